Background: an optimization exercise with open tools, aiming at small area, a short achievable clock period and few clock cycles. Do not read the settings as production practice. The RTL was checked by simulation tests, not by an equivalence proof against the original design. The runs stand in the order in which they began. Some may have run side by side, so a run need not build on the results above it, and the first need not be the original design. The series may have gaps, and a smaller design here may also do less where the tests do not look. Power and IR drop assume default switching activity.

<file path="config.mk">
export PLATFORM = sky130hd
export DESIGN_NAME = mips_core
export DESIGN_NICKNAME = mips_core
export VERILOG_FILES = /design/flow/design.v
export SDC_FILE = /design/flow/constraint.sdc
export NUM_CORES = 4
export LEC_CHECK = 0
export CAP_MARGIN = 20
export CORE_MARGIN = 2
export CORE_UTILIZATION = 40
export SLEW_MARGIN = 20
</file>
<file path="constraint.sdc">
create_clock -name core_clock -period 10.0 [get_ports {clk}]
set_input_delay 2.0000 -clock core_clock [delete_from_list [all_inputs] [get_ports {clk}]]
set_output_delay 2.0000 -clock core_clock [all_outputs]
set_load 0.01 [all_outputs]
</file>
<file path="design.v">
module ALU(Zero, ALU_Result, InputData1, InputData2, shamt, ALU_Control);
input [31:0] InputData1, InputData2;
input [4:0] shamt;
input [3:0] ALU_Control;
output Zero;
output reg [31:0] ALU_Result;
assign Zero = (ALU_Result == 0) ? 1 : 0;
always @ (*)
begin
	case(ALU_Control)
		4'd1: begin 
			ALU_Result <= InputData1+InputData2;
		       end
		4'd2: begin 
			ALU_Result <= InputData1-InputData2;
		       end
		4'd3: begin 
			ALU_Result <= InputData2 << shamt;
		       end
		4'd4: begin 
			ALU_Result <= InputData2 >> shamt;
		       end
		4'd5: begin 
			ALU_Result <= InputData1&InputData2;
		       end
		4'd6: begin 
			ALU_Result <= InputData1|InputData2;
		       end
		4'd7: begin 
			ALU_Result <= ~(InputData1|InputData2);
		       end
		4'd8: begin 
			ALU_Result <= (InputData1<InputData2)? 1 : 0;
		       end
		4'd9: begin
			ALU_Result <= (InputData1 < InputData2);
		       end
		default: ALU_Result <= 0;
	endcase
end
endmodule
module ALU_Controller(ALU_Control,ALUOP,Function);
output reg [3:0] ALU_Control;
input wire [5:0] ALUOP;
input wire [5:0] Function;
always @ (*)
begin
	ALU_Control = 4'd0;	 
	case(ALUOP)
		6'h0:  
		begin
			case(Function)
				6'h20: ALU_Control = 4'd1;	 
				6'h22: ALU_Control = 4'd2;	 
				6'h0: ALU_Control = 4'd3;	 
				6'h2: ALU_Control = 4'd4;	 
				6'h24: ALU_Control = 4'd5;	 
				6'h25: ALU_Control = 4'd6;	 
				6'h27: ALU_Control = 4'd7;	 
				6'h2B: ALU_Control = 4'd8;	 
				6'h2A: ALU_Control = 4'd9;	 
			endcase
		end
		6'h8: ALU_Control = 4'd1;	 
		6'h23: ALU_Control = 4'd1;	 
		6'h21: ALU_Control = 4'd1;	 
		6'h25: ALU_Control = 4'd1;	 
		6'h2B: ALU_Control = 4'd1;	 
		6'hC : ALU_Control = 4'd5;	 
		6'hD : ALU_Control = 4'd6;	 
		6'h4 : ALU_Control = 4'd2;	 
	endcase
end  
endmodule
module SignExtender(ExtendedValue,HalfWord,Unsigned);
output reg [31:0]ExtendedValue;
input wire [15:0]HalfWord;
input wire Unsigned;
always @ (*) begin
	ExtendedValue[15:0] <= HalfWord;
	if(Unsigned==1)
		ExtendedValue[31:16] <= 0;
	else
		ExtendedValue[31:16] <= { 16 { HalfWord[15] } };
end
endmodule
module control_unit (
			beq, shift, aluSrc, regDst, memToReg,
			regWrite, memWrite, memRead, loadFullWord, loadSigned,
			instrOpCode, instrFunct);
	input [5:0] instrOpCode, instrFunct;
	output beq, shift, aluSrc, regDst, memToReg;
	output regWrite, memWrite, memRead, loadFullWord, loadSigned;
	assign beq = (instrOpCode == 6'h4);  
	assign shift = (instrOpCode == 6'h0) & (instrFunct == 6'h0 | instrFunct == 6'h2);  
	assign aluSrc = (instrOpCode == 6'h23 | instrOpCode == 6'h2B		 
			| instrOpCode == 6'h21 | instrOpCode == 6'h25		 
			| instrOpCode == 6'h8);					 
	assign regDst = ~aluSrc;
	assign regWrite = (instrOpCode != 6'h2B & instrOpCode != 6'h4);  
	assign memWrite = (instrOpCode == 6'h2B);  
	assign memRead = (instrOpCode == 6'h23 | instrOpCode == 6'h21 | instrOpCode == 6'h25);
	assign loadFullWord = (instrOpCode == 6'h23);
	assign loadSigned = (instrOpCode == 6'h23 | instrOpCode == 6'h21);
	assign memToReg = memRead;
endmodule
module fwd_unit(fwdA, fwdB,
		instrRs_E, instrRt_E, writeReg_M, writeReg_WB, regWrite_M, regWrite_WB);
	input [4:0] instrRs_E, instrRt_E, writeReg_M, writeReg_WB;
	input regWrite_M, regWrite_WB;
	output [1:0] fwdA, fwdB;
	wire fwd_ALU_A, fwd_Full_A;
	wire fwd_ALU_B, fwd_Full_B;
	wire fwd_ALU, fwd_Full;
	assign fwdA = { fwd_ALU_A, fwd_Full_A };
	assign fwdB = { fwd_ALU_B, fwd_Full_B };
	assign fwd_ALU = regWrite_M & (writeReg_M != 5'd0);
	assign fwd_Full = regWrite_WB & (writeReg_WB != 5'd0);
	assign fwd_ALU_A = fwd_ALU & (instrRs_E == writeReg_M);
	assign fwd_ALU_B = fwd_ALU & (instrRt_E == writeReg_M);
	assign fwd_Full_A = fwd_Full & (instrRs_E == writeReg_WB) & ~fwd_ALU_A;
	assign fwd_Full_B = fwd_Full & (instrRt_E == writeReg_WB) & ~fwd_ALU_B;
endmodule
module mux_4_x_32 (out, in0, in1, in2, in3, defaultWire, sel);
	input [1:0] sel;
	input [31:0] in0, in1, in2, in3, defaultWire;
	output reg [31:0] out;
	always @(*) begin
		case (sel)
			00: out <= in0;
			01: out <= in1;
			10: out <= in2;
			11: out <= in3;
			default: out <= defaultWire;
		endcase
	end
endmodule
module register_32 (wordOut, wordIn, write, reset, clk);
	input write, reset, clk;
	input [31:0] wordIn;
	output reg [31:0] wordOut;
	always @(posedge clk, posedge reset) begin
		if(reset) wordOut <= 32'd0;
		else if(write) wordOut <= wordIn;
	end
endmodule
module register_5 (wordOut, wordIn, write, reset, clk);
	input write, reset, clk;
	input [4:0] wordIn;
	output reg [4:0] wordOut;
	always @(posedge clk, posedge reset) begin
		if(reset) wordOut <= 4'd0;
		else if(write) wordOut <= wordIn;
	end
endmodule
module D_FlipFlop (bitOut, bitIn, write, reset, clk);
	input write, reset, clk;
	input bitIn;
	output reg bitOut;
	always @(posedge clk, posedge reset) begin
		if(reset) bitOut <= 1'd0;
		else if(write) bitOut <= bitIn;
	end
endmodule
module IF_ID_ppreg (instrOut, pcPlus4Out, instrIn, pcPlus4In, write, reset, clk);
	input write, reset, clk;
	input [31:0] instrIn, pcPlus4In;
	output [31:0] instrOut, pcPlus4Out;
	register_32 instrReg (instrOut, instrIn, write, reset, clk);
	register_32 pcPlus4Reg (pcPlus4Out, pcPlus4In, write, reset, clk);
endmodule
module ID_EXE_ppreg (
	pcPlus4Out, pcPlus4In, syscallOut, syscallIn,
	instrRsOut, instrRsIn, instrRtOut, instrRtIn, instrRdOut, instrRdIn,
	imm32Out, imm32In, shamtOut, shamtIn,
	regData1Out, regData1In, regData2Out, regData2In,
	aluOpOut, aluOpIn, aluSrcOut, aluSrcIn, shiftOut, shiftIn,
	regDstOut, regDstIn, regWriteOut, regWriteIn,
	branchOut, branchIn, memToRegOut, memToRegIn,
	memWriteOut, memWriteIn, memReadOut, memReadIn,
	loadFullWordOut, loadFullWordIn, loadSignedOut, loadSignedIn,
	write, reset, clk);
	input write, reset, clk;
	input [31:0] pcPlus4In, imm32In, regData1In, regData2In;
	input [4:0] instrRsIn, instrRtIn, instrRdIn, shamtIn;
	input [3:0] aluOpIn;
	input aluSrcIn, shiftIn, regDstIn, regWriteIn, branchIn, memToRegIn;
	input memWriteIn, memReadIn, loadFullWordIn, loadSignedIn;
	input syscallIn;
	output [31:0] pcPlus4Out, imm32Out, regData1Out, regData2Out;
	output [4:0] instrRsOut, instrRtOut, instrRdOut, shamtOut;
	output [3:0] aluOpOut;
	output aluSrcOut, shiftOut, regDstOut, regWriteOut, branchOut, memToRegOut;
	output memWriteOut, memReadOut, loadFullWordOut, loadSignedOut;
	output syscallOut;
	wire [4:0] aluOpIn5, aluOpOut5;
	assign aluOpOut = aluOpOut5[3:0];
	assign aluOpIn5 = { 1'd0, aluOpIn };
	register_32 pcPlus4Reg (pcPlus4Out, pcPlus4In, write, reset, clk);
	register_32 imm32Reg (imm32Out, imm32In, write, reset, clk);
	register_32 regData1Reg (regData1Out, regData1In, write, reset, clk);
	register_32 regData2Reg (regData2Out, regData2In, write, reset, clk);
	register_5 instrRsReg (instrRsOut, instrRsIn, write, reset, clk);
	register_5 instrRtReg (instrRtOut, instrRtIn, write, reset, clk);
	register_5 instrRdReg (instrRdOut, instrRdIn, write, reset, clk);
	register_5 shamtReg (shamtOut, shamtIn, write, reset, clk);
	register_5 aluOpReg (aluOpOut5, aluOpIn5, write, reset, clk);
	D_FlipFlop aluSrcFF	(aluSrcOut, aluSrcIn, write, reset, clk);
	D_FlipFlop shiftFF	(shiftOut, shiftIn, write, reset, clk);
	D_FlipFlop regDstFF	(regDstOut, regDstIn, write, reset, clk);
	D_FlipFlop regWriteFF	(regWriteOut, regWriteIn, write, reset, clk);
	D_FlipFlop branchFF	(branchOut, branchIn, write, reset, clk);
	D_FlipFlop memToRegFF	(memToRegOut, memToRegIn, write, reset, clk);
	D_FlipFlop memWriteFF	(memWriteOut, memWriteIn, write, reset, clk);
	D_FlipFlop memReadFF	(memReadOut, memReadIn, write, reset, clk);
	D_FlipFlop loadFullWord	(loadFullWordOut, loadFullWordIn, write, reset, clk);
	D_FlipFlop loadSignedFF	(loadSignedOut, loadSignedIn, write, reset, clk);
	D_FlipFlop syscallFF	(syscallOut, syscallIn, write, reset, clk);
endmodule
module EXE_MEM_ppreg (
	syscallOut, syscallIn,
	regData2Out, regData2In, aluResultOut, aluResultIn,
	writeRegOut, writeRegIn,
	regWriteOut, regWriteIn, memToRegOut, memToRegIn,
	memWriteOut, memWriteIn, memReadOut, memReadIn,
	loadFullWordOut, loadFullWordIn, loadSignedOut, loadSignedIn,
	write, reset, clk);
	input write, reset, clk;
	input [31:0] regData2In, aluResultIn;
	input [4:0] writeRegIn;
	input regWriteIn, memToRegIn;
	input memWriteIn, memReadIn, loadFullWordIn, loadSignedIn;
	input syscallIn;
	output [31:0] regData2Out, aluResultOut;
	output [4:0] writeRegOut;
	output regWriteOut, memToRegOut;
	output memWriteOut, memReadOut, loadFullWordOut, loadSignedOut;
	output syscallOut;
	register_32 regData2Reg (regData2Out, regData2In, write, reset, clk);
	register_32 aluResultReg (aluResultOut, aluResultIn, write, reset, clk);
	register_5 writeRegReg (writeRegOut, writeRegIn, write, reset, clk);
	D_FlipFlop regWriteFF	(regWriteOut, regWriteIn, write, reset, clk);
	D_FlipFlop memToRegFF	(memToRegOut, memToRegIn, write, reset, clk);
	D_FlipFlop memWriteFF	(memWriteOut, memWriteIn, write, reset, clk);
	D_FlipFlop memReadFF	(memReadOut, memReadIn, write, reset, clk);
	D_FlipFlop loadFullWord	(loadFullWordOut, loadFullWordIn, write, reset, clk);
	D_FlipFlop loadSignedFF	(loadSignedOut, loadSignedIn, write, reset, clk);
	D_FlipFlop syscallFF	(syscallOut, syscallIn, write, reset, clk);
endmodule
module MEM_WB_ppreg (
	syscallOut, syscallIn,
	memDataOut, memDataIn, aluResultOut, aluResultIn,
	writeRegOut, writeRegIn,
	regWriteOut, regWriteIn, memToRegOut, memToRegIn,
	write, reset, clk);
	input write, reset, clk;
	input [31:0] memDataIn, aluResultIn;
	input [4:0] writeRegIn;
	input regWriteIn, memToRegIn;
	input syscallIn;
	output [31:0] memDataOut, aluResultOut;
	output [4:0] writeRegOut;
	output regWriteOut, memToRegOut;
	output syscallOut;
	register_32 memDataReg (memDataOut, memDataIn, write, reset, clk);
	register_32 aluResultReg (aluResultOut, aluResultIn, write, reset, clk);
	register_5 writeRegReg (writeRegOut, writeRegIn, write, reset, clk);
	D_FlipFlop regWriteFF	(regWriteOut, regWriteIn, write, reset, clk);
	D_FlipFlop memToRegFF	(memToRegOut, memToRegIn, write, reset, clk);
	D_FlipFlop syscallFF	(syscallOut, syscallIn, write, reset, clk);
endmodule
module RegisterFile(ReadData1,ReadData2,ReadReg1,ReadReg2,WriteReg,WriteData,RegWriteSignal,clk);
    input [4:0] ReadReg1, ReadReg2, WriteReg;
    input [31:0] WriteData;
    input clk, RegWriteSignal;
    output [31:0] ReadData1, ReadData2;
    reg [31:0] Registers[31:0];
	assign ReadData1 = (ReadReg1 == 0) ? 32'd0 : Registers[ReadReg1];
	assign ReadData2 = (ReadReg2 == 0) ? 32'd0 : Registers[ReadReg2];
    always @ (posedge clk)
    begin
        if(RegWriteSignal==1)
            Registers[WriteReg] <= WriteData; 
    end
endmodule
module mips_core (
	input         clk,
	input         rst,           
	output [31:0] imem_addr,     
	input  [31:0] imem_rdata,    
	output [31:0] dmem_addr,     
	output [31:0] dmem_wdata,    
	output        dmem_we,       
	input  [31:0] dmem_rdata,    
	output        halt           
);
	wire pipeReset = rst;
	wire pipeWrite = 1'b1;
	wire syscall_D, syscall_E, syscall_M, syscall_W;
	wire [31:0] pcValue, pcNext;
	wire [31:0] pcPlus4_F, pcPlus4_D, pcPlus4_E;
	wire [31:0] pcOffsetNextInst_E;
	wire pcSrc;
	wire [31:0] instruction, instruction_D;
	wire [5:0] instrOpCode, instrFunct;
	wire [15:0] instrImm;
	wire [4:0] instrRs, instrRs_E;
	wire [4:0] instrRt, instrRt_E;
	wire [4:0] instrRd, instrRd_E;
	wire [4:0] instrShamt;
	wire [31:0] imm32_D, imm32_E;
	wire [31:0] regData1, regData1_E;
	wire [31:0] regData2, regData2_E, regData2_M;
	wire [31:0] writeData;
	wire [4:0] readReg1, readReg2;
	wire [4:0] writeReg_E, writeReg_M, writeReg;
	wire regWrite_D, regWrite_E, regWrite_M, regWrite;
	wire [31:0] aluOprd1, aluOprd2_FWD, aluOprd2;
	wire [4:0] aluShamt;
	wire [3:0] aluOp_D, aluOp;
	wire [31:0] aluResult, aluResult_M, aluResult_W;
	wire aluZero;
	wire [31:0] memDataOut, memDataOut_W;
	wire memWrite_D, memRead_D, loadFullWord_D, loadSigned_D;
	wire memWrite_E, memRead_E, loadFullWord_E, loadSigned_E;
	wire memWrite_M, memRead_M, loadFullWord_M, loadSigned_M;
	wire branch_D, aluSrc_D, regDst_D;
	wire branch_E, aluSrc_E, regDst_E;
	wire memToReg_D, memToReg_E, memToReg_M, memToReg_W;
	wire shift_D, shift_E;
	wire [1:0] fwdA, fwdB;
	assign pcPlus4_F = pcValue + 4;
	assign pcOffsetNextInst_E = pcPlus4_E + (imm32_E << 2);
	assign pcSrc = branch_E & aluZero;
	assign pcNext = pcSrc ? pcOffsetNextInst_E : pcPlus4_F;
	assign imem_addr = pcValue;
	assign instruction = imem_rdata;
	assign instrOpCode = instruction_D[31:26];
	assign instrRs = instruction_D[25:21];
	assign instrRt = instruction_D[20:16];
	assign instrRd = instruction_D[15:11];
	assign instrFunct = instruction_D[5:0];
	assign instrShamt = instruction_D[10:6];
	assign instrImm = instruction_D[15:0];
	assign syscall_D = (instruction_D == 32'h0000000c);
	SignExtender offsetSignExtender (imm32_D, instrImm, 1'b0);
	assign readReg1 = instrRs;
	assign readReg2 = instrRt;
	assign aluOprd2 = aluSrc_E ? imm32_E : aluOprd2_FWD;
	mux_4_x_32 aluOprd1_fwdMux (aluOprd1, regData1_E, writeData, aluResult_M, 32'd0, regData1_E, fwdA);
	mux_4_x_32 aluOprd2_fwdMux (aluOprd2_FWD, regData2_E, writeData, aluResult_M, 32'd0, regData2_E, fwdB);
	assign writeReg_E = regDst_E ? instrRd_E : instrRt_E;
	assign dmem_addr = aluResult_M;
	assign dmem_wdata = regData2_M;
	assign dmem_we = memWrite_M;
	assign memDataOut[15:0] = dmem_rdata[15:0];
	assign memDataOut[31:16] = loadFullWord_M ? dmem_rdata[31:16] :
				   loadSigned_M ? {16{dmem_rdata[15]}} : 16'd0;
	assign writeData = memToReg_W ? memDataOut_W : aluResult_W;
	assign halt = syscall_W;
	register_32	PC (pcValue, pcNext, pipeWrite, pipeReset, clk);
	RegisterFile	reg_file (regData1, regData2, readReg1, readReg2, writeReg, writeData, regWrite, clk);
	ALU		alu (aluZero, aluResult, aluOprd1, aluOprd2, aluShamt, aluOp);
	ALU_Controller	aluControl (aluOp_D, instrOpCode, instrFunct);
	control_unit	CU (branch_D, shift_D, aluSrc_D, regDst_D, memToReg_D, regWrite_D,
				memWrite_D, memRead_D, loadFullWord_D, loadSigned_D,
				instrOpCode, instrFunct);
	fwd_unit	FU (fwdA, fwdB, instrRs_E, instrRt_E, writeReg_M, writeReg, regWrite_M, regWrite);
	IF_ID_ppreg IF_ID (instruction_D, pcPlus4_D, instruction, pcPlus4_F, pipeWrite, pipeReset, clk);
	ID_EXE_ppreg ID_EXE (
		pcPlus4_E, pcPlus4_D, syscall_E, syscall_D,
		instrRs_E, instrRs, instrRt_E, instrRt, instrRd_E, instrRd,
		imm32_E, imm32_D, aluShamt, instrShamt,
		regData1_E, regData1, regData2_E, regData2,
		aluOp, aluOp_D, aluSrc_E, aluSrc_D, shift_E, shift_D,
		regDst_E, regDst_D, regWrite_E, regWrite_D, branch_E, branch_D, memToReg_E, memToReg_D,
		memWrite_E, memWrite_D, memRead_E, memRead_D,
		loadFullWord_E, loadFullWord_D, loadSigned_E, loadSigned_D,
		pipeWrite, pipeReset, clk);
	EXE_MEM_ppreg EXE_MEM (
		syscall_M, syscall_E,
		regData2_M, regData2_E, aluResult_M, aluResult,
		writeReg_M, writeReg_E,
		regWrite_M, regWrite_E, memToReg_M, memToReg_E,
		memWrite_M, memWrite_E, memRead_M, memRead_E,
		loadFullWord_M, loadFullWord_E, loadSigned_M, loadSigned_E,
		pipeWrite, pipeReset, clk);
	MEM_WB_ppreg MEM_WB (
		syscall_W, syscall_M,
		memDataOut_W, memDataOut, aluResult_W, aluResult_M,
		writeReg, writeReg_M,
		regWrite, regWrite_M, memToReg_W, memToReg_M,
		pipeWrite, pipeReset, clk);
endmodule
</file>
<file path="run.sh">
#!/bin/bash
# synth_recipe.tcl (not shown) runs the flow's synth.tcl, then flattens the netlist and writes it again
# the make line also repeats each setting of config.mk as NAME=value (left out here)
make -C /OpenROAD-flow-scripts/flow DESIGN_CONFIG=/design/flow/config.mk WORK_HOME=/design/flow/orfs CLKGATE_MAP_FILE= SYNTH_SCRIPT=/design/flow/synth_recipe.tcl finish
</file>
==> impl_metrics.csv, run 1 <==
group,metric,value,unit
run_status,status,"complete, no violations",
synthesis,yosysWarningCount,8,
cts,cts_buffers,149,
global_routing,grt-ovfl-total,0,
critical_path,rrSetupSlack,1150,ps
sta,min_period_over_period,0.885,
cts,cts_tree,"built",
sta,finalClockSkew,32.2,ps
synthesis,syn-cell-area,0.0700,mm2
floorplanning,pin_count,164,
layout,layout.nets,4817,
synthesis,synth-edff-count,1024,
cts,ctsResizeCount,0,
critical_path,cp_slowest_cell,"or4_1",
pwr,powerDensity,198,mW/mm2
critical_path,crit_fanout,32,
layout,syn_to_final_growth,13.3,%
synthesis,synth_cells,4479,
synthesis,synth_flop_cell,"edfxtp_1",
sta,period_needed,8850,ps
synthesis,synth_area_per_cell,15.6,um2
min_path,hold_path.class,"reg2reg",
drt,vias,44900,
global_routing,antenna_found_initial,6,
layout,nFillCells,15100,
critical_path,cp_num_buf_inv,1,
sta,rsz0062_at_grt,"no",
critical_path,cpPeakStageDelay,870,ps
cts,cts-root-buf,"clkbuf_16",
critical_path,crit_path_cell_trace,"or4_1, o21ai_2, or4_1, a21oi_1, o31ai_1, ha_1, or4_1, o2111a_1, o41ai_1, a21o_1, nor4b_1, o21ai_0, o2bb2ai_1, o311ai_0, nand2_1, a2111oi_0, o2111ai_1, nor4_4, buf_4, mux2_2",
critical_path,cpMostUsedCell,"or4_1",
critical_path,required,10680,ps
floorplanning,die_area,0.178,mm2
sta,clock.fmax,0.113,GHz
sta,drv_slew,0,
critical_path,cp.arrival,9530,ps
sta,hold_viol,0,
sta,worst_slew_pin_slew,1270,ps
run,drv_cap,0,
synthesis,seq_area_frac_synth,0.574,
cts,clockBufferDepth,3,
drt,routed_wl,237000,um
drt,drc,0,
synthesis,synth.distinct_cells,93,
floorplanning,start_util,0.403,
layout,finalNonFillerCells,7055,
drt,post_drt_wl_per_cell,33.6,um
placement,dp_cells,6788,
global_routing,grt_pass1_wl,336000,um
placement,gp_congestion,0.989,
sta,fin_tns_setup,0,ps
critical_path,crit_type,"reg2reg",
global_routing,grt_pass1_vias,44600,
placement,numPortBuffers,163,
pwr,leakagePower,0.0282,uW
synthesis,async_reset_ff_frac,0.270,
critical_path,cp-start-kind,"flop",
critical_path,crit_family,"compound AO/OA/AOI/OAI gates",
layout,seq_area,0.0402,mm2
sta,maxSlewHeadroom,0.144,
pwr,power.total,15700,uW
drt,drtIter0Drc,6218,
floorplanning,coreArea,0.174,mm2
sta,setup_violations,0,
floorplanning,rows,153,
drt,post_drt_via_cell_ratio,6.36,
floorplanning,die_h,422,um
global_routing,grt_use_total,0.264,
drt,drt-pass1-iter-count,8,
pwr,worst_ir_drop_vdd,0.000184,V
drt,ant_nets,0,
cts,post_cts.repair.setup_buffers,0,
cts,cts_hold_buf,0,
cts,cts_max_level,4,
cts,clock_latency,820,ps
critical_path,cp-end-kind,"flop",
global_routing,grt_start_max_net_pins,165,
cts,cts_sinks,1402,
layout,drive_gt1_frac,0.245,
synthesis,synth-seq-cells,1402,
placement,place_hpwl,149000,um
layout,multiInputGateArea,0.0283,mm2
cts,clk_pin_slew,60,ps
floorplanning,die_x,422,um
cell usage after synthesis (31+ instances only):
library cell     n  share of area
edfxtp_1      1024           0.44
mux4_2         648           0.21
dfrtp_1        378           0.14
nor2_1         290          0.016
nand2_1        221          0.012
clkbuf_1       202          0.011
a21oi_1        162          0.012
inv_1          147         0.0079
mux2i_1        135          0.019
ha_1           131          0.023
nand3_1        111         0.0079
o21ai_0        109         0.0078
buf_1           77         0.0041
nor3_1          59         0.0042
mux2_2          55         0.0088
xnor2_1         52         0.0065
o22ai_1         44         0.0039
xor2_1          35         0.0044
o211ai_1        33         0.0035
a21o_1          32         0.0034
nor2b_1         31         0.0028
cell families (layout without fill, tap and decap cells):
| logic type | count (synthesis) | in the layout | synth area share |
|---|---|---|---|
| AOI/OAI and AO/OA | 652 | 652 | 0.0626 |
| xor gates and xnor gates | 87 | 87 | 0.0109 |
| adders and majority gates | 134 | 134 | 0.0243 |
| buffers and inverters | 452 | 701 | 0.0254 |
| DFF | 1402 | 1402 | 0.574 |
| muxes | 866 | 866 | 0.243 |
| other | 0 | 2 | 0 |
| and+or+nand+nor | 886 | 886 | 0.0599 |
sequential cells by signal, indices dropped and copies added (netlist names), 16 cells and up:
register                      flops
ID_EXE.imm32Reg.wordOut          16
MEM_WB.memDataReg.wordOut        32
ID_EXE.pcPlus4Reg.wordOut        32
reg_file.Registers             1024
ID_EXE.regData2Reg.wordOut       32
EXE_MEM.aluResultReg.wordOut     32
PC.wordOut                       32
IF_ID.instrReg.wordOut           32
ID_EXE.regData1Reg.wordOut       32
EXE_MEM.regData2Reg.wordOut      32
IF_ID.pcPlus4Reg.wordOut         32
MEM_WB.aluResultReg.wordOut      32
area by class of cell:
| cell class | instances | area share |
|---|---|---|
| antenna | 2 | 0.0000631 |
| clock buffer | 206 | 0.0520 |
| clock inverter | 56 | 0.00576 |
| inverter | 151 | 0.00719 |
| multi-input combinational | 2625 | 0.357 |
| sequential | 1402 | 0.508 |
| tap | 2325 | 0.0367 |
| timing repair buffer | 288 | 0.0337 |
stage by stage:
stage | hold slack, ps | setup slack [ps] | cell area [um2] | util
after floorplan | 331 | 2920 | 70000 | -
after global placement | 332 | 1560 | 74600 | 0.429
after detailed placement | 335 | 1500 | 74600 | 0.429
after CTS | 346 | 1430 | 79200 | 0.456
after global routing | 353 | 736 | 79300 | 0.456
final | 334 | 1150 | 79300 | 0.456
worst paths after layout:
path / from / end / cells after the start
worst max-delay path: EXE_MEM.writeRegReg.wordOut[0] / PC.wordOut[1] / 20
worst min-delay path: IF_ID.pcPlus4Reg.wordOut[0] / ID_EXE.pcPlus4Reg.wordOut[0] / 0
worst max register to register: EXE_MEM.writeRegReg.wordOut[0] / PC.wordOut[1] / 20
worst min register to register: IF_ID.pcPlus4Reg.wordOut[0] / ID_EXE.pcPlus4Reg.wordOut[0] / 0
max in group asynchronous: rst / ID_EXE.regData1Reg.wordOut[24] / 4
min in group asynchronous: rst / ID_EXE.pcPlus4Reg.wordOut[28] / 3
power breakdown:
group          switching, uW  internal, uW
Combinational           2050          1120
Clock                   2330          2990
Sequential               292          6930
Total                   4670         11000
routing by layer:
metal / wire length, um / global-route usage
met5: 8 / 0
met4: 11600 / 0.114
met1: 90900 / 0.346
met3: 19600 / 0.0499
met2: 115000 / 0.430
cell usage in the layout (no fill, tap or decap), drive strengths merged, types with 13 or more instances in the layout:
| master | netlist | final |
|---|---|---|
| clkdlybuf4s50 | 0 | 163 |
| a22oi | 15 | 15 |
| dfrtp | 378 | 378 |
| xor2 | 35 | 35 |
| nand3 | 111 | 111 |
| mux4 | 648 | 648 |
| clkbuf | 202 | 206 |
| ha | 131 | 131 |
| a211oi | 15 | 15 |
| inv | 149 | 155 |
| nor2b | 31 | 31 |
| a221oi | 14 | 14 |
| o221ai | 29 | 29 |
| nand2b | 24 | 24 |
| or4 | 27 | 27 |
| nor3 | 61 | 61 |
| o21ai | 129 | 129 |
| edfxtp | 1024 | 1024 |
| a31oi | 17 | 17 |
| buf | 99 | 125 |
| o22ai | 44 | 44 |
| o211ai | 33 | 33 |
| mux2 | 83 | 83 |
| mux2i | 135 | 135 |
| o32ai | 13 | 13 |
| xnor2 | 52 | 52 |
| nor2 | 291 | 291 |
| a21o | 32 | 32 |
| a21oi | 162 | 162 |
| nand4 | 24 | 24 |
| clkinv | 2 | 44 |
| o31ai | 31 | 31 |
| nand2 | 222 | 222 |
| nor4 | 22 | 22 |
| a211o | 14 | 14 |
Testbench counts, summed over its fixed seeds: cycles 77,646.
==> run 2, diff against run 1 <==
==> design.v (replaced) <==
module mips_core (
	input         clk,
	input         rst,           
	output [31:0] imem_addr,
	input  [31:0] imem_rdata,
	output [31:0] dmem_addr,
	output [31:0] dmem_wdata,
	output        dmem_we,
	input  [31:0] dmem_rdata,
	output        halt
);
	reg  [9:0]  pc;                  
	reg  [31:0] aX, bX;              
	reg  [15:0] immX;                
	reg  [9:0]  tgtX;                
	reg  [4:0]  rdX;
	reg         weX, swX, beqX, sysX, ldX, lwX, lhX;
	reg         immSelX, addX, subX, sltX, andX, orX, norX, sllX, srlX;
	reg  [31:0] resM, wdM;           
	reg  [4:0]  rdM;
	reg         weM, swM, sysM, ldM, lwM, lhM;
	wire [31:0] valM;                
	wire [31:0] rq [0:31];
	assign rq[0] = 32'd0;
	genvar g;
	generate
		for (g = 1; g < 32; g = g + 1) begin : R
			reg [31:0] r;
			always @(posedge clk)
				if (weM && rdM == g) r <= valM;
			assign rq[g] = r;
		end
	endgenerate
	wire [31:0] ir = imem_rdata;
	wire [5:0] op = ir[31:26];
	wire [5:0] fn = ir[5:0];
	wire [4:0] rs = ir[25:21];
	wire [4:0] rt = ir[20:16];
	wire [4:0] rd = ir[15:11];
	wire isR    = op == 6'h00;
	wire isAddi = op == 6'h08;
	wire isLw   = op == 6'h23;
	wire isLh   = op == 6'h21;
	wire isLhu  = op == 6'h25;
	wire isSw   = op == 6'h2B;
	wire isBeq  = op == 6'h04;
	wire isLd   = isLw | isLh | isLhu;
	wire isImm  = isAddi | isLd | isSw;
	wire isSys  = ir == 32'h0000000c;
	wire [4:0] dst = isR ? rd : rt;
	wire weF = (isR | isAddi | isLd) & (dst != 5'd0);
	wire beqSame = isBeq & (rs == rt);           
	wire [9:0] tgtF = pc + 10'd1 + ir[9:0];
	reg [31:0] rfA, rfB;
	integer k;
	always @(*) begin
		rfA = 32'd0;
		rfB = 32'd0;
		for (k = 1; k < 32; k = k + 1) begin
			rfA = rfA | ({32{rs == k}} & rq[k]);
			rfB = rfB | ({32{rt == k}} & rq[k]);
		end
	end
	wire hitA = weM & (rdM == rs);
	wire hitB = weM & (rdM == rt);
	wire [31:0] opA = hitA ? valM : rfA;
	wire [31:0] opB = hitB ? valM : rfB;
	wire [31:0] imm32 = {{16{immX[15]}}, immX};
	wire [31:0] b  = immSelX ? imm32 : bX;
	wire [31:0] bx = subX ? ~b : b;
	wire [32:0] sum = {1'b0, aX} + {1'b0, bx} + {32'd0, subX};
	wire lt = ~sum[32];              
	wire [4:0] sh = immX[10:6];
	wire [31:0] res = ({32{addX}} & sum[31:0])
			| {31'd0, sltX & lt}
			| ({32{andX}} & (aX & bX))
			| ({32{orX}}  & (aX | bX))
			| ({32{norX}} & ~(aX | bX))
			| ({32{sllX}} & (bX << sh))
			| ({32{srlX}} & (bX >> sh));
	wire takeX = beqX & (aX == bX);
	wire [31:0] ldv = {lwM ? dmem_rdata[31:16] : {16{lhM & dmem_rdata[15]}}, dmem_rdata[15:0]};
	assign valM = ldM ? ldv : resM;
	wire [9:0] pcNext = takeX   ? tgtX :
			    beqSame ? tgtF :
			    isBeq   ? pc + 10'd3 : pc + 10'd1;
	wire vF = ~takeX;                
	always @(posedge clk or posedge rst) begin
		if (rst) begin
			pc <= 10'd0;
			weX <= 1'b0; swX <= 1'b0; beqX <= 1'b0; sysX <= 1'b0;
			weM <= 1'b0; swM <= 1'b0; sysM <= 1'b0;
		end else begin
			pc <= pcNext;
			weX  <= vF & weF;
			swX  <= vF & isSw;
			beqX <= vF & isBeq & ~beqSame;
			sysX <= vF & isSys;
			weM  <= weX;
			swM  <= swX;
			sysM <= sysX;
		end
	end
	always @(posedge clk) begin
		aX      <= opA;
		bX      <= opB;
		immX    <= ir[15:0];
		tgtX    <= tgtF;
		rdX     <= dst;
		ldX     <= isLd;
		lwX     <= isLw;
		lhX     <= isLh;
		immSelX <= isImm;
		addX    <= isImm | (isR & (fn == 6'h20 | fn == 6'h22));
		subX    <= isR & (fn == 6'h22 | fn == 6'h2A | fn == 6'h2B);
		sltX    <= isR & (fn == 6'h2A | fn == 6'h2B);
		andX    <= isR & fn == 6'h24;
		orX     <= isR & fn == 6'h25;
		norX    <= isR & fn == 6'h27;
		sllX    <= isR & fn == 6'h00;
		srlX    <= isR & fn == 6'h02;
		resM <= res;
		wdM  <= bX;
		rdM  <= rdX;
		ldM  <= ldX;
		lwM  <= lwX;
		lhM  <= lhX;
	end
	assign imem_addr  = {20'd0, pc, 2'b00};
	assign dmem_addr  = resM;
	assign dmem_wdata = wdM;
	assign dmem_we    = swM;
	assign halt       = sysM;
endmodule
==> run 2 against run 1 <==
Compared with the run above:
- still clean
- worst hold slack got worse by 9.6 ps
- combinational power decreased by 48%
- non-clock buffer count is 15 higher
- total power is 22% lower
- sequential power is about 20% lower
- sequential share of layout area is 2.6 points higher
- flip-flop and latch count is 214 lower
- routed wire length rose by 13%
- largest power group unchanged
==> impl_metrics.csv, run 2 <==
group,metric,value,unit
min_path,min_from,"ldX",
critical_path,cp-end-kind,"flop",
floorplanning,start_util,0.404,
global_routing,met2_usage,0.528,
drt,post_drt_wl_per_cell,43.3,um
global_routing,grt_pass1_wl,360000,um
pwr,p_sw,3360,uW
drt,ant_nets,0,
synthesis,synth.distinct_cells,84,
sta,min_period_over_period,0.522,
pwr,internal-power,8910,uW
pwr,p_seq_frac,0.469,
synthesis,synth_most_common_cell,"edfxtp_1",
sta,fin_ws,4780,ps
critical_path,cp-start-kind,"primary input",
synthesis,synth-edff-count,992,
run,drv_cap,0,
global_routing,grt_start_max_net_pins,63,
drt,drtIter0Drc,10400,
global_routing,grt-ovfl-total,0,
min_path,hold_path.class,"reg2reg",
layout,syn_to_final_growth,15.7,%
critical_path,cp.arrival,5850,ps
sta,clock.fmax,0.192,GHz
pwr,powerDensity,194,mW/mm2
synthesis,synth_area_per_cell,13.1,um2
pwr,worst_ir_drop_vdd,0.000133,V
layout,mostFrequentLayoutCells,"edfxtp_1 (992), a22oi_1 (380), a221oi_1 (293)",
critical_path,crit_fanout,18,
layout,drive_gt1_frac,0.126,
synthesis,syn-cell-area,0.0547,mm2
floorplanning,die_h,374,um
sta,drv_slew,0,
placement,place_hpwl,160000,um
cts,post_cts.repair.setup_buffers,0,
critical_path,required,10640,ps
synthesis,synth_cells,4189,
placement,post-place-ws,4300,ps
floorplanning,die_x,374,um
cts,cts_max_level,4,
cts,cts_tree,"built",
pwr,power.total,12300,uW
sta,maxSlewHeadroom,0.167,
cts,cts_hold_buf,0,
pwr,comb_power_share,0.135,
floorplanning,rows,135,
drt,post_drt_via_cell_ratio,7.48,
global_routing,grt.busiest_layer,"met2",
drt,drt-pass1-iter-count,15,
global_routing,grt_util_met1,0.455,
global_routing,grt_pass1_vias,43300,
synthesis,synth_top_area_share,0.544,
cts,clockBufferDepth,3,
global_routing,grt_use_total,0.372,
sta,fin_tns_setup,0,ps
cts,clock_latency,810,ps
critical_path,reg2regPathDepth,12,
sta,rsz0062_at_grt,"no",
sta,period_needed,5220,ps
layout,largest_register_ffs,992,
sta,holdWs,324,ps
floorplanning,coreArea,0.136,mm2
drt,vias,46500,
drt,routed_wl,269000,um
sta,finalClockSkew,50.1,ps
cts,cts_sinks,1188,
placement,numPortBuffers,141,
synthesis,yosysTopAreaCell,"edfxtp_1",
critical_path,r2r_end,"resM[0]",
synthesis,synth_flop_cell,"edfxtp_1",
sta,hold_viol,0,
critical_path,crit_type,"in2reg",
global_routing,antenna_found_initial,10,
floorplanning,die_area,0.140,mm2
layout,layout.nets,4494,
synthesis,seq_area_frac_synth,0.617,
synthesis,yosys-top-cells-count,"edfxtp_1 (992), a22oi_1 (380), a221oi_1 (293)",
global_routing,grt_use_met3,0.174,
cts,ctsResizeCount,0,
pwr,switching_share,0.274,
min_path,worst_hold_path.num_cells,0,
drt,drc,0,
pwr,clockPowerShare,0.396,
cts,cts_buffers,130,
synthesis,synth-seq-cells,1188,
placement,gp_congestion,1.03,
critical_path,r2r-start,"immSelX",
synthesis,async_reset_ff_frac,0.0143,
layout,top_register,"R.r",
layout,final_util,0.467,
min_path,hold-path-endpoint,"ldM",
critical_path,rrSetupSlack,5400,ps
layout,layout_commonest_cell,"edfxtp_1",
floorplanning,pin_count,164,
sta,worst_slew_pin_slew,1250,ps
cts,clk_pin_slew,60,ps
sta,setup_violations,0,
synthesis,synth_area_leaders,"edfxtp_1 (54%), dfxtp_1 (6.5%), a22oi_1 (5.2%)",
cts,cts-root-buf,"clkbuf_16",
run_status,status,"complete, no violations",
synthesis,yosysWarningCount,1,
pwr,leakagePower,0.0213,uW
## run 2: cell count changes after synthesis, moves of 40 or more
cell	change
a22oi_1	+365
dfxtp_1	+179
mux4_2	-613
buf_2	+84
buf_1	-61
o22ai_1	-40
a222oi_1	+58
nand2_1	-111
dfrtp_1	-361
a221oi_1	+279
a22o_1	+259
inv_1	-62
nand4_1	+92
## run 2: cell families (layout without fill, tap and decap cells)
family | after synthesis | after routing | synth area share
other | 1 | 30 | 0.0000685
AOI/OAI and AO/OA | 1381 | 1381 | 0.196
DFF | 1188 | 1188 | 0.617
adders and majority gates | 109 | 109 | 0.0251
buffers and inverters | 412 | 623 | 0.0327
xor gates and xnor gates | 89 | 89 | 0.0142
and+or+nand+nor | 836 | 836 | 0.0741
muxes | 173 | 173 | 0.0407
## run 2: worst max-delay path by stage
stage	from	to	slack, ps	cells after the start
6_report	imem_rdata[22]	aX[24]	4780	9
5_1_grt	imem_rdata[22]	aX[24]	4810	10
4_1_cts	immSelX	resM[0]	5060	12
3_5_place_dp	imem_rdata[22]	aX[24]	4300	9
3_3_place_gp	imem_rdata[22]	aX[24]	4250	10
2_1_floorplan	imem_rdata[0]	pc[8]	6080	10
## run 2: power by group through the flow
stage | combinational, uW | sequential, uW | clock [uW]
2_1_floorplan | 976 | 5740 | 0
3_3_place_gp | 1570 | 5850 | 0
3_5_place_dp | 1590 | 5850 | 0
4_1_cts | 1590 | 5740 | 4850
5_1_grt | 1740 | 5760 | 5060
6_report | 1650 | 5760 | 4860
## run 2: through the flow
stage / instances / instance area, um2
after global routing: 6204 / 63300
after global placement: 5966 / 59000
after detailed placement: 5966 / 59000
after CTS: 6199 / 63200
final: 6210 / 63300
after floorplan: 4210 / 54800
## run 2: layout make-up
cell class	count	area (um2)
fill	11900	72300
sequential	1188	33800
multi-input combinational	2610	20000
clock buffer	169	3530
timing repair buffer	303	2660
tap	1781	2230
clock inverter	64	681
inverter	87	327
antenna	8	20.0
## run 2: per-layer routing
| metal | vias up | wire [um] |
|---|---|---|
| met1 | 22400 | 91900 |
| met5 | - | 166 |
| met4 | 16 | 23300 |
| met3 | 1546 | 45400 |
| li1 | 17400 | - |
| met2 | 5059 | 108000 |
## run 2: worst max-delay path, cell delays in order
cell,delay [ps]
clkdlybuf4s50_1,730
nand2b_1,770
nor2_4,380
buf_4,410
a22o_1,240
a221oi_1,260
nand4_1,140
nor3_1,720
a21oi_1,150
Testbench counts for the RTL of run 2, summed over its fixed seeds: cycles 60,988.
==> run 3, diff against run 2 <==
--- a/config.mk
+++ b/config.mk
@@ -7,5 +7,6 @@
 export LEC_CHECK = 0
-export CAP_MARGIN = 20
+export CAP_MARGIN = 50
 export CORE_MARGIN = 2
 export CORE_UTILIZATION = 40
-export SLEW_MARGIN = 20
+export SETUP_SLACK_MARGIN = 5
+export SLEW_MARGIN = 80
==> run 3 against run 2 <==
Compared with the run above:
- still clean
- non-clock buffer count is 481 higher
- first-iteration DRC count is 8.6% higher
- final area is 13% higher
- largest cell class unchanged
==> impl_metrics.csv, run 3 <==
group,metric,value,unit
cts,clk_pin_slew,60,ps
critical_path,required,10700,ps
layout,syn_to_final_growth,30.4,%
pwr,power.total,12500,uW
global_routing,grt_start_max_net_pins,38,
synthesis,yosys-top-cells-count,"edfxtp_1 (992), a22oi_1 (380), a221oi_1 (293)",
synthesis,synth.distinct_cells,84,
floorplanning,rows,135,
sta,min_period_over_period,0.468,
critical_path,cp.arrival,5380,ps
synthesis,synth-seq-cells,1188,
global_routing,grt_use_total,0.380,
drt,ant_nets,0,
sta,fin_tns_setup,0,ps
sta,hold_viol,0,
layout,layout_commonest_cell,"edfxtp_1",
synthesis,synthMuxAreaShare,0.0407,
critical_path,crit_fanout,9,
critical_path,cp-start-kind,"primary input",
synthesis,yosysWarningCount,1,
drt,routed_wl,276000,um
run_status,status,"complete, no violations",
pwr,worst_ir_drop_vdd,0.000175,V
placement,dp_cells,6425,
global_routing,grt-ovfl-total,0,
floorplanning,coreArea,0.136,mm2
sta,clock.fmax,0.213,GHz
synthesis,synth_area_per_cell,13.1,um2
synthesis,synth_top_family_by_area,"compound AO/OA/AOI/OAI gates",
floorplanning,die_area,0.140,mm2
sta,setup_violations,0,
synthesis,syn-cell-area,0.0547,mm2
synthesis,async_reset_ff_frac,0.0143,
cts,cts-root-buf,"clkbuf_16",
synthesis,synth_most_common_cell,"edfxtp_1",
pwr,leakagePower,0.0248,uW
synthesis,synth-simple-area-share,0.0741,
layout,largest_register_ffs,992,
cts,clockBufferDepth,3,
placement,gp_congestion,1.03,
sta,drv_slew,0,
cts,cts_max_level,3,
sta,period_needed,4680,ps
layout,top_register,"R.r",
synthesis,synth-xor-area-share,0.0142,
drt,drtIter0Drc,11300,
floorplanning,die_h,374,um
run,drv_cap,0,
layout,layout.nets,4964,
cts,cts_buffers,119,
cts,cts_tree,"built",
drt,vias,49200,
synthesis,synth_top_area_share,0.544,
global_routing,grt_pass1_vias,46200,
drt,post_drt_via_cell_ratio,7.36,
global_routing,grt_pass1_wl,371000,um
sta,finalClockSkew,82.9,ps
synthesis,synth_flop_cell,"edfxtp_1",
synthesis,synth_adder_area_share,0.0251,
synthesis,synth_compound_area_frac,0.196,
critical_path,crit_type,"in2reg",
floorplanning,start_util,0.404,
placement,place_hpwl,192000,um
drt,drt-pass1-iter-count,17,
critical_path,cp-end-kind,"flop",
drt,drc,0,
synthesis,synth-edff-count,992,
sta,holdWs,324,ps
cts,cts_sinks,1188,
cts,clock_latency,830,ps
layout,finalNonFillerCells,6689,
global_routing,antenna_found_initial,12,
layout,final_util,0.526,
sta,rsz0062_at_grt,"no",
synthesis,synth_area_leaders,"edfxtp_1 (54%), dfxtp_1 (6.5%), a22oi_1 (5.2%)",
synthesis,seq_area_frac_synth,0.617,
placement,numPortBuffers,141,
synthesis,yosysTopAreaCell,"edfxtp_1",
floorplanning,pin_count,164,
layout,mostFrequentLayoutCells,"edfxtp_1 (992), a22oi_1 (379), a221oi_1 (267)",
min_path,hold_path.class,"reg2reg",
synthesis,synth_cells,4189,
pwr,powerDensity,176,mW/mm2
layout,drive_gt1_frac,0.261,
floorplanning,die_x,374,um
drt,post_drt_wl_per_cell,41.3,um
run 3: power breakdown:
group	switching, uW	internal, uW	total, uW
combinational	1190	803	1990
clock	2060	2720	4780
sequential	230	5530	5760
run 3: through the flow:
| step | setup slack (ps) | instance area, um2 |
|---|---|---|
| 2_1_floorplan | 6080 | 54800 |
| 3_3_place_gp | 4250 | 59000 |
| 3_5_place_dp | 4200 | 66300 |
| 4_1_cts | 5200 | 70400 |
| 5_1_grt | 5150 | 71300 |
| 6_report | 5320 | 71400 |
run 3: critical path: stages:
cell,delay [ps]
buf_2,170
ha_1,310
a21oi_1,220
o21ai_2,110
a2111oi_4,290
clkdlybuf4s50_1,540
clkdlybuf4s50_1,520
clkdlybuf4s50_1,510
o31ai_2,80
xnor2_1,190
nor2_1,70
a211oi_1,250
a21o_1,120
run 3: path summary, 6_finish.rpt:
| check | start | end | slack (ps) | depth (start not counted) |
|---|---|---|---|---|
| setup / recovery | imem_rdata[1] | pc[9] | 5320 | 13 |
| hold / removal | ldX | ldM | 320 | 0 |
| setup reg to reg | pc[2] | pc[9] | 5720 | 14 |
| hold reg to reg | ldX | ldM | 320 | 0 |
| max in group asynchronous | rst | pc[0] | 8240 | 2 |
| min in group asynchronous | rst | swX | 1550 | 2 |
run 3: routing by layer:
layer | global-route usage | wire length [um]
met1 | 0.452 | 90400
met2 | 0.540 | 111000
met3 | 0.179 | 47700
met4 | 0.265 | 26600
met5 | 0.0226 | 747
run 3: what timing repair did:
action | CTS | global route
resized for setup | 3 | 0
setup endpoints to repair | 1 | 0
buffers inserted | 0 | 0
hold buffers | 0 | 0
run 3: kinds of logic after synthesis:
| family | Yosys count |
|---|---|
| other | 1 |
| AO/OA/AOI/OAI | 1381 |
| XOR/XNOR | 89 |
| multiplexers | 173 |
| adder cells (fa/ha/maj) | 109 |
| flip-flops | 1188 |
| buffers and inverters | 412 |
| AND/OR/NAND/NOR | 836 |
run 3: cell type report:
type / instances / area [um2]
timing repair buffer: 784 / 8770
clock buffer: 134 / 3080
inverter: 87 / 372
sequential: 1188 / 34000
fill: 11100 / 64300
multi-input combinational: 2610 / 21800
antenna: 16 / 40.0
tap: 1781 / 2230
clock inverter: 89 / 1090
==> run 4, diff against run 3 <==
==> flow/run.sh (new file) <==
#!/bin/bash
cp standard.sh standard_sh.txt.log
cat config.mk > config_in.log
echo "export SETUP_SLACK_MARGIN = 6.6" >> config.mk
bash standard.sh > standard.log 2>&1
==> standard.sh (new file) <==
#!/bin/bash
# synth_recipe.tcl (not shown) runs the flow's synth.tcl, then flattens the netlist and writes it again
# the make line also repeats each setting of config.mk as NAME=value (left out here)
make -C /OpenROAD-flow-scripts/flow DESIGN_CONFIG=/design/flow/config.mk WORK_HOME=/design/flow/orfs CLKGATE_MAP_FILE= SYNTH_SCRIPT=/design/flow/synth_recipe.tcl "${@:-finish}"
--- a/config.mk
+++ b/config.mk
@@ -7,6 +7,6 @@
 export LEC_CHECK = 0
-export CAP_MARGIN = 50
+export CAP_MARGIN = 20
 export CORE_MARGIN = 2
 export CORE_UTILIZATION = 40
-export SETUP_SLACK_MARGIN = 5
-export SLEW_MARGIN = 80
+export SLEW_MARGIN = 20
+export SETUP_SLACK_MARGIN = 6.6
removed: run.sh
==> run 4 against run 3 <==
Compared with the run above:
- critical endpoint is now aX[10]
- via count shrank 3.5%
- critical path type unchanged
- final area shrank 6.8%
- clock power shrank 3%
==> impl_metrics.csv, run 4 <==
group,metric,value,unit
run_status,status,"complete, no violations",
synthesis,yosys-top-cells-count,"edfxtp_1 (992), a22oi_1 (380), a221oi_1 (293)",
floorplanning,die_h,374,um
synthesis,synth_area_leaders,"edfxtp_1 (54%), dfxtp_1 (6.5%), a22oi_1 (5.2%)",
layout,syn_to_final_growth,21.5,%
drt,drc,0,
global_routing,grt_pass1_wl,367000,um
synthesis,synth_top_area_share,0.544,
placement,post-place-ws,4190,ps
layout,drive_gt1_frac,0.213,
synthesis,synth_most_common_cell,"edfxtp_1",
sta,rsz0062_at_grt,"yes",
min_path,min_from,"rdX[2]",
critical_path,crit_start,"imem_rdata[23]",
critical_path,cp.arrival,4250,ps
synthesis,synth-edff-count,992,
drt,routed_wl,278000,um
critical_path,r2r-start,"immSelX",
layout,mostFrequentLayoutCells,"edfxtp_1 (992), a22oi_1 (377), a22o_1 (263)",
critical_path,cp-end-kind,"flop",
cts,cts-root-buf,"clkbuf_16",
layout,n_antenna_cell,0,
floorplanning,rows,135,
cts,clock_latency,800,ps
sta,setup_violations,0,
global_routing,grt_use_total,0.379,
critical_path,crit_type,"in2reg",
cts,cts_buffers,118,
drt,drt-pass1-iter-count,15,
layout,layout.nets,4649,
min_path,hold_path.class,"reg2reg",
sta,fin_ws,6350,ps
critical_path,rrSetupSlack,6570,ps
layout,top_register,"R.r",
sta,finalClockSkew,80.6,ps
synthesis,async_reset_ff_frac,0.0143,
critical_path,crit_fanout,11,
global_routing,grt-ovfl-total,0,
placement,numPortBuffers,141,
cts,clockBufferDepth,3,
drt,post_drt_wl_per_cell,43.7,um
run,drv_cap,0,
cts,cts_max_level,3,
global_routing,antenna_found_initial,7,
drt,drtIter0Drc,10800,
sta,worst_slew_pin_slew,1220,ps
pwr,leakagePower,0.0227,uW
floorplanning,die_area,0.140,mm2
layout,largest_register_ffs,992,
drt,post_drt_via_cell_ratio,7.47,
synthesis,yosysWarningCount,1,
floorplanning,coreArea,0.136,mm2
sta,period_needed,3650,ps
placement,place_hpwl,150000,um
floorplanning,pin_count,164,
synthesis,synth_cells,4189,
synthesis,seq_area_frac_synth,0.617,
critical_path,required,10600,ps
placement,dp_cells,5951,
cts,clk_pin_slew,60,ps
synthesis,synth_area_per_cell,13.1,um2
global_routing,grt_start_max_net_pins,65,
pwr,power.total,12200,uW
cts,cts_tree,"built",
floorplanning,start_util,0.404,
placement,gp_congestion,1.01,
synthesis,yosysTopAreaCell,"edfxtp_1",
synthesis,synth-seq-cells,1188,
layout,nFillCells,11700,
synthesis,syn-cell-area,0.0547,mm2
drt,ant_nets,0,
cts,cts_hold_buf,0,
sta,fin_tns_setup,0,ps
floorplanning,die_x,374,um
cts,cts_sinks,1188,
drt,vias,47500,
synthesis,synth_flop_cell,"edfxtp_1",
sta,min_period_over_period,0.365,
synthesis,synth.distinct_cells,84,
sta,maxSlewHeadroom,0.185,
pwr,worst_ir_drop_vdd,0.000161,V
sta,clock.fmax,0.274,GHz
pwr,powerDensity,184,mW/mm2
critical_path,cp-start-kind,"primary input",
global_routing,grt_pass1_vias,44300,
layout,finalNonFillerCells,6362,
sta,drv_slew,0,
layout,layout_commonest_cell,"edfxtp_1",
sta,hold_viol,0,
-- run 4: routing by layer --
metal	share of wire	global-route usage
met1	0.33	0.464
met2	0.40	0.538
met3	0.18	0.166
met4	0.093	0.253
met5	0.0013	0.0117
-- run 4: worst paths after layout --
| kind | endpoint | cells past startpoint |
|---|---|---|
| max in group asynchronous | pc[0] | 2 |
| worst min register to register | rdM[2] | 0 |
| worst max register to register | resM[24] | 15 |
| worst min-delay path | rdM[2] | 0 |
| worst max-delay path | aX[10] | 10 |
| min in group asynchronous | swX | 2 |
-- run 4: layout make-up --
type                    count  area [um2]  share of cell area
well taps                1781        2230              0.0335
repair buffers            454        4630              0.0697
flip-flops and latches   1188       33900               0.509
multi-input cells        2621       21300               0.321
clock buffers             154        3260              0.0490
repair inverters            5        32.5            0.000489
inverters                  87         348             0.00523
clock inverters            72         788              0.0119
-- run 4: timing repair --
item                                    4_1_cts  5_1_grt
endpoints found under the setup margin      377      366
cloned                                       13        7
pin swaps                                    57       45
gates resized for setup                     388      179
buffers inserted                            105       60
-- run 4: power by group --
group	internal, uW	switching [uW]	leakage [uW]	total (uW)
logic	710	1180	0.00991	1890
clock network	2600	2030	0.00194	4630
registers	5530	192	0.0109	5720
-- run 4: logic make-up (layout without fill, tap and decap cells) --
logic type	after synthesis	in the layout	synth area share
buffers and inverters	412	772	0.0327
AND/OR/NAND/NOR	836	836	0.0741
multiplexers	173	173	0.0407
AO/OA/AOI/OAI	1381	1392	0.196
other	1	22	0.0000685
XOR/XNOR	89	89	0.0142
adder cells (fa/ha/maj)	109	109	0.0251
flip-flops	1188	1188	0.617
-- run 4: worst max-delay path, stage by stage --
cell,delay (ps)
buf_6,130
or3b_4,460
buf_4,170
nor2_4,270
buf_4,370
a22o_1,210
a221oi_2,40
nand4_1,100
nor3_1,70
a21oi_2,410
-- run 4: metrics by stage --
stage | util | hold slack (ps) | instance area, um2
after floorplan | - | 310 | 56500
after global placement | 0.439 | 311 | 59500
after detailed placement | 0.439 | 313 | 59500
after CTS | 0.481 | 327 | 65200
after global routing | 0.490 | 330 | 66500
final | 0.490 | 320 | 66500
==> run 5, diff against run 4 <==
--- a/design.v
+++ b/design.v
@@ -12,2 +12,5 @@
 	reg  [9:0]  pc;                  
+	reg  [31:0] ir;                  
+	reg  [9:0]  tgtD;                
+	reg         vD;                  
 	reg  [31:0] aX, bX;              
@@ -22,4 +25,3 @@
 	wire [31:0] valM;                
-	wire [31:0] rq [0:31];
-	assign rq[0] = 32'd0;
+	wire [32*31-1:0] rqv;            
 	genvar g;
@@ -30,6 +32,9 @@
 				if (weM && rdM == g) r <= valM;
-			assign rq[g] = r;
-		end
-	endgenerate
-	wire [31:0] ir = imem_rdata;
+			assign rqv[32*(g-1) +: 32] = r;
+		end
+	endgenerate
+	wire [31:0] ins = imem_rdata;
+	wire beqF  = ins[31:26] == 6'h04;
+	wire sameF = beqF & (ins[25:21] == ins[20:16]);    
+	wire [9:0] tgtF = pc + 10'd1 + ins[9:0];
 	wire [5:0] op = ir[31:26];
@@ -50,19 +55,16 @@
 	wire [4:0] dst = isR ? rd : rt;
-	wire weF = (isR | isAddi | isLd) & (dst != 5'd0);
+	wire weD = (isR | isAddi | isLd) & (dst != 5'd0);
 	wire beqSame = isBeq & (rs == rt);           
-	wire [9:0] tgtF = pc + 10'd1 + ir[9:0];
-	reg [31:0] rfA, rfB;
-	integer k;
-	always @(*) begin
-		rfA = 32'd0;
-		rfB = 32'd0;
-		for (k = 1; k < 32; k = k + 1) begin
-			rfA = rfA | ({32{rs == k}} & rq[k]);
-			rfB = rfB | ({32{rt == k}} & rq[k]);
-		end
-	end
 	wire hitA = weM & (rdM == rs);
 	wire hitB = weM & (rdM == rt);
-	wire [31:0] opA = hitA ? valM : rfA;
-	wire [31:0] opB = hitB ? valM : rfB;
+	reg [31:1] selA, selB;
+	integer k;
+	always @(*)
+		for (k = 1; k < 32; k = k + 1) begin
+			selA[k] = (rs == k) & ~(weM & (rdM == k));
+			selB[k] = (rt == k) & ~(weM & (rdM == k));
+		end
+	wire [31:0] opA, opB;
+	rf_read readA (selA, rqv, hitA, valM, opA);
+	rf_read readB (selB, rqv, hitB, valM, opB);
 	wire [31:0] imm32 = {{16{immX[15]}}, immX};
@@ -70,19 +72,43 @@
 	wire [31:0] bx = subX ? ~b : b;
-	wire [32:0] sum = {1'b0, aX} + {1'b0, bx} + {32'd0, subX};
-	wire lt = ~sum[32];              
+	wire [31:0] p0, g0, G, sum;
+	wire [31:0] cin = {G[30:0], subX};    
+	genvar q;
+	generate
+		for (q = 0; q < 32; q = q + 1) begin : PG
+			xor2_g px (aX[q], bx[q], p0[q]);
+			and2_g gx (aX[q], bx[q], g0[q]);
+			xor2_g sx (p0[q], cin[q], sum[q]);
+		end
+	endgenerate
+	prefix32 carries (p0, g0, subX, G);
+	wire lt = ~G[31];                
+	integer i;
 	wire [4:0] sh = immX[10:6];
-	wire [31:0] res = ({32{addX}} & sum[31:0])
-			| {31'd0, sltX & lt}
-			| ({32{andX}} & (aX & bX))
-			| ({32{orX}}  & (aX | bX))
-			| ({32{norX}} & ~(aX | bX))
-			| ({32{sllX}} & (bX << sh))
-			| ({32{srlX}} & (bX >> sh));
-	wire takeX = beqX & (aX == bX);
+	reg  [31:0] bs, shr;
+	wire [31:0] shl = bs << sh;
+	always @(*)
+		for (i = 0; i < 32; i = i + 1) begin
+			bs[i]  = srlX ? bX[31 - i] : bX[i];
+			shr[i] = shl[31 - i];
+		end
+	wire [31:0] orv = p0 | g0;
+	wire [31:0] other = {31'd0, sltX & lt}
+			| ({32{andX}} & g0)
+			| ({32{orX}}  & orv)
+			| ({32{norX}} & ~orv)
+			| ({32{sllX}} & shl)
+			| ({32{srlX}} & shr);
+	wire [31:0] res;
+	generate
+		for (q = 0; q < 32; q = q + 1) begin : RS
+			ao21_g r (addX, sum[q], other[q], res[q]);
+		end
+	endgenerate
+	wire takeX = beqX & ~|p0;        
 	wire [31:0] ldv = {lwM ? dmem_rdata[31:16] : {16{lhM & dmem_rdata[15]}}, dmem_rdata[15:0]};
 	assign valM = ldM ? ldv : resM;
-	wire [9:0] pcNext = takeX   ? tgtX :
-			    beqSame ? tgtF :
-			    isBeq   ? pc + 10'd3 : pc + 10'd1;
-	wire vF = ~takeX;                
+	wire [9:0] pcNext = takeX ? tgtX :
+			    sameF ? tgtF :
+			    beqF  ? pc + 10'd3 : pc + 10'd1;
+	wire kD = vD & ~takeX;           
 	always @(posedge clk or posedge rst) begin
@@ -90,2 +116,3 @@
 			pc <= 10'd0;
+			vD <= 1'b0;
 			weX <= 1'b0; swX <= 1'b0; beqX <= 1'b0; sysX <= 1'b0;
@@ -94,6 +121,7 @@
 			pc <= pcNext;
-			weX  <= vF & weF;
-			swX  <= vF & isSw;
-			beqX <= vF & isBeq & ~beqSame;
-			sysX <= vF & isSys;
+			vD <= ~takeX;
+			weX  <= kD & weD;
+			swX  <= kD & isSw;
+			beqX <= kD & isBeq & ~beqSame;
+			sysX <= kD & isSys;
 			weM  <= weX;
@@ -104,2 +132,4 @@
 	always @(posedge clk) begin
+		ir      <= ins;
+		tgtD    <= tgtF;
 		aX      <= opA;
@@ -107,3 +137,3 @@
 		immX    <= ir[15:0];
-		tgtX    <= tgtF;
+		tgtX    <= tgtD;
 		rdX     <= dst;
@@ -134 +164,109 @@
 endmodule
+module rf_read (
+	input  [31:1]        sel,
+	input  [32*31-1:0]   d,
+	input                byp,
+	input  [31:0]        bv,
+	output [31:0]        q
+);
+	genvar b, t;
+	generate
+		for (b = 0; b < 32; b = b + 1) begin : B
+			wire [10:0] n;       
+			for (t = 0; t < 10; t = t + 1) begin : T
+				aoi222 g (sel[3*t+1], d[32*(3*t)+b], sel[3*t+2], d[32*(3*t+1)+b],
+					  sel[3*t+3], d[32*(3*t+2)+b], n[t]);
+			end
+			nand2_g  g10 (sel[31], d[32*30+b], n[10]);
+			wire o0, o1, o2;     
+			nand4_g  h0 (n[0], n[1], n[2], n[3], o0);
+			nand4_g  h1 (n[4], n[5], n[6], n[7], o1);
+			nand3_g  h2 (n[8], n[9], n[10], o2);
+			wire m0, m1;         
+			nor2_g   k0 (o0, o1, m0);
+			aoi21_g  k1 (byp, bv[b], o2, m1);
+			nand2_g  k2 (m0, m1, q[b]);
+		end
+	endgenerate
+endmodule
+module aoi222 (
+	input  a0, b0, a1, b1, a2, b2,
+	output y
+);
+	assign y = ~((a0 & b0) | (a1 & b1) | (a2 & b2));
+endmodule
+module aoi21_g (
+	input  a0, a1, b,
+	output y
+);
+	assign y = ~((a0 & a1) | b);
+endmodule
+module nand2_g (
+	input  a, b,
+	output y
+);
+	assign y = ~(a & b);
+endmodule
+module nand3_g (
+	input  a, b, c,
+	output y
+);
+	assign y = ~(a & b & c);
+endmodule
+module nand4_g (
+	input  a, b, c, d,
+	output y
+);
+	assign y = ~(a & b & c & d);
+endmodule
+module nor2_g (
+	input  a, b,
+	output y
+);
+	assign y = ~(a | b);
+endmodule
+module prefix32 (
+	input  [31:0] p,
+	input  [31:0] g,
+	input         c,
+	output [31:0] G
+);
+	reg [31:0] Gs, Ps, Gn, Pn;
+	integer l, i, j;
+	always @(*) begin
+		Gs = g;
+		Ps = p;
+		Gs[0] = g[0] | (p[0] & c);
+		for (l = 0; l < 5; l = l + 1) begin
+			Gn = Gs;
+			Pn = Ps;
+			for (i = 0; i < 32; i = i + 1)
+				if ((i >> l) & 1) begin
+					j = ((i >> l) << l) - 1;
+					Gn[i] = Gs[i] | (Ps[i] & Gs[j]);
+					Pn[i] = Ps[i] & Ps[j];
+				end
+			Gs = Gn;
+			Ps = Pn;
+		end
+	end
+	assign G = Gs;
+endmodule
+module xor2_g (
+	input  a, b,
+	output y
+);
+	assign y = a ^ b;
+endmodule
+module and2_g (
+	input  a, b,
+	output y
+);
+	assign y = a & b;
+endmodule
+module ao21_g (
+	input  a0, a1, b,
+	output y
+);
+	assign y = (a0 & a1) | b;
+endmodule
==> flow/run.sh (replaced) <==
#!/bin/bash
# Standard layout (standard.sh, its synthesis unchanged), with:
# - gates allowed to be resized to any footprint;
# - the ports buffered with buf_2 rather than a delay cell.
# The SDC (clock period, I/O delays) is the standard flow's.
cp standard.sh standard_sh.txt.log
cat config.mk > config_in.log
echo "export SETUP_SLACK_MARGIN = 6.8" >> config.mk
echo "export MATCH_CELL_FOOTPRINT = 0" >> config.mk
echo "export BUFFER_PORTS_ARGS = -buffer_cell sky130_fd_sc_hd__buf_2" >> config.mk
bash standard.sh > standard.log 2>&1
--- a/config.mk
+++ b/config.mk
@@ -9,4 +9,9 @@
 export CORE_MARGIN = 2
-export CORE_UTILIZATION = 40
+export CORE_UTILIZATION = 50
+export CTS_CLUSTER_DIAMETER = 120
+export CTS_CLUSTER_SIZE = 20
 export SLEW_MARGIN = 20
-export SETUP_SLACK_MARGIN = 6.6
+export SYNTH_HIERARCHICAL = 1
+export SETUP_SLACK_MARGIN = 6.8
+export MATCH_CELL_FOOTPRINT = 0
+export BUFFER_PORTS_ARGS = -buffer_cell sky130_fd_sc_hd__buf_2
==> run 5 against run 4 <==
Compared with the run above:
- maximum frequency grew 8.6%
- flip-flop and latch count grew 43
- sequential power grew 12%
- final area shrank 7.8%
- critical path type is now reg2reg
- clock-buffer cell count shrank 47
- setup slack gained 290 ps
- clock power shrank 33%
- sequential share of layout area grew 5.8 points
- routed wire length shrank 24%
- critical path depth grew 5
- still clean on timing, DRC and antenna
==> impl_metrics.csv, run 5 <==
group,metric,value,unit
run_status,status,"complete, no violations",
synthesis,synth_flop_cell,"edfxtp_1",
drt,wl_met3,28600,um
critical_path,required,10570,ps
global_routing,grt_pass1_wl,288000,um
placement,dp_cells,5144,
cts,cts_sinks,1231,
cts,cts-root-buf,"clkbuf_16",
drt,drtIter0Drc,8597,
synthesis,syn-cell-area,0.0524,mm2
floorplanning,rows,118,
layout,largest_register_ffs,992,
critical_path,reg2regPathDepth,15,
sta,period_needed,3360,ps
synthesis,synth_adder_area_share,0.00301,
sta,hold_viol,0,
drt,top_layer_used,"met5",
cts,cts_hold_buf,0,
synthesis,synth_most_common_cell,"edfxtp_1",
critical_path,cp-end-kind,"flop",
synthesis,synthMuxAreaShare,0.0370,
layout,mostFrequentLayoutCells,"edfxtp_1 (992), a222oi_1 (641), nand2_1 (223)",
drt,drc,0,
min_path,worst_hold_path.num_cells,0,
synthesis,synth-xor-area-share,0.0239,
run,drv_cap,0,
layout,finalNonFillerCells,5388,
floorplanning,coreArea,0.104,mm2
critical_path,crit_fanout,7,
drt,wl_met2,95300,um
synthesis,synth.distinct_cells,87,
sta,finalClockSkew,65.3,ps
synthesis,yosysWarningCount,8,
drt,post_drt_via_cell_ratio,7.68,
sta,clock.fmax,0.298,GHz
synthesis,synth-seq-cells,1231,
layout,drive_gt1_frac,0.242,
sta,worst_slew_pin_slew,1120,ps
floorplanning,die_x,328,um
synthesis,synth_compound_area_frac,0.180,
sta,fin_tns_setup,0,ps
drt,wl_met1,74600,um
cts,clock_latency,710,ps
synthesis,yosysTopAreaCell,"edfxtp_1",
synthesis,synth-simple-area-share,0.0810,
synthesis,yosys-top-cells-count,"edfxtp_1 (992), a222oi_1 (641), nand2_1 (228)",
synthesis,synth_area_leaders,"edfxtp_1 (57%), a222oi_1 (12%), dfxtp_1 (8.4%)",
layout,layout.nets,4041,
global_routing,grt_start_max_net_pins,66,
drt,routed_wl,212000,um
layout,layout_commonest_cell,"edfxtp_1",
synthesis,synth_top_area_share,0.569,
synthesis,async_reset_ff_frac,0.0146,
floorplanning,die_area,0.107,mm2
drt,drt-pass1-iter-count,14,
pwr,worst_ir_drop_vdd,0.000211,V
drt,ant_nets,0,
global_routing,grt-ovfl-total,0,
global_routing,antenna_found_initial,4,
cts,clk_pin_slew,100,ps
critical_path,cp.arrival,3930,ps
placement,place_hpwl,129000,um
critical_path,r2r-start,"immSelX",
layout,top_register,"R.r",
synthesis,synth-edff-count,992,
drt,post_drt_wl_per_cell,39.4,um
sta,maxSlewHeadroom,0.250,
floorplanning,start_util,0.505,
layout,nFillCells,8040,
critical_path,crit_type,"reg2reg",
pwr,powerDensity,198,mW/mm2
global_routing,grt_use_total,0.378,
sta,drv_slew,0,
critical_path,r2r_end,"resM[0]",
min_path,hold-path-endpoint,"rdM[2]",
synthesis,synth_top_family_by_area,"compound AO/OA/AOI/OAI gates",
placement,numPortBuffers,141,
sta,min_period_over_period,0.336,
pwr,leakagePower,0.0201,uW
layout,syn_to_final_growth,17.1,%
cts,cts_buffers,72,
layout,final_util,0.592,
critical_path,rrSetupSlack,6640,ps
global_routing,grt_pass1_vias,39200,
floorplanning,pin_count,164,
cts,cts_max_level,3,
placement,gp_congestion,0.948,
cts,cts_tree,"built",
synthesis,seq_area_frac_synth,0.662,
synthesis,synth_cells,3591,
sta,rsz0062_at_grt,"yes",
critical_path,cp-start-kind,"flop",
min_path,min_from,"rdX[2]",
sta,setup_violations,0,
cts,clockBufferDepth,3,
synthesis,synth_area_per_cell,14.6,um2
drt,vias,41400,
min_path,hold_path.class,"reg2reg",
floorplanning,die_h,328,um
[run 5: cell count changes in the layout (fill, tap and decap cells not counted), moves of 82 or more]
cell      before  now
nand2_1      104  223
a222oi_1      59  641
a22oi_1      377    5
buf_2          4  118
a22o_1       263    1
a21oi_1      138   56
ha_1          98    6
a221oi_1     225    3
[run 5: layer usage]
| metal | vias to the layer above | track usage |
|---|---|---|
| met5 | - | 0 |
| met4 | 6 | 0.204 |
| met3 | 667 | 0.0958 |
| met2 | 3443 | 0.584 |
| met1 | 20800 | 0.493 |
| li1 | 16500 | - |
[run 5: worst max-delay path by stage]
stage / depth (start not counted) / endpoint / slack, ps / startpoint
floorplan: 9 / pc[8] / 6650 / imem_rdata[0]
global placement: 15 / resM[0] / 5800 / immSelX
detailed placement: 15 / resM[0] / 5780 / immSelX
CTS: 1 / imem_addr[7] / 6670 / pc[5]
global route: 15 / resM[0] / 6600 / immSelX
finish: 15 / resM[0] / 6640 / immSelX
[run 5: final cells by class]
cell class              count  area (um2)  area share
diodes                      3        7.51    0.000122
clock buffers             107        1950      0.0319
clock inverters             9         150     0.00245
inverters                  32         128     0.00208
multi-input cells        2250       19200       0.314
flip-flops and latches   1231       34800       0.567
well taps                1380        1730      0.0282
repair buffers            376        3330      0.0542
[run 5: logic make-up after synthesis]
kind of cell             count (synthesis)
flip-flops                            1231
XOR/XNOR                               143
buffers and inverters                  132
AND/OR/NAND/NOR                        865
AO/OA/AOI/OAI                         1051
other                                    1
multiplexers                           156
adder cells (fa/ha/maj)                 12
[run 5: where the power goes]
part           internal [uW]  switching, uW
Combinational            832           1800
Clock                   1390           1720
Sequential              6160            231
Total                   8380           3750
[run 5: modules after synthesis (local to each module, per instance), excerpt]
module | copies in the design | cell area (um2) | cells inside
mips_core | 1 | 41900 | 2264
aoi222 | 640 | 10.0 | 1
nand2_g | 128 | 3.75 | 1
aoi21_g | 64 | 8.76 | 1
nor2_g | 64 | 3.75 | 1
nand4_g | 128 | 6.26 | 1
xor2_g | 64 | 8.76 | 1
nand3_g | 64 | 5.00 | 1
[run 5: what timing repair did]
item,CTS,global route
setup endpoints to repair,149,115
gates cloned,5,7
resized for setup,234,135
setup buffers,55,58
pin swaps,43,57
[run 5: stage by stage]
stage	area [um2]	hold slack [ps]	worst slack, ps	total power (uW)
2_1_floorplan	53300	310	6650	7670
3_3_place_gp	56500	310	5800	8680
3_5_place_dp	56500	314	5780	8730
4_1_cts	60000	305	6670	11900
5_1_grt	61300	311	6600	12400
6_report	61300	297	6640	12100
[run 5: worst max-delay path, stage by stage (launching register included)]
cell and delay (ps):
dfxtp_2 340, buf_12 140, buf_4 150, mux2i_1 130, xnor2_1 340, xor2_2 230, nand4_1 260, nor4_4 400
inv_2 80, o31ai_4 210, o21ai_2 110, a21oi_2 240, o221ai_1 160, nor3_1 200, o21ai_1 100, a21o_1 170
Testbench counts for the RTL of run 5, summed over its fixed seeds: cycles 62,370.
==> run 6, diff against run 5 <==
--- a/design.v
+++ b/design.v
@@ -20,3 +20,3 @@
 	reg         weX, swX, beqX, sysX, ldX, lwX, lhX;
-	reg         immSelX, addX, subX, sltX, andX, orX, norX, sllX, srlX;
+	reg         addX, sltX, andX, orX, norX, sllX, srlX;
 	reg  [31:0] resM, wdM;           
@@ -54,2 +54,3 @@
 	wire isSys  = ir == 32'h0000000c;
+	wire isSub  = isR & (fn == 6'h22 | fn == 6'h2A | fn == 6'h2B);
 	wire [4:0] dst = isR ? rd : rt;
@@ -69,5 +70,16 @@
 	rf_read readB (selB, rqv, hitB, valM, opB);
+	wire [3:0] immSelQ, subQ;
+	genvar y;
+	generate
+		for (y = 0; y < 4; y = y + 1) begin : DUP
+			dff1 immSelR (clk, isImm, immSelQ[y]);
+			dff1 subR    (clk, isSub, subQ[y]);
+		end
+	endgenerate
+	wire [31:0] immSelV = {{8{immSelQ[3]}}, {8{immSelQ[2]}}, {8{immSelQ[1]}}, {8{immSelQ[0]}}};
+	wire [31:0] subV    = {{8{subQ[3]}}, {8{subQ[2]}}, {8{subQ[1]}}, {8{subQ[0]}}};
+	wire        subX    = subQ[0];
 	wire [31:0] imm32 = {{16{immX[15]}}, immX};
-	wire [31:0] b  = immSelX ? imm32 : bX;
-	wire [31:0] bx = subX ? ~b : b;
+	wire [31:0] b  = (immSelV & imm32) | (~immSelV & bX);
+	wire [31:0] bx = b ^ subV;
 	wire [31:0] p0, g0, G, sum;
@@ -142,5 +154,3 @@
 		lhX     <= isLh;
-		immSelX <= isImm;
 		addX    <= isImm | (isR & (fn == 6'h20 | fn == 6'h22));
-		subX    <= isR & (fn == 6'h22 | fn == 6'h2A | fn == 6'h2B);
 		sltX    <= isR & (fn == 6'h2A | fn == 6'h2B);
@@ -272 +282,9 @@
 endmodule
+module dff1 (
+	input      clk,
+	input      d,
+	output reg q
+);
+	always @(posedge clk)
+		q <= d;
+endmodule
==> run 6 against run 5 <==
Compared with the run above:
- critical endpoint is now R[9].r[17]
- largest power group unchanged
- combinational power hardly changed
- sequential power rose by 1%
- final cell count grew 0.41%
==> impl_metrics.csv, run 6 <==
group,metric,value,unit
layout,final_util,0.589,
global_routing,antenna_found_initial,11,
placement,numPortBuffers,141,
min_path,hold_path.class,"reg2reg",
sta,drv_slew,0,
drt,routed_wl,229000,um
synthesis,synth_cells,3616,
global_routing,grt_start_max_net_pins,66,
critical_path,required,10340,ps
global_routing,grt_pass1_wl,302000,um
synthesis,async_reset_ff_frac,0.0146,
layout,layout_commonest_cell,"edfxtp_1",
synthesis,synth_top_area_share,0.569,
floorplanning,die_x,328,um
synthesis,yosysWarningCount,9,
global_routing,grt_use_total,0.400,
synthesis,syn-cell-area,0.0524,mm2
cts,cts_tree,"built",
critical_path,cp_slowest_cell,"a21oi_4",
cts,cts_max_level,3,
sta,fin_tns_setup,0,ps
cts,cts_buffers,73,
layout,top_register,"R.r",
layout,layout.nets,4046,
drt,post_drt_via_cell_ratio,7.80,
cts,clockBufferDepth,3,
synthesis,seq_area_frac_synth,0.664,
synthesis,synth-seq-cells,1237,
synthesis,synth.distinct_cells,81,
drt,post_drt_wl_per_cell,42.3,um
floorplanning,die_area,0.107,mm2
pwr,leakagePower,0.0200,uW
sta,setup_violations,0,
synthesis,synth_area_per_cell,14.5,um2
run,drv_cap,0,
drt,vias,42200,
drt,ant_nets,0,
global_routing,grt-ovfl-total,0,
cts,cts-root-buf,"clkbuf_16",
sta,fin_ws,6650,ps
sta,maxSlewHeadroom,0.206,
critical_path,cp-start-kind,"primary input",
sta,min_period_over_period,0.335,
synthesis,synth_area_leaders,"edfxtp_1 (57%), a222oi_1 (12%), dfxtp_1 (8.7%)",
floorplanning,die_h,328,um
floorplanning,pin_count,164,
cts,cts_hold_buf,0,
drt,drt-pass1-iter-count,14,
floorplanning,start_util,0.505,
floorplanning,rows,118,
critical_path,crit_path_cell_trace,"buf_2, nand2_1, o21a_4, a21oi_4",
placement,post-place-ws,5860,ps
critical_path,cp.arrival,3690,ps
critical_path,crit_fanout,33,
cts,clk_pin_slew,80,ps
layout,drive_gt1_frac,0.233,
synthesis,synth-edff-count,992,
placement,place_hpwl,136000,um
cts,clock_latency,710,ps
placement,gp_congestion,1.02,
pwr,powerDensity,203,mW/mm2
synthesis,yosys-top-cells-count,"edfxtp_1 (992), a222oi_1 (641), nand2_1 (245)",
sta,finalClockSkew,40.0,ps
floorplanning,coreArea,0.104,mm2
layout,finalNonFillerCells,5410,
sta,period_needed,3350,ps
sta,clock.fmax,0.298,GHz
critical_path,cp-end-kind,"flop",
sta,worst_slew_pin_slew,1190,ps
cts,cts_sinks,1237,
layout,mostFrequentLayoutCells,"edfxtp_1 (992), a222oi_1 (641), nand2_1 (240)",
sta,hold_viol,0,
sta,rsz0062_at_grt,"yes",
synthesis,synth_flop_cell,"edfxtp_1",
run_status,status,"complete, no violations",
synthesis,yosysTopAreaCell,"edfxtp_1",
sta,holdWs,332,ps
synthesis,synth_most_common_cell,"edfxtp_1",
layout,largest_register_ffs,992,
global_routing,grt_pass1_vias,39700,
drt,drc,0,
layout,syn_to_final_growth,16.8,%
critical_path,cp_num_buf_inv,1,
critical_path,crit_family,"compound AO/OA/AOI/OAI gates",
critical_path,crit_type,"in2reg",
placement,dp_cells,5172,
critical_path,cpPeakStageDelay,950,ps
pwr,worst_ir_drop_vdd,0.000199,V
drt,drtIter0Drc,10100,
run 6: worst reg2reg max path: stages, from the launching register on:
cell      delay (ps)
dfxtp_2          380
nor2_1           260
nand3_2          260
nor2_4           160
buf_8            400
nor3_4           100
buf_4            330
a222oi_1         620
nand4_1          180
nor2_1           390
nand2_1           90
run 6: cells by family after synthesis:
family / synth area share
buffers and inverters: 0.0119
multiplexers: 0.0353
other: 0.0000716
flip-flops: 0.664
AND/OR/NAND/NOR: 0.0826
AO/OA/AOI/OAI: 0.179
XOR/XNOR: 0.0239
adder cells (fa/ha/maj): 0.00301
run 6: metrics by stage:
| step | instance area, um2 | total power, uW |
|---|---|---|
| after global placement | 56500 | 8760 |
| after global routing | 61200 | 12700 |
| final | 61200 | 12400 |
| after detailed placement | 56500 | 8790 |
| after floorplan | 53200 | 7670 |
| after CTS | 60000 | 12200 |
run 6: final timing paths:
kind | from | endpoint | slack [ps] | depth (start not counted)
hold reg to reg | tgtD[2] | tgtX[2] | 330 | 0
setup / recovery | dmem_rdata[15] | R[9].r[17] | 6650 | 4
setup reg to reg | rdM[2] | aX[23] | 6730 | 10
max in group asynchronous | rst | pc[6] | 7920 | 2
hold / removal | tgtD[2] | tgtX[2] | 330 | 0
min in group asynchronous | rst | pc[7] | 1480 | 2
run 6: Yosys stat by module, one instance, submodules excluded, a selection:
module,cell area (um2),copies in the design,flops+latches
and2_g,6.26,32,0
ao21_g,7.51,32,0
aoi21_g,8.76,64,0
aoi222,10.0,640,0
dff1,20.0,8,1
mips_core,41700,1,1229
nand2_g,3.75,128,0
nand3_g,5.00,64,0
nand4_g,6.26,128,0
nor2_g,3.75,64,0
prefix32,706,1,0
xor2_g,8.76,64,0
run 6: layer usage:
| layer | share of wire | global-route usage |
|---|---|---|
| met5 | 0.00022 | 0.00222 |
| met4 | 0.063 | 0.211 |
| met3 | 0.15 | 0.113 |
| met2 | 0.45 | 0.630 |
| met1 | 0.34 | 0.503 |
run 6: layout make-up:
cell class	count	area (um2)
fillers	8066	42600
flip-flops and latches	1237	34900
multi-input cells	2271	19100
repair buffers	353	3080
clock buffers	124	2030
well taps	1380	1730
clock inverters	12	223
inverters	32	124
diodes	1	2.50
run 6: repair_timing:
item | CTS | global route
setup endpoints to repair | 197 | 437
buffers inserted | 42 | 40
gates resized for setup | 244 | 133
cloned | 2 | 17
pin swaps | 20 | 64
endpoints found under the hold margin | 0 | 0
run 6: power by group:
part           switching [uW]  leakage, uW  internal [uW]
clock                    1780      0.00107           1480
sequential                273       0.0112           6200
combinational            1860      0.00776            799
Testbench counts for the RTL of run 6, summed over its fixed seeds: cycles 62,370.
==> run 7, diff against run 6 <==
--- a/design.v
+++ b/design.v
@@ -106,4 +106,3 @@
 	wire [31:0] orv = p0 | g0;
-	wire [31:0] other = {31'd0, sltX & lt}
-			| ({32{andX}} & g0)
+	wire [31:0] other = ({32{andX}} & g0)
 			| ({32{orX}}  & orv)
@@ -115,3 +114,6 @@
 		for (q = 0; q < 32; q = q + 1) begin : RS
-			ao21_g r (addX, sum[q], other[q], res[q]);
+			if (q == 0)      
+				ao221_g r (sltX, lt, addX, sum[q], other[q], res[q]);
+			else
+				ao21_g r (addX, sum[q], other[q], res[q]);
 		end
@@ -290 +292,7 @@
 endmodule
+module ao221_g (
+	input  a0, a1, b0, b1, c,
+	output y
+);
+	assign y = (a0 & a1) | (b0 & b1) | c;
+endmodule
--- a/flow/run.sh
+++ b/flow/run.sh
@@ -7,3 +7,3 @@
 cat config.mk > config_in.log
-echo "export SETUP_SLACK_MARGIN = 6.8" >> config.mk
+echo "export SETUP_SLACK_MARGIN = 6.65" >> config.mk
 echo "export MATCH_CELL_FOOTPRINT = 0" >> config.mk
--- a/config.mk
+++ b/config.mk
@@ -14,3 +14,3 @@
 export SYNTH_HIERARCHICAL = 1
-export SETUP_SLACK_MARGIN = 6.8
+export SETUP_SLACK_MARGIN = 6.65
 export MATCH_CELL_FOOTPRINT = 0
==> run 7 against run 6 <==
Compared with the run above:
- total power is 0.49% higher
- final cell count is 0.31% lower
- still clean on timing, DRC and antenna
- critical endpoint is now aX[26]
- largest power group unchanged
- largest cell class unchanged
- flip-flop and latch count stayed put
- clock-buffer cell count is 14 lower
- core utilization hardly changed
- area after synthesis hardly changed
- maximum frequency is 6.2% lower
- setup slack worse by 220 ps
- first-iteration DRC count is 0.87% higher
==> impl_metrics.csv, run 7 <==
group,metric,value,unit
cts,cts_buffers,73,
layout,syn_to_final_growth,16.7,%
sta,fin_tns_setup,0,ps
global_routing,grt_start_max_net_pins,60,
critical_path,crit_fanout,32,
critical_path,required,10570,ps
sta,clock.fmax,0.280,GHz
critical_path,cp-start-kind,"flop",
drt,post_drt_wl_per_cell,44.2,um
cts,clk_pin_slew,90,ps
synthesis,synth_area_leaders,"edfxtp_1 (57%), a222oi_1 (12%), dfxtp_1 (8.7%)",
drt,vias,42400,
cts,cts_sinks,1237,
placement,numPortBuffers,141,
synthesis,yosysWarningCount,9,
synthesis,synth_top_area_share,0.569,
floorplanning,pin_count,164,
global_routing,grt_pass1_vias,38700,
sta,worst_slew_pin_slew,1250,ps
sta,finalClockSkew,53.4,ps
layout,layout_commonest_cell,"edfxtp_1",
min_path,hold_path.class,"reg2reg",
placement,gp_congestion,1.02,
cts,cts_tree,"built",
layout,largest_register_ffs,992,
sta,period_needed,3580,ps
pwr,powerDensity,204,mW/mm2
critical_path,rrSetupSlack,6420,ps
drt,drtIter0Drc,10200,
floorplanning,die_h,328,um
critical_path,r2r-start,"weM",
layout,top_register,"R.r",
run_status,status,"complete, no violations",
placement,place_hpwl,145000,um
run,drv_cap,0,
synthesis,seq_area_frac_synth,0.664,
floorplanning,coreArea,0.104,mm2
synthesis,synth_most_common_cell,"edfxtp_1",
min_path,min_from,"tgtD[6]",
pwr,worst_ir_drop_vdd,0.000184,V
sta,maxSlewHeadroom,0.166,
cts,clock_latency,720,ps
cts,clockBufferDepth,3,
sta,drv_slew,0,
synthesis,synth_area_per_cell,14.5,um2
critical_path,r2r_end,"aX[26]",
pwr,leakagePower,0.0201,uW
placement,post-place-ws,5510,ps
critical_path,reg2regPathDepth,10,
critical_path,cp.arrival,4140,ps
floorplanning,start_util,0.505,
layout,mostFrequentLayoutCells,"edfxtp_1 (992), a222oi_1 (641), nand2_1 (232)",
floorplanning,die_x,328,um
sta,fin_ws,6420,ps
critical_path,cp-end-kind,"flop",
synthesis,synth-edff-count,992,
placement,dpl_cell_area,0.0564,mm2
layout,layout.nets,4039,
global_routing,antenna_found_initial,15,
synthesis,yosysTopAreaCell,"edfxtp_1",
min_path,hold-path-endpoint,"tgtX[6]",
layout,final_util,0.590,
drt,drt-pass1-iter-count,13,
min_path,worst_hold_path.num_cells,0,
cts,cts_max_level,3,
synthesis,synth.distinct_cells,86,
cts,cts_hold_buf,0,
global_routing,grt_pass1_wl,316000,um
sta,rsz0062_at_grt,"yes",
synthesis,async_reset_ff_frac,0.0146,
layout,post-route-cell-area,0.0611,mm2
drt,routed_wl,239000,um
cts,cts-root-buf,"clkbuf_16",
layout,drive_gt1_frac,0.218,
drt,ant_nets,0,
drt,post_drt_via_cell_ratio,7.87,
sta,hold_viol,0,
global_routing,grt_use_total,0.425,
floorplanning,rows,118,
drt,drc,0,
sta,setup_violations,0,
sta,min_period_over_period,0.358,
global_routing,grt-ovfl-total,0,
synthesis,synth-seq-cells,1237,
synthesis,syn-cell-area,0.0524,mm2
synthesis,synth_flop_cell,"edfxtp_1",
floorplanning,die_area,0.107,mm2
synthesis,synth_cells,3604,
critical_path,crit_type,"reg2reg",
synthesis,yosys-top-cells-count,"edfxtp_1 (992), a222oi_1 (641), nand2_1 (237)",
[run 7: changes by cell type after synthesis, sizes merged, moves of 5 or more]
| cell | previous run | this run |
|---|---|---|
| o21ai | 35 | 49 |
| a21oi | 151 | 138 |
| nand2 | 245 | 237 |
| nand3 | 102 | 94 |
| nor4 | 25 | 17 |
| mux2 | 45 | 39 |
| o221ai | 34 | 28 |
| a211oi | 12 | 17 |
| inv | 32 | 27 |
| nor2 | 186 | 181 |
[run 7: worst max-delay path by stage]
| stage | slack (ps) | to | from | cells after the start |
|---|---|---|---|---|
| detailed placement | 5510 | bX[8] | rdM[2] | 10 |
| floorplan | 6320 | R[10].r[16] | dmem_rdata[15] | 3 |
| global route | 6470 | aX[26] | weM | 10 |
| global placement | 5590 | bX[11] | rdM[0] | 9 |
| CTS | 6550 | resM[0] | bX[17] | 11 |
| finish | 6420 | aX[26] | weM | 10 |
[run 7: routing by layer]
metal  routed length [um]  GRT usage  up-vias  part of all wire
met3                35100      0.126      818              0.15
met4                22100      0.292       16             0.093
met5                   96          0        -           0.00040
li1                     -          -    16500                 -
met2               104000      0.647     3979              0.43
met1                77500      0.525    21100              0.33
[run 7: final cells by class]
cell class                      count  area [um2]
Antenna cell                        7        17.5
Clock buffer                      110        1970
Clock inverter                     10         176
Fill cell                        8092       42500
Inverter                           27         105
Multi-Input combinational cell   2256       18800
Sequential cell                  1237       34800
Tap cell                         1380        1730
Timing Repair Buffer              366        3460
[run 7: report_power, final]
group          leakage (uW)  switching [uW]  total, uW  internal, uW
sequential           0.0112             267       6450          6180
combinational       0.00787            2030       2840           806
clock               0.00102            1760       3160          1400
total                0.0201            4060      12400          8380
[run 7: metrics by stage]
stage	instances	power, uW	hold slack, ps
floorplan	3625	7640	310
global placement	5156	8920	311
detailed placement	5158	8970	312
CTS	5305	12100	325
global route	5386	12700	338
finish	5393	12400	326
[run 7: logic make-up after synthesis]
kind of cell             after synthesis  share of synthesized area
flip-flops                          1237                      0.664
AO/OA/AOI/OAI                       1065                      0.182
AND/OR/NAND/NOR                      871                     0.0820
multiplexers                         145                     0.0332
buffers and inverters                137                     0.0129
XOR/XNOR                             136                     0.0227
adder cells (fa/ha/maj)               12                    0.00301
other                                  1                  0.0000716
[run 7: Yosys stat by module (local to each module, per instance), a selection]
module | cell area [um2] | times used
nand4_g | 6.26 | 128
dff1 | 20.0 | 8
nand3_g | 5.00 | 64
and2_g | 6.26 | 32
ao21_g | 7.51 | 31
aoi222 | 10.0 | 640
ao221_g | 10.0 | 1
mips_core | 41700 | 1
nor2_g | 3.75 | 64
xor2_g | 8.76 | 64
nand2_g | 3.75 | 128
prefix32 | 706 | 1
aoi21_g | 8.76 | 64
[run 7: timing repair]
action	CTS	global route
buffers inserted	15	60
resized for setup	207	74
pin swaps	34	48
cloned	12	12
setup endpoints to repair	112	106
[run 7: critical path: stages (launching register included)]
cell and delay, ps:
dfrtp_2 480, nor2b_4 230, nand2_1 210, nor2_4 200, buf_12 210, nor3_4 70
buf_6 250, a222oi_1 410, nand4_1 870, nor2_1 380, nand2_1 80
Testbench counts for the RTL of run 7, summed over its fixed seeds: cycles 62,370.
==> run 8, diff against run 7 <==
--- a/design.v
+++ b/design.v
@@ -170,3 +170,5 @@
 	end
-	assign imem_addr  = {20'd0, pc, 2'b00};
+	wire [9:0] pcOut;
+	dffr10 pcCopy (clk, rst, pcNext, pcOut);
+	assign imem_addr  = {20'd0, pcOut, 2'b00};
 	assign dmem_addr  = resM;
@@ -298 +300,13 @@
 endmodule
+module dffr10 (
+	input            clk,
+	input            rst,
+	input      [9:0] d,
+	output reg [9:0] q
+);
+	always @(posedge clk or posedge rst)
+		if (rst)
+			q <= 10'd0;
+		else
+			q <= d;
+endmodule
--- a/flow/run.sh
+++ b/flow/run.sh
@@ -7,3 +7,3 @@
 cat config.mk > config_in.log
-echo "export SETUP_SLACK_MARGIN = 6.65" >> config.mk
+echo "export SETUP_SLACK_MARGIN = 6.8" >> config.mk
 echo "export MATCH_CELL_FOOTPRINT = 0" >> config.mk
--- a/config.mk
+++ b/config.mk
@@ -14,3 +14,3 @@
 export SYNTH_HIERARCHICAL = 1
-export SETUP_SLACK_MARGIN = 6.65
+export SETUP_SLACK_MARGIN = 6.8
 export MATCH_CELL_FOOTPRINT = 0
==> run 8 against run 7 <==
Compared with the run above:
- sequential share of layout area up 0.85 points
- critical path depth down 6
- critical endpoint is now R[10].r[18]
- global-route usage down 4.3 points
- non-clock buffer count down 37
- total power down 1.7%
- still clean on timing, DRC and antenna
- final cell count down 0.57%
- first-iteration DRC count down 12%
- synthesized cell count up 0.31%
- maximum frequency up 7.8%
- die area up 0.48%
==> impl_metrics.csv, run 8 <==
group,metric,value,unit
floorplanning,coreArea,0.105,mm2
synthesis,synth.distinct_cells,86,
cts,cts_tree,"built",
critical_path,cp_slowest_cell,"a21oi_4",
critical_path,cpPeakStageDelay,1000,ps
cts,cts-root-buf,"clkbuf_16",
synthesis,yosys-top-cells-count,"edfxtp_1 (992), a222oi_1 (641), nand2_1 (237)",
drt,drtIter0Drc,8925,
synthesis,synth-edff-count,992,
layout,drive_gt1_frac,0.219,
critical_path,crit_type,"in2reg",
placement,gp_congestion,1.03,
critical_path,crit_fanout,33,
global_routing,grt_pass1_wl,293000,um
sta,hold_viol,0,
drt,routed_wl,215000,um
layout,top_register,"R.r",
layout,syn_to_final_growth,15.6,%
sta,setup_violations,0,
layout,largest_register_ffs,992,
synthesis,synth_top_family_by_area,"compound AO/OA/AOI/OAI gates",
layout,layout.nets,4012,
global_routing,grt-ovfl-total,0,
global_routing,grt_pass1_vias,38800,
synthesis,synth_top_area_share,0.566,
synthesis,async_reset_ff_frac,0.0225,
floorplanning,start_util,0.502,
sta,drv_slew,0,
floorplanning,die_area,0.108,mm2
drt,vias,41200,
sta,clock.fmax,0.302,GHz
pwr,powerDensity,201,mW/mm2
synthesis,synth_area_per_cell,14.6,um2
sta,min_period_over_period,0.332,
drt,drt-pass1-iter-count,13,
run,drv_cap,0,
placement,place_hpwl,134000,um
critical_path,cp-end-kind,"flop",
cts,cts_hold_buf,0,
critical_path,required,10320,ps
synthesis,syn-cell-area,0.0526,mm2
floorplanning,pin_count,164,
synthesis,synth_cells,3615,
global_routing,antenna_found_initial,19,
critical_path,crit_path_cell_trace,"buf_2, nand2_1, o21a_4, a21oi_4",
min_path,hold_path.class,"reg2reg",
sta,fin_tns_setup,0,ps
synthesis,seq_area_frac_synth,0.666,
layout,layout_commonest_cell,"edfxtp_1",
sta,maxSlewHeadroom,0.183,
cts,clk_pin_slew,90,ps
cts,clockBufferDepth,3,
pwr,leakagePower,0.0199,uW
placement,dpl_cell_area,0.0566,mm2
critical_path,cp.arrival,3640,ps
global_routing,grt_start_max_net_pins,60,
synthesis,yosysWarningCount,10,
synthesis,synth_area_leaders,"edfxtp_1 (57%), a222oi_1 (12%), dfxtp_1 (8.6%)",
layout,mostFrequentLayoutCells,"edfxtp_1 (992), a222oi_1 (641), nand2_1 (232)",
synthesis,synth-simple-area-share,0.0816,
synthesis,synth_flop_cell,"edfxtp_1",
run_status,status,"complete, no violations",
layout,post-route-cell-area,0.0608,mm2
synthesis,synth-seq-cells,1247,
sta,rsz0062_at_grt,"yes",
sta,period_needed,3320,ps
sta,worst_slew_pin_slew,1220,ps
drt,post_drt_wl_per_cell,40.1,um
drt,drc,0,
drt,ant_nets,0,
synthesis,synthMuxAreaShare,0.0331,
critical_path,cp-start-kind,"primary input",
floorplanning,rows,119,
synthesis,synth_most_common_cell,"edfxtp_1",
synthesis,synth-xor-area-share,0.0226,
global_routing,grt_use_total,0.382,
floorplanning,die_h,328,um
layout,finalNonFillerCells,5362,
drt,post_drt_via_cell_ratio,7.69,
floorplanning,die_x,328,um
synthesis,yosysTopAreaCell,"edfxtp_1",
placement,numPortBuffers,141,
cts,cts_buffers,74,
synthesis,synth_compound_area_frac,0.181,
placement,dp_cells,5177,
cts,cts_max_level,3,
cts,clock_latency,710,ps
cts,cts_sinks,1247,
synthesis,synth_adder_area_share,0.00300,
sta,finalClockSkew,63.6,ps
pwr,worst_ir_drop_vdd,0.000161,V
-- run 8: cell count changes after synthesis, sizes merged --
cell | previous run | this run
dfrtp | 18 | 28
inv | 27 | 28
-- run 8: where the power goes --
| part | switching, uW | internal, uW |
|---|---|---|
| Combinational | 1730 | 777 |
| Sequential | 303 | 6260 |
| Clock | 1750 | 1410 |
-- run 8: final timing paths --
| check | startpoint | endpoint | slack, ps | cells after the start |
|---|---|---|---|---|
| worst min register to register | rdX[4] | rdM[4] | 330 | 0 |
| worst min-delay path | rdX[4] | rdM[4] | 330 | 0 |
| worst max register to register | DUP[1].immSelR.q | resM[26] | 6780 | 11 |
| min in group asynchronous | rst | pcCopy.q[1] | 1340 | 2 |
| max in group asynchronous | rst | weM | 7980 | 2 |
| worst max-delay path | dmem_rdata[15] | R[10].r[18] | 6680 | 4 |
-- run 8: metrics by stage --
stage,utilization,total power [uW],hold WS [ps],setup WS (ps)
after floorplan,-,7710,310,6500
after global placement,0.540,8760,312,5890
after detailed placement,0.540,8800,312,5800
after CTS,0.571,12000,326,6710
after global routing,0.580,12500,330,6660
final,0.580,12200,325,6680
-- run 8: timing repair --
action,CTS,global route
setup endpoints to repair,163,169
resized for setup,249,104
pin swaps,18,47
buffers inserted,16,48
gates cloned,1,7
-- run 8: cell families after synthesis --
kind of cell | after synthesis
and+or+nand+nor | 871
xor gates and xnor gates | 136
buffers and inverters | 138
adders and majority gates | 12
AOI/OAI and AO/OA | 1065
DFF | 1247
other | 1
muxes | 145
-- run 8: Yosys stat by module, one instance, submodules excluded, excerpt --
module / flops+latches / cell area (um2)
and2_g: 0 / 6.26
nand3_g: 0 / 5.00
prefix32: 0 / 706
dff1: 1 / 20.0
ao21_g: 0 / 7.51
xor2_g: 0 / 8.76
aoi222: 0 / 10.0
-- run 8: worst max-delay path: cells and delay by family --
kind            cells  cell delay (ps)
compound gates      2             1410
buf+inv             1               90
simple gates        1               60
-- run 8: layout make-up --
cell class              count  area [um2]
multi-input cells        2253       18800
well taps                1391        1740
clock buffers              97        1960
inverters                  28         109
flip-flops and latches   1247       35200
clock inverters            12         218
diodes                      4        10.0
repair buffers            329        2850
repair inverters            1        7.51
fillers                  8227       44000
-- run 8: layer usage --
metal / wire length [um] / vias up / GRT usage / part of all wire
met5: 24 / - / 0 / 0.00011
met4: 13100 / 4 / 0.187 / 0.061
met3: 27700 / 651 / 0.0826 / 0.13
met2: 99900 / 3436 / 0.617 / 0.46
met1: 74100 / 20700 / 0.491 / 0.34
li1: - / 16400 / - / -
Testbench counts for the RTL of run 8, summed over its fixed seeds: cycles 62,370.
==> run 9, diff against run 8 <==
--- a/design.v
+++ b/design.v
@@ -24,3 +24,3 @@
 	reg         weM, swM, sysM, ldM, lwM, lhM;
-	wire [31:0] valM;                
+	wire [31:0] valM, valM2;
 	wire [32*31-1:0] rqv;            
@@ -31,3 +31,3 @@
 			always @(posedge clk)
-				if (weM && rdM == g) r <= valM;
+				if (weM && rdM == g) r <= (g < 16) ? valM : valM2;
 			assign rqv[32*(g-1) +: 32] = r;
@@ -121,4 +121,4 @@
 	wire takeX = beqX & ~|p0;        
-	wire [31:0] ldv = {lwM ? dmem_rdata[31:16] : {16{lhM & dmem_rdata[15]}}, dmem_rdata[15:0]};
-	assign valM = ldM ? ldv : resM;
+	mem_value valLo (dmem_rdata, resM, ldM, lwM, lhM, valM);
+	mem_value valHi (dmem_rdata, resM, ldM, lwM, lhM, valM2);
 	wire [9:0] pcNext = takeX ? tgtX :
@@ -312 +312,12 @@
 endmodule
+module mem_value (
+	input  [31:0] d,
+	input  [31:0] res,
+	input         ld,
+	input         lw,
+	input         lh,
+	output [31:0] v
+);
+	wire [31:0] ldv = {lw ? d[31:16] : {16{lh & d[15]}}, d[15:0]};
+	assign v = ld ? ldv : res;
+endmodule
==> run 9 against run 8 <==
Compared with the run above:
- die area is 1.1% higher
- maximum frequency is 2.0% lower
- via count is 2.2% higher
- critical path depth is 1 lower
- clock-buffer cell count is 10 higher
- sequential share of layout area is 0.76 points lower
- final cell count is 1.7% higher
- synthesized cell count is 1.2% higher
- routed wire length is 6.9% higher
- non-clock buffer count is 47 higher
- clock power is 2% lower
- flip-flop and latch count stayed put
- still clean on timing, DRC and antenna
==> impl_metrics.csv, run 9 <==
group,metric,value,unit
critical_path,required,10350,ps
pwr,worst_ir_drop_vdd,0.000147,V
synthesis,yosys-top-cells-count,"edfxtp_1 (992), a222oi_1 (640), nand2_1 (241)",
layout,drive_gt1_frac,0.232,
cts,cts_max_level,3,
synthesis,synth_adder_area_share,0.00296,
sta,drv_slew,0,
floorplanning,die_h,330,um
drt,drt-pass1-iter-count,23,
synthesis,yosysTopAreaCell,"edfxtp_1",
cts,cts_tree,"built",
run,drv_cap,0,
floorplanning,start_util,0.505,
critical_path,crit_type,"in2reg",
floorplanning,die_area,0.109,mm2
sta,worst_slew_pin_slew,1170,ps
placement,dp_cells,5215,
layout,syn_to_final_growth,16.1,%
layout,nFillCells,8249,
sta,clock.fmax,0.296,GHz
synthesis,seq_area_frac_synth,0.658,
placement,place_hpwl,141000,um
cts,cts_hold_buf,0,
sta,hold_viol,0,
drt,ant_nets,0,
sta,fin_ws,6620,ps
layout,finalNonFillerCells,5451,
min_path,worst_hold_path.num_cells,0,
global_routing,grt_start_max_net_pins,56,
placement,gp_congestion,0.984,
critical_path,cp-end-kind,"flop",
min_path,hold-path-endpoint,"rdM[1]",
layout,mostFrequentLayoutCells,"edfxtp_1 (992), a222oi_1 (640), nand2_1 (234)",
floorplanning,rows,119,
global_routing,grt_use_total,0.404,
drt,vias,42200,
pwr,powerDensity,202,mW/mm2
synthesis,synth.distinct_cells,86,
sta,holdWs,322,ps
synthesis,synth_top_area_share,0.560,
cts,cts_sinks,1247,
synthesis,yosysWarningCount,10,
min_path,min_from,"rdX[1]",
synthesis,synth-seq-cells,1247,
drt,drc,0,
sta,period_needed,3380,ps
critical_path,rrSetupSlack,6690,ps
sta,min_period_over_period,0.338,
global_routing,grt_pass1_vias,38700,
layout,top_register,"R.r",
global_routing,grt-ovfl-total,0,
critical_path,cpPeakStageDelay,1020,ps
synthesis,synth_compound_area_frac,0.179,
critical_path,cp_slowest_cell,"a31oi_2",
synthesis,synth-xor-area-share,0.0229,
cts,cts_buffers,72,
placement,post-place-ws,5840,ps
drt,wl_met3,37500,um
cts,clockBufferDepth,3,
layout,largest_register_ffs,992,
cts,cts-root-buf,"clkbuf_16",
critical_path,r2r-start,"rdM[4]",
sta,setup_violations,0,
synthesis,synth_top_family_by_area,"compound AO/OA/AOI/OAI gates",
pwr,leakagePower,0.0204,uW
cts,clock_latency,710,ps
layout,layout.nets,4089,
synthesis,synth_most_common_cell,"edfxtp_1",
synthesis,synth-edff-count,992,
synthesis,synth_flop_cell,"edfxtp_1",
synthesis,synthMuxAreaShare,0.0412,
drt,wl_met2,97100,um
drt,top_layer_used,"met5",
drt,post_drt_via_cell_ratio,7.73,
drt,drtIter0Drc,9610,
floorplanning,die_x,330,um
synthesis,synth_area_per_cell,14.6,um2
drt,post_drt_wl_per_cell,42.2,um
cts,clk_pin_slew,90,ps
critical_path,r2r_end,"bX[3]",
critical_path,crit_fanout,17,
synthesis,synth_cells,3657,
floorplanning,coreArea,0.105,mm2
synthesis,synth_area_leaders,"edfxtp_1 (56%), a222oi_1 (12%), dfxtp_1 (8.5%)",
sta,rsz0062_at_grt,"yes",
global_routing,antenna_found_initial,10,
critical_path,crit_path_cell_trace,"buf_2, nand3b_4, a31oi_2",
global_routing,grt_pass1_wl,304000,um
run_status,status,"complete, no violations",
synthesis,syn-cell-area,0.0532,mm2
drt,routed_wl,230000,um
critical_path,cp.arrival,3730,ps
sta,finalClockSkew,39.6,ps
sta,fin_tns_setup,0,ps
sta,maxSlewHeadroom,0.219,
floorplanning,pin_count,164,
synthesis,async_reset_ff_frac,0.0225,
placement,numPortBuffers,141,
synthesis,synth-simple-area-share,0.0819,
layout,layout_commonest_cell,"edfxtp_1",
critical_path,reg2regPathDepth,11,
critical_path,cp-start-kind,"primary input",
drt,wl_met1,80400,um
critical_path,crit_start,"dmem_rdata[15]",
min_path,hold_path.class,"reg2reg",
-- run 9: changes by cell type after synthesis, sizes merged, moves of 6 or more --
cell,delta
o32a,+9
buf,+13
nor4,+7
o32ai,-13
o221ai,-15
o22ai,-12
mux2,+21
a21oi,-12
a31oi,+32
nor2,+13
clkbuf,-6
nand2b,+6
mux4,+12
-- run 9: what timing repair did --
| action | CTS | global route |
|---|---|---|
| endpoints found under the setup margin | 309 | 386 |
| endpoints found under the hold margin | 0 | 0 |
| resized for setup | 253 | 98 |
| buffers inserted | 51 | 46 |
| pin swaps | 20 | 52 |
| cloned | 3 | 13 |
-- run 9: Yosys stat by module (local to each module, per instance), a selection --
module	flip-flops and latches	times used
xor2_g	0	64
mips_core	1229	1
nand3_g	0	64
nand2_g	0	128
aoi222	0	640
nor2_g	0	64
dff1	1	8
nand4_g	0	128
ao21_g	0	31
and2_g	0	32
ao221_g	0	1
dffr10	10	1
aoi21_g	0	64
-- run 9: area by class of cell --
type                            count  area, um2  share of cell area
Tap cell                         1391       1740              0.0282
Antenna cell                        6       15.0            0.000243
Inverter                           32        124             0.00201
Timing Repair Buffer              376       3340              0.0542
Multi-Input combinational cell   2282      19200               0.311
Clock inverter                     10        128             0.00207
Sequential cell                  1247      35300               0.571
Clock buffer                      107       1930              0.0313
-- run 9: cells by family (layout without fill, tap and decap cells) --
kind of cell,count (synthesis),count (layout)
compound gates,1045,1045
simple gates,890,890
flops,1247,1247
mux,174,174
xor+xnor,139,139
buf+inv,149,525
other cells,1,28
fa+ha+maj,12,12
-- run 9: critical path, delay by kind of cell --
kind / cells / cell delay, ps
and+or+nand+nor: 1 / 450
AOI/OAI and AO/OA: 1 / 1020
buffers and inverters: 1 / 210
-- run 9: power breakdown --
part / internal, uW / switching, uW / total [uW]
Sequential: 6260 / 338 / 6600
Combinational: 882 / 1860 / 2740
Clock: 1380 / 1720 / 3110
-- run 9: worst max path at each step --
stage                         end  cells after the start
floorplan             pcCopy.q[8]                      9
global placement      R[11].r[30]                      3
detailed placement    R[28].r[19]                      3
CTS                 imem_addr[10]                      1
global route           R[2].r[21]                      3
finish                 R[2].r[21]                      3
-- run 9: through the flow --
stage | total power, uW | area (um2) | utilization
4_1_cts | 12200 | 60600 | 0.575
3_3_place_gp | 8900 | 57100 | 0.542
5_1_grt | 12700 | 61800 | 0.586
3_5_place_dp | 8960 | 57100 | 0.542
6_report | 12400 | 61800 | 0.586
2_1_floorplan | 7780 | 53800 | -
-- run 9: layer usage --
layer	global-route usage	up-vias
met5	0.0109	-
met4	0.204	8
met3	0.140	552
met2	0.581	3771
met1	0.543	21200
li1	-	16700
Testbench counts for the RTL of run 9, summed over its fixed seeds: cycles 62,370.
==> run 10, diff against run 9 <==
--- a/design.v
+++ b/design.v
@@ -24,3 +24,3 @@
 	reg         weM, swM, sysM, ldM, lwM, lhM;
-	wire [31:0] valM, valM2;
+	wire [31:0] valM;                
 	wire [32*31-1:0] rqv;            
@@ -31,3 +31,3 @@
 			always @(posedge clk)
-				if (weM && rdM == g) r <= (g < 16) ? valM : valM2;
+				if (weM && rdM == g) r <= valM;
 			assign rqv[32*(g-1) +: 32] = r;
@@ -121,4 +121,4 @@
 	wire takeX = beqX & ~|p0;        
-	mem_value valLo (dmem_rdata, resM, ldM, lwM, lhM, valM);
-	mem_value valHi (dmem_rdata, resM, ldM, lwM, lhM, valM2);
+	wire [31:0] ldv = {lwM ? dmem_rdata[31:16] : {16{lhM & dmem_rdata[15]}}, dmem_rdata[15:0]};
+	assign valM = ldM ? ldv : resM;
 	wire [9:0] pcNext = takeX ? tgtX :
@@ -312,12 +312 @@
 endmodule
-module mem_value (
-	input  [31:0] d,
-	input  [31:0] res,
-	input         ld,
-	input         lw,
-	input         lh,
-	output [31:0] v
-);
-	wire [31:0] ldv = {lw ? d[31:16] : {16{lh & d[15]}}, d[15:0]};
-	assign v = ld ? ldv : res;
-endmodule
--- a/flow/run.sh
+++ b/flow/run.sh
@@ -7,3 +7,3 @@
 cat config.mk > config_in.log
-echo "export SETUP_SLACK_MARGIN = 6.8" >> config.mk
+echo "export SETUP_SLACK_MARGIN = 7.0" >> config.mk
 echo "export MATCH_CELL_FOOTPRINT = 0" >> config.mk
--- a/config.mk
+++ b/config.mk
@@ -14,3 +14,3 @@
 export SYNTH_HIERARCHICAL = 1
-export SETUP_SLACK_MARGIN = 6.8
+export SETUP_SLACK_MARGIN = 7.0
 export MATCH_CELL_FOOTPRINT = 0
==> run 10 against run 9 <==
Compared with the run above:
- worst hold slack improved by 8.7 ps
- sequential power shrank 0.8%
- largest power group unchanged
- flip-flop and latch count is the same
- total power up 3.7%
- clock skew grew 3.1 ps
- still clean on timing, DRC and antenna
- final area is 5.5% higher
- maximum frequency up 0.15%
- routed wire length grew 9.4%
- register-to-register slack worse by 70 ps
- final cell count increased by 2.7%
- clock-buffer cell count rose by 10
==> impl_metrics.csv, run 10 <==
group,metric,value,unit
cts,clk_pin_slew,90,ps
critical_path,crit_fanout,6,
sta,hold_viol,0,
placement,place_hpwl,142000,um
drt,drtIter0Drc,11100,
critical_path,reg2regPathDepth,11,
critical_path,cp-start-kind,"flop",
layout,drive_gt1_frac,0.292,
synthesis,synth_most_common_cell,"edfxtp_1",
floorplanning,die_x,328,um
cts,clock_latency,720,ps
synthesis,syn-cell-area,0.0526,mm2
synthesis,yosysTopAreaCell,"edfxtp_1",
synthesis,synth_cells,3615,
sta,period_needed,3380,ps
floorplanning,rows,119,
global_routing,grt-ovfl-total,0,
critical_path,required,10540,ps
sta,worst_slew_pin_slew,1180,ps
synthesis,seq_area_frac_synth,0.666,
drt,post_drt_via_cell_ratio,7.91,
cts,cts_hold_buf,0,
synthesis,synth_area_leaders,"edfxtp_1 (57%), a222oi_1 (12%), dfxtp_1 (8.6%)",
drt,post_drt_wl_per_cell,44.9,um
sta,rsz0062_at_grt,"yes",
critical_path,cp.arrival,3920,ps
drt,routed_wl,252000,um
floorplanning,pin_count,164,
pwr,power.total,12900,uW
synthesis,yosys-top-cells-count,"edfxtp_1 (992), a222oi_1 (641), nand2_1 (237)",
sta,finalClockSkew,42.6,ps
drt,drt-pass1-iter-count,15,
min_path,worst_hold_path.num_cells,0,
critical_path,cp-end-kind,"flop",
sta,setup_violations,0,
synthesis,synth_area_per_cell,14.6,um2
cts,cts-root-buf,"clkbuf_16",
synthesis,yosysWarningCount,10,
synthesis,async_reset_ff_frac,0.0225,
cts,cts_sinks,1247,
placement,gp_congestion,1.07,
sta,min_period_over_period,0.338,
cts,cts_tree,"built",
global_routing,antenna_found_initial,25,
synthesis,synth-edff-count,992,
sta,fin_tns_setup,0,ps
pwr,leakagePower,0.0218,uW
run,drv_cap,0,
drt,vias,44300,
run_status,status,"complete, no violations",
synthesis,synth_top_area_share,0.566,
pwr,powerDensity,198,mW/mm2
critical_path,crit_type,"reg2reg",
sta,clock.fmax,0.296,GHz
pwr,worst_ir_drop_vdd,0.000241,V
floorplanning,die_h,328,um
layout,layout_commonest_cell,"edfxtp_1",
synthesis,synth-seq-cells,1247,
cts,cts_buffers,73,
drt,ant_nets,0,
layout,largest_register_ffs,992,
cts,cts_max_level,3,
sta,maxSlewHeadroom,0.214,
floorplanning,die_area,0.108,mm2
placement,numPortBuffers,141,
global_routing,grt_use_total,0.441,
global_routing,grt_start_max_net_pins,60,
synthesis,synth.distinct_cells,86,
floorplanning,start_util,0.502,
floorplanning,coreArea,0.105,mm2
sta,drv_slew,0,
layout,layout.nets,4224,
synthesis,synth_flop_cell,"edfxtp_1",
layout,finalNonFillerCells,5600,
global_routing,grt_pass1_wl,327000,um
global_routing,grt_pass1_vias,40200,
placement,dp_cells,5184,
layout,top_register,"R.r",
cts,clockBufferDepth,3,
layout,mostFrequentLayoutCells,"edfxtp_1 (992), a222oi_1 (641), buf_4 (239)",
layout,syn_to_final_growth,23.8,%
drt,drc,0,
min_path,hold_path.class,"reg2reg",
==> run 10: power by group <==
| part | internal, uW | total (uW) | switching [uW] |
|---|---|---|---|
| clock network | 1400 | 3150 | 1750 |
| logic | 1010 | 3200 | 2190 |
| registers | 6250 | 6550 | 302 |
==> run 10: per-module statistics from Yosys, one instance, submodules excluded, a selection <==
| module | flip-flops and latches | times used | cells inside |
|---|---|---|---|
| dff1 | 1 | 8 | 1 |
| aoi21_g | 0 | 64 | 1 |
| nand3_g | 0 | 64 | 1 |
| mips_core | 1229 | 1 | 2269 |
| prefix32 | 0 | 1 | 111 |
| and2_g | 0 | 32 | 1 |
| dffr10 | 10 | 1 | 11 |
| nand2_g | 0 | 128 | 1 |
| ao21_g | 0 | 31 | 1 |
| nor2_g | 0 | 64 | 1 |
| aoi222 | 0 | 640 | 1 |
| nand4_g | 0 | 128 | 1 |
==> run 10: cells by family after synthesis <==
kind of cell / share of synthesized area
compound gates: 0.181
xor+xnor: 0.0226
fa+ha+maj: 0.00300
buf+inv: 0.0129
flops: 0.666
mux: 0.0331
other cells: 0.0000712
simple gates: 0.0816
==> run 10: cell type report <==
| class | instances | area (um2) |
|---|---|---|
| clock inverters | 8 | 124 |
| flip-flops and latches | 1247 | 35200 |
| well taps | 1391 | 1740 |
| clock buffers | 117 | 1990 |
| fillers | 7722 | 39700 |
| multi-input cells | 2257 | 20100 |
| inverters | 28 | 109 |
| diodes | 13 | 32.5 |
| repair buffers | 539 | 5880 |
==> run 10: routing by layer <==
metal  global-route usage  part of all wire
met5                    0           0.00057
met4                0.319             0.098
met3                0.164              0.16
met2                0.651              0.42
met1                0.532              0.32
==> run 10: path summary, 6_finish.rpt <==
kind	startpoint	end	slack (ps)
min in group asynchronous	rst	pcCopy.q[6]	1330
worst min register to register	tgtD[5]	tgtX[5]	330
worst max-delay path	rdM[2]	bX[10]	6620
worst max register to register	rdM[2]	bX[10]	6620
max in group asynchronous	rst	weM	7770
worst min-delay path	tgtD[5]	tgtX[5]	330
==> run 10: what timing repair did <==
action                                  4_1_cts  5_1_grt
endpoints found under the setup margin      352      276
gates cloned                                 26       20
hold endpoints to repair                      0        0
pin swaps                                   124      143
gates resized for setup                     455      260
setup buffers                               103      129
==> run 10: through the flow <==
step	setup slack (ps)	cell area (um2)	util	hold WS (ps)
final	6620	65200	0.622	331
after global routing	6710	65100	0.621	337
after CTS	6720	62400	0.595	332
after detailed placement	5330	56700	0.541	312
after global placement	5380	56700	0.541	311
after floorplan	6500	53500	-	310
==> run 10: worst max-delay path, stage by stage (launching register included) <==
cell      delay (ps)
dfxtp_4          410
nor2b_4          220
nand3_4          140
nor2_4           150
buf_12           160
buf_12           130
nor3_4            50
buf_12           170
a222oi_1         420
nand4_1          690
nor2_4           490
nand2_2          150
Testbench counts for the RTL of run 10, summed over its fixed seeds: cycles 62,370.
==> run 11, diff against run 10 <==
--- a/flow/run.sh
+++ b/flow/run.sh
@@ -7,3 +7,3 @@
 cat config.mk > config_in.log
-echo "export SETUP_SLACK_MARGIN = 7.0" >> config.mk
+echo "export SETUP_SLACK_MARGIN = 6.8" >> config.mk
 echo "export MATCH_CELL_FOOTPRINT = 0" >> config.mk
--- a/config.mk
+++ b/config.mk
@@ -9,3 +9,3 @@
 export CORE_MARGIN = 2
-export CORE_UTILIZATION = 50
+export CORE_UTILIZATION = 60
 export CTS_CLUSTER_DIAMETER = 120
@@ -14,3 +14,3 @@
 export SYNTH_HIERARCHICAL = 1
-export SETUP_SLACK_MARGIN = 7.0
+export SETUP_SLACK_MARGIN = 6.8
 export MATCH_CELL_FOOTPRINT = 0
==> run 11 against run 10 <==
Compared with the run above:
- still clean on timing, DRC and antenna
- core utilization is 7.0 points higher
- clock skew fell by 0.62 ps
- critical path depth fell by 2
- sequential share of layout area increased by 4.4 points
- flip-flop and latch count unchanged
- via count down 4.9%
- routed wire length decreased by 19%
- global-route usage fell by 1.5 points
- die area down 16%
- non-clock buffer count fell by 241
- clock-buffer cell count is 13 lower
- critical path type unchanged
- critical endpoint is now resM[0]
==> impl_metrics.csv, run 11 <==
group,metric,value,unit
placement,gp_congestion,1.05,
run_status,status,"complete, no violations",
layout,largest_register_ffs,992,
synthesis,synth_cells,3615,
global_routing,grt_use_total,0.426,
floorplanning,pin_count,164,
sta,hold_viol,0,
global_routing,grt_pass1_vias,38300,
critical_path,crit_fanout,8,
sta,holdWs,332,ps
synthesis,synth-edff-count,992,
cts,clock_latency,680,ps
critical_path,cp-end-kind,"flop",
drt,vias,42100,
critical_path,cpPeakStageDelay,550,ps
pwr,worst_ir_drop_vdd,0.000218,V
layout,syn_to_final_growth,14.2,%
critical_path,crit_path_cell_trace,"mux2i_1, xnor2_1, xor2_2, mux2i_1, o32ai_4, o221ai_1, a221oi_4, o21ai_0, a221o_1",
critical_path,crit_family,"compound AO/OA/AOI/OAI gates",
synthesis,yosysWarningCount,10,
floorplanning,die_x,300,um
sta,drv_slew,0,
sta,worst_slew_pin_slew,1320,ps
sta,fin_tns_setup,0,ps
critical_path,cp_num_buf_inv,0,
layout,layout.nets,3985,
floorplanning,die_area,0.0901,mm2
drt,post_drt_via_cell_ratio,8.25,
synthesis,syn-cell-area,0.0526,mm2
global_routing,grt_start_max_net_pins,60,
floorplanning,coreArea,0.0869,mm2
layout,mostFrequentLayoutCells,"edfxtp_1 (992), a222oi_1 (641), nand2_1 (232)",
placement,dp_cells,4938,
sta,finalClockSkew,42.0,ps
critical_path,cp.arrival,4040,ps
layout,top_register,"R.r",
synthesis,synth_area_per_cell,14.6,um2
layout,seq_area,0.0351,mm2
placement,place_hpwl,122000,um
synthesis,synth.distinct_cells,86,
layout,finalNonFillerCells,5104,
synthesis,synth_area_leaders,"edfxtp_1 (57%), a222oi_1 (12%), dfxtp_1 (8.6%)",
drt,drtIter0Drc,10200,
drt,drc,0,
global_routing,grt-ovfl-total,0,
synthesis,async_reset_ff_frac,0.0225,
global_routing,grt_pass1_wl,275000,um
critical_path,crit_type,"reg2reg",
cts,cts_tree,"built",
critical_path,cp-start-kind,"flop",
pwr,power.total,12100,uW
floorplanning,die_h,300,um
sta,min_period_over_period,0.348,
synthesis,synth_top_area_share,0.566,
cts,cts-root-buf,"clkbuf_16",
drt,post_drt_wl_per_cell,40.1,um
sta,clock.fmax,0.287,GHz
synthesis,yosysTopAreaCell,"edfxtp_1",
cts,cts_buffers,72,
drt,ant_nets,0,
sta,setup_violations,0,
run,drv_cap,0,
synthesis,seq_area_frac_synth,0.666,
global_routing,antenna_found_initial,8,
cts,cts_hold_buf,0,
synthesis,synth_most_common_cell,"edfxtp_1",
cts,cts_sinks,1247,
synthesis,synth-seq-cells,1247,
layout,multiInputGateArea,0.0190,mm2
drt,drt-pass1-iter-count,15,
layout,layout_commonest_cell,"edfxtp_1",
floorplanning,start_util,0.606,
cts,cts_max_level,3,
critical_path,cpMostUsedCell,"mux2i_1",
cts,clockBufferDepth,3,
layout,drive_gt1_frac,0.215,
layout,nFillCells,5802,
critical_path,cp_slowest_cell,"a221oi_4",
min_path,hold_path.class,"reg2reg",
sta,rsz0062_at_grt,"yes",
floorplanning,rows,108,
sta,period_needed,3480,ps
synthesis,synth_flop_cell,"edfxtp_1",
pwr,leakagePower,0.0197,uW
drt,routed_wl,205000,um
sta,maxSlewHeadroom,0.114,
placement,numPortBuffers,141,
pwr,powerDensity,202,mW/mm2
cts,clk_pin_slew,100,ps
synthesis,yosys-top-cells-count,"edfxtp_1 (992), a222oi_1 (641), nand2_1 (237)",
critical_path,required,10560,ps
run 11: cell types whose count changed in the layout (fill, tap and decap cells not counted), moves of 15 or more:
cell,before,now
buf_12,60,19
dfxtp_2,78,47
a21oi_2,48,73
xor2_1,40,55
xnor2_1,27,43
a21oi_4,57,25
buf_6,92,26
buf_2,94,128
buf_4,239,117
clkbuf_16,93,76
dfxtp_1,127,166
xnor2_2,24,8
bufbuf_16,20,0
run 11: where the power goes:
part | leakage (uW) | internal (uW) | switching (uW)
Sequential | 0.0113 | 6250 | 271
Clock | 0.00100 | 1410 | 1680
Combinational | 0.00734 | 721 | 1800
run 11: repair_timing:
item	4_1_cts	5_1_grt
gates resized for setup	181	136
setup buffers	7	32
pin swaps	8	60
gates cloned	0	11
setup endpoints to repair	142	399
run 11: cell type report:
| class | instances | area share |
|---|---|---|
| clock inverter | 7 | 0.00192 |
| timing repair buffer | 298 | 0.0390 |
| multi-input combinational | 2260 | 0.315 |
| sequential | 1247 | 0.585 |
| inverter | 28 | 0.00175 |
| clock buffer | 104 | 0.0327 |
| antenna | 5 | 0.000208 |
| tap | 1155 | 0.0241 |
run 11: metal layers:
layer / track usage / vias up / wire length, um
li1: - / 16400 / -
met4: 0.174 / 4 / 12500
met1: 0.561 / 20500 / 64600
met3: 0.107 / 837 / 35200
met5: 0 / - / 23
met2: 0.681 / 4325 / 92600
run 11: worst register-to-register path: cells and delay by family (launching register included):
family	cells	cell delay, ps
AO/OA/AOI/OAI	5	1840
multiplexers	2	460
XOR/XNOR	2	600
flip-flops	1	490
run 11: kinds of logic (layout without fill, tap and decap cells):
| logic type | count (synthesis) | after routing | synth area share |
|---|---|---|---|
| multiplexers | 145 | 145 | 0.0331 |
| other | 1 | 27 | 0.0000712 |
| flip-flops | 1247 | 1247 | 0.666 |
| AO/OA/AOI/OAI | 1065 | 1074 | 0.181 |
| adder cells (fa/ha/maj) | 12 | 12 | 0.00300 |
| buffers and inverters | 138 | 437 | 0.0129 |
| XOR/XNOR | 136 | 136 | 0.0226 |
| AND/OR/NAND/NOR | 871 | 871 | 0.0816 |
run 11: worst paths after layout:
path,from,endpoint,slack (ps),cells after the start
setup reg to reg,DUP[0].immSelR.q,resM[0],6520,9
hold / removal,rdX[1],rdM[1],330,0
hold reg to reg,rdX[1],rdM[1],330,0
setup / recovery,DUP[0].immSelR.q,resM[0],6520,9
max in group asynchronous,rst,weM,7940,2
min in group asynchronous,rst,pcCopy.q[1],1350,2
run 11: modules after synthesis (local to each module, per instance), excerpt:
module	cells inside	copies in the design	area, um2	flip-flops and latches
mips_core	2269	1	41700	1229
prefix32	111	1	706	0
dffr10	11	1	254	10
aoi222	1	640	10.0	0
xor2_g	1	64	8.76	0
aoi21_g	1	64	8.76	0
ao21_g	1	31	7.51	0
and2_g	1	32	6.26	0
nand4_g	1	128	6.26	0
nand3_g	1	64	5.00	0
nand2_g	1	128	3.75	0
nor2_g	1	64	3.75	0
run 11: metrics by stage:
| step | util | instance area (um2) | setup WS, ps |
|---|---|---|---|
| after floorplan | - | 53300 | 6500 |
| after CTS | 0.681 | 59200 | 6730 |
| after global routing | 0.691 | 60100 | 6460 |
| final | 0.691 | 60100 | 6520 |
| after detailed placement | 0.648 | 56300 | 5820 |
| after global placement | 0.648 | 56300 | 5910 |

==> port drivers added, routing unchanged <==
Ports are ideal in the flow. The routed layouts listed here were re-timed in OpenROAD. Step 1 assumes that a clkbuf_16 drives the clock port and a buf_2 every other input. Step 2 also shifts input and output timing later by t, the mid clock arrival at the registers, as if the neighbouring blocks saw the same clock. Slacks: no drivers / after step 1 / after step 2; pairs: no drivers / after step 1.
run	t (ns)	setup slack, ns	hold slack, ns	worst register clock-pin slew, ns	worst data-port slew with drivers (ns)
run 1	0.887	1.151 / 1.151 / 1.151	0.334 / 0.334 / 0.334	0.07 / 0.07	0.06
run 2	0.865	4.780 / 4.742 / 3.878	0.324 / 0.324 / 0.324	0.07 / 0.07	0.24
run 3	0.865	5.316 / 5.374 / 4.509	0.324 / 0.324 / 0.324	0.07 / 0.07	0.28
run 4	0.836	6.352 / 6.372 / 5.536	0.320 / 0.320 / 0.320	0.08 / 0.08	0.20
run 5	0.752	6.642 / 6.609 / 6.125	0.297 / 0.297 / 0.297	0.10 / 0.10	0.07
run 6	0.763	6.646 / 6.600 / 5.901	0.332 / 0.332 / 0.332	0.09 / 0.09	0.11
run 7	0.766	6.424 / 6.424 / 5.972	0.326 / 0.326 / 0.326	0.10 / 0.10	0.07
run 8	0.750	6.684 / 6.691 / 5.961	0.325 / 0.325 / 0.325	0.09 / 0.09	0.12
run 9	0.767	6.617 / 6.657 / 5.890	0.322 / 0.322 / 0.322	0.10 / 0.10	0.09
run 10	0.772	6.622 / 6.622 / 6.229	0.331 / 0.331 / 0.331	0.10 / 0.10	0.05
run 11	0.723	6.516 / 6.516 / 5.895	0.332 / 0.332 / 0.332	0.10 / 0.10	0.08
After both steps every run listed still meets setup and hold. For run 2, which loses most, drivers alone change the setup slack by -0.038 ns; drivers and shift together by -0.902 ns.
